Context: an optimization exercise on an open-source flow, tuned for small area and a short achievable clock period. The choices shown serve that exercise and are no tape-out recipe. In this exercise RTL edits were held to simulation tests only and were not proved equivalent to the original. The runs stand in the order in which they began. Some may have run side by side, so a run need not build on the results above it, and the first need not be the original design. Some runs may be left out. An edit can pass the tests and still lose a function that they never use. Power figures rest on the tool's default switching activity, not on a simulated workload.

==> design.v <==
`timescale 1ns / 1ps
module RV32ICore(
    input wire CPU_CLK,
    input wire CPU_RST,
    output wire [31:0] imem_addr,
    input wire [31:0] imem_rdata,
    output wire [31:0] dmem_addr,
    output wire [31:0] dmem_wdata,
    output wire [3:0] dmem_we,
    input wire [31:0] dmem_rdata
    );
    wire clk = CPU_CLK;
    wire rst = CPU_RST;
    reg  [31:2] pc_if;
    reg         pred_id, pred_ex;       
    reg  [31:5] btb_tag [0:7];
    reg  [7:1]  btb_val;                
    reg  [10:0] btb_ofs [0:7];
    reg  [7:0]  btb_st;
    reg  [1:0]  bht [0:7];
    reg  [31:2] pc_id;
    reg         found_id;
    reg         bub_d, fl_d;            
    reg  [31:0] ir_old;
    reg  [31:2] pc_ex;
    reg  [31:0] reg1_ex, reg2_ex;
    reg  [31:0] imm_ex;                 
    reg  [10:0] bofs_ex;                
    reg  [4:0]  rs1_ex, rs2_ex, rd_ex;
    reg         found_ex;
    reg         e_wen, e_ld, e_jalr, e_link, e_br, e_brinv, e_fwd1, e_pc1, e_fwd2, e_rr;
    reg  [1:0]  e_brk;
    reg  [2:0]  e_ldt;
    reg  [2:0]  e_st;                   
    reg  [3:0]  e_alu;
    reg  [31:0] res_m, wdata_m;
    reg  [3:0]  we_m;
    reg  [4:0]  rd_m;
    reg         wen_m, ld_m;
    reg  [2:0]  ldt_m;
    reg  [31:0] res_w;
    reg  [4:0]  rd_w;
    reg         wen_w, ld_w;
    reg  [2:0]  ldt_w;
    reg [31:0] ext;
    always @(*) begin
        case (ldt_w)
            3'd1: case (res_w[1:0])
                      2'b00: ext = {{24{dmem_rdata[7]}},  dmem_rdata[7:0]};
                      2'b01: ext = {{24{dmem_rdata[15]}}, dmem_rdata[15:8]};
                      2'b10: ext = {{24{dmem_rdata[23]}}, dmem_rdata[23:16]};
                      default: ext = {{24{dmem_rdata[31]}}, dmem_rdata[31:24]};
                  endcase
            3'd2: case (res_w[1:0])
                      2'b00: ext = {{16{dmem_rdata[15]}}, dmem_rdata[15:0]};
                      2'b10: ext = {{16{dmem_rdata[31]}}, dmem_rdata[31:16]};
                      default: ext = 32'b0;
                  endcase
            3'd3: ext = (res_w[1:0] == 2'b00) ? dmem_rdata : 32'b0;
            3'd4: case (res_w[1:0])
                      2'b00: ext = {24'b0, dmem_rdata[7:0]};
                      2'b01: ext = {24'b0, dmem_rdata[15:8]};
                      2'b10: ext = {24'b0, dmem_rdata[23:16]};
                      default: ext = {24'b0, dmem_rdata[31:24]};
                  endcase
            3'd5: case (res_w[1:0])
                      2'b00: ext = {16'b0, dmem_rdata[15:0]};
                      2'b10: ext = {16'b0, dmem_rdata[31:16]};
                      default: ext = 32'b0;
                  endcase
            default: ext = 32'b0;
        endcase
    end
    wire [31:0] data_wb = ld_w ? ext : res_w;
    wire [2:0]  idx_if   = pc_if[4:2];
    wire [7:0]  valv     = {btb_val, 1'b1};
    wire        val_if   = valv[idx_if];
    wire        found_if = val_if & (btb_tag[idx_if] == pc_if[31:5]);
    wire        pred_if  = found_if & btb_st[idx_if] & bht[idx_if][1];
    wire [29:0] step_if  = pred_if ? {{19{btb_ofs[idx_if][10]}}, btb_ofs[idx_if]} : 30'd1;
    wire [31:2] npc_pred = pc_if + step_if;
    wire [31:0] inst = bub_d ? ir_old : (fl_d ? 32'b0 : imem_rdata);
    wire [6:0]  opc = inst[6:0];
    wire [2:0]  f3  = inst[14:12];
    wire [6:0]  f7  = inst[31:25];
    wire [4:0]  rs1 = inst[19:15];
    wire [4:0]  rs2 = inst[24:20];
    wire is_op   = opc == 7'b0110011;
    wire is_opi  = opc == 7'b0010011;
    wire is_lui  = opc == 7'b0110111;
    wire is_aui  = opc == 7'b0010111;
    wire is_jal  = opc == 7'b1101111;
    wire is_jalr = opc == 7'b1100111;
    wire is_br   = opc == 7'b1100011;
    wire is_ld   = opc == 7'b0000011;
    wire is_st   = opc == 7'b0100011;
    wire is_sys  = opc == 7'b1110011;
    wire f7_0  = f7 == 7'h00;
    wire f7_20 = f7 == 7'h20;
    wire f7_ok = f7_0 | f7_20;
    wire op_ok  = is_op  & (((f3 == 3'b000) | (f3 == 3'b101)) ? f7_ok : 1'b1);
    wire opi_ok = is_opi & ((f3 == 3'b101) ? f7_ok : 1'b1);
    wire br_ok  = is_br  & (f3 != 3'b010) & (f3 != 3'b011);
    wire ld_ok  = is_ld  & (f3 != 3'b011) & (f3 != 3'b110) & (f3 != 3'b111);
    wire st_ok  = is_st  & ~f3[2] & (f3[1:0] != 2'b11);
    wire sys_ok = is_sys & (f3[1:0] != 2'b00);
    wire sys_rs = sys_ok & ~f3[2];
    reg [3:0] alu_f;
    always @(*) begin
        case (f3)
            3'b000: alu_f = (is_op & f7_20) ? 4'd4 : 4'd3;
            3'b001: alu_f = 4'd0;
            3'b010: alu_f = 4'd8;
            3'b011: alu_f = 4'd9;
            3'b100: alu_f = 4'd5;
            3'b101: alu_f = f7_20 ? 4'd2 : 4'd1;
            3'b110: alu_f = 4'd6;
            default: alu_f = 4'd7;
        endcase
    end
    wire alu_rr   = op_ok | opi_ok;
    wire [3:0] d_alu = alu_rr ? alu_f : (is_lui ? 4'd10 : 4'd3);
    wire d_wen  = op_ok | opi_ok | is_lui | is_aui | is_jal | is_jalr | ld_ok | sys_ok;
    wire d_src1 = op_ok | opi_ok | is_jalr | br_ok | ld_ok | st_ok | sys_rs;
    wire d_src2 = op_ok | br_ok | st_ok;
    wire d_rr   = is_op | is_br;                       
    wire [2:0] d_ldt = ld_ok ? ((f3 == 3'b000) ? 3'd1 : (f3 == 3'b001) ? 3'd2 :
                                (f3 == 3'b010) ? 3'd3 : (f3 == 3'b100) ? 3'd4 : 3'd5) : 3'd0;
    wire [2:0] d_st = st_ok ? {f3[1], f3[1] | f3[0], 1'b1} : 3'b000;
    wire [1:0] d_brk = f3[2] ? (f3[1] ? 2'd2 : 2'd1) : 2'd0;
    wire       d_brinv = f3[0];
    wire [31:0] imm_i = {{21{inst[31]}}, inst[30:20]};
    wire [31:0] imm_s = {{21{inst[31]}}, inst[30:25], inst[11:7]};
    wire [31:0] imm_b = {{20{inst[31]}}, inst[7], inst[30:25], inst[11:8], 1'b0};
    wire [31:0] imm_u = {inst[31:12], 12'b0};
    wire [31:0] imm_j = {{12{inst[31]}}, inst[19:12], inst[20], inst[30:25], inst[24:21], 1'b0};
    wire [31:0] imm = is_st ? imm_s : ((is_lui | is_aui) ? imm_u : (is_sys ? 32'b0 : imm_i));
    wire [31:2] tgt_id = pc_id + (inst[3] ? imm_j[31:2] : imm_b[31:2]);
    wire [31:0] rf_q [0:31];
    assign rf_q[0] = 32'b0;
    genvar g;
    generate
        for (g = 1; g < 32; g = g + 1) begin : rf
            reg [31:0] r;
            always @(posedge clk)
                if (wen_w && rd_w == g)
                    r <= data_wb;
            assign rf_q[g] = r;
        end
    endgenerate
    wire [31:0] reg1 = (rs1 == 5'd0) ? 32'b0 : ((wen_w && rd_w == rs1) ? data_wb : rf_q[rs1]);
    wire [31:0] reg2 = (rs2 == 5'd0) ? 32'b0 : ((wen_w && rd_w == rs2) ? data_wb : rf_q[rs2]);
    wire m1 = e_fwd1 && wen_m && rs1_ex == rd_m && rs1_ex != 5'd0;
    wire w1 = e_fwd1 && wen_w && rs1_ex == rd_w && rs1_ex != 5'd0;
    wire m2 = e_fwd2 && wen_m && rs2_ex == rd_m && rs2_ex != 5'd0;
    wire w2 = e_fwd2 && wen_w && rs2_ex == rd_w && rs2_ex != 5'd0;
    wire [31:0] op1_early = m1 ? res_m : (e_pc1 ? {pc_ex, 2'b00} : reg1_ex);
    wire [31:0] op1  = (w1 & ~m1) ? data_wb : op1_early;
    wire [31:0] fwd2_early = m2 ? res_m : reg2_ex;
    wire [31:0] fwd2 = (w2 & ~m2) ? data_wb : fwd2_early;
    wire [31:0] op2  = e_rr ? fwd2 : imm_ex;
    wire a_sll = e_alu == 4'd0;
    wire a_srl = e_alu == 4'd1;
    wire a_sra = e_alu == 4'd2;
    wire a_add = e_alu == 4'd3;
    wire a_sub = e_alu == 4'd4;
    wire a_xor = e_alu == 4'd5;
    wire a_or  = e_alu == 4'd6;
    wire a_and = e_alu == 4'd7;
    wire a_slt = e_alu == 4'd8;
    wire a_sltu= e_alu == 4'd9;
    wire a_lui = e_alu == 4'd10;
    wire        sub = a_sub | a_slt | a_sltu | e_br;
    wire [32:0] sum = {1'b0, op1} + {1'b0, op2 ^ {32{sub}}} + {32'b0, sub};
    wire        lt_s = (op1[31] ^ op2[31]) ? op1[31] : sum[31];
    wire        lt_u = ~sum[32];
    wire        eq   = op1 == op2;
    function [31:0] rev32(input [31:0] x);
        integer k;
        for (k = 0; k < 32; k = k + 1) rev32[k] = x[31 - k];
    endfunction
    wire [31:0] sh_in  = a_sll ? rev32(op1) : op1;
    wire [32:0] sh_ext = {a_sra & op1[31], sh_in};
    wire [32:0] sh_r   = $signed(sh_ext) >>> op2[4:0];
    wire [31:0] sh_out = a_sll ? rev32(sh_r[31:0]) : sh_r[31:0];
    wire [31:0] alu_out =
        ({32{a_add | a_sub}} & sum[31:0]) |
        ({32{a_sll | a_srl | a_sra}} & sh_out) |
        ({32{a_xor}} & (op1 ^ op2)) |
        ({32{a_or}}  & (op1 | op2)) |
        ({32{a_and}} & (op1 & op2)) |
        {31'b0, (a_slt & lt_s) | (a_sltu & lt_u)} |
        ({32{a_lui}} & op2);
    wire cond = (e_brk == 2'd0) ? eq : ((e_brk == 2'd1) ? lt_s : lt_u);
    wire br   = e_br & (cond ^ e_brinv);
    wire fail = found_ex ? (br ^ pred_ex) : br;
    wire [31:2] link = pc_ex + 30'd1;
    wire [31:0] result = e_link ? {link, 2'b00} : alu_out;
    wire loaduse = e_ld && (rs1 == rd_ex || rs2 == rd_ex);
    wire flush_d = rst | fail | e_jalr | is_jal;
    wire flush_e = rst | fail | e_jalr | (~is_jal & loaduse);
    wire [31:2] npc = fail ? (br ? imm_ex[31:2] : pc_ex) :
                      e_jalr ? sum[31:2] :
                      is_jal ? tgt_id : npc_pred;
    integer i;
    always @(posedge clk) begin
        if (rst)
            pc_if <= 30'd0;
        else if (!loaduse)
            pc_if <= npc;
        pred_id <= rst ? 1'b0 : pred_if;
        pred_ex <= rst ? 1'b0 : pred_id;
        if (!loaduse) begin
            pc_id    <= pc_if;
            found_id <= flush_d ? 1'b0 : found_if;
        end
        bub_d  <= loaduse;
        fl_d   <= flush_d;
        ir_old <= inst;
        pc_ex   <= pc_id;
        reg1_ex <= reg1;
        reg2_ex <= reg2;
        imm_ex  <= br_ok ? {tgt_id, 2'b00} : imm;
        bofs_ex <= imm_b[12:2];
        rs1_ex  <= rs1;
        rs2_ex  <= rs2;
        rd_ex   <= inst[11:7];
        if (flush_e) begin
            found_ex <= 1'b0;
            e_wen <= 1'b0; e_ld <= 1'b0; e_jalr <= 1'b0; e_link <= 1'b0;
            e_br <= 1'b0; e_brinv <= 1'b0; e_brk <= 2'd0;
            e_fwd1 <= 1'b0; e_pc1 <= 1'b0; e_fwd2 <= 1'b0; e_rr <= 1'b0;
            e_ldt <= 3'd0; e_st <= 3'd0; e_alu <= 4'd0;
        end else begin
            found_ex <= found_id;
            e_wen <= d_wen; e_ld <= is_ld; e_jalr <= is_jalr; e_link <= is_jal | is_jalr;
            e_br <= br_ok; e_brinv <= d_brinv; e_brk <= d_brk;
            e_fwd1 <= d_src1; e_pc1 <= is_aui; e_fwd2 <= d_src2; e_rr <= d_rr;
            e_ldt <= d_ldt; e_st <= d_st; e_alu <= d_alu;
        end
        res_m   <= result;
        wdata_m <= fwd2 << {sum[1:0], 3'b000};
        rd_m    <= rd_ex;
        if (rst) begin
            wen_m <= 1'b0; ld_m <= 1'b0; ldt_m <= 3'd0; we_m <= 4'd0;
        end else begin
            wen_m <= e_wen; ld_m <= e_ld; ldt_m <= e_ldt;
            we_m  <= {e_st[2], e_st[2], e_st[1], e_st[0]} << sum[1:0];
        end
        res_w <= res_m;
        rd_w  <= rd_m;
        ld_w  <= ld_m;
        ldt_w <= ldt_m;
        wen_w <= rst ? 1'b0 : wen_m;
        if (rst) begin
            btb_val    <= 7'd0;
            btb_tag[0] <= 27'd0;
            btb_ofs[0] <= 11'd0;
            btb_st[0]  <= 1'b0;
            for (i = 0; i < 8; i = i + 1)
                bht[i] <= 2'b00;
        end else begin
            if (!found_ex) begin
                if (br) begin
                    btb_tag[pc_ex[4:2]] <= pc_ex[31:5];
                    btb_ofs[pc_ex[4:2]] <= bofs_ex;
                    btb_st[pc_ex[4:2]]  <= 1'b1;
                    if (pc_ex[4:2] != 3'd0)
                        btb_val[pc_ex[4:2]] <= 1'b1;
                end
            end else if (!e_br) begin
                btb_st[pc_ex[4:2]] <= 1'b0;
                if (pred_ex)
                    btb_ofs[pc_ex[4:2]] <= 11'd1;
            end else if (br | pred_ex) begin
                btb_st[pc_ex[4:2]] <= br;
            end
            if (e_br)
                bht[pc_ex[4:2]] <= br ? ((bht[pc_ex[4:2]] == 2'b00) ? 2'b01 : 2'b11)
                                      : ((bht[pc_ex[4:2]] == 2'b11) ? 2'b10 : 2'b00);
        end
    end
    assign imem_addr  = {pc_if, 2'b00};
    assign dmem_addr  = res_m;
    assign dmem_wdata = wdata_m;
    assign dmem_we    = we_m;
endmodule
==> run.sh <==
#!/bin/bash
# synth_recipe.tcl (not shown) runs the flow's synth.tcl, then flattens the netlist and writes it again
# the make line also repeats each setting of config.mk as NAME=value (left out here)
make -C /OpenROAD-flow-scripts/flow DESIGN_CONFIG=/design/flow/config.mk WORK_HOME=/design/flow/orfs CLKGATE_MAP_FILE= SYNTH_SCRIPT=/design/flow/synth_recipe.tcl finish
==> config.mk <==
export PLATFORM = sky130hd
export DESIGN_NAME = RV32ICore
export DESIGN_NICKNAME = RV32ICore
export VERILOG_FILES = /design/flow/design.v
export SDC_FILE = /design/flow/constraint.sdc
export NUM_CORES = 4
export LEC_CHECK = 0
export CAP_MARGIN = 20
export CORE_MARGIN = 2
export CORE_UTILIZATION = 40
export SLEW_MARGIN = 20
==> constraint.sdc <==
create_clock -name core_clock -period 10.0 [get_ports {CPU_CLK}]
set_input_delay 2.0000 -clock core_clock [delete_from_list [all_inputs] [get_ports {CPU_CLK}]]
set_output_delay 2.0000 -clock core_clock [all_outputs]
set_load 0.01 [all_outputs]
==> results of run 1 <==
synthesized netlist by cell type (15+ instances only):
cell	number	share of area
xnor2_1	145	0.016
nor2_1	495	0.023
nand4_1	191	0.015
dfxtp_1	346	0.085
o211ai_1	82	0.0076
a311oi_1	20	0.0021
and2_1	55	0.0042
o21ai_0	322	0.020
a22oi_1	642	0.059
o21bai_1	18	0.0017
nor2b_1	48	0.0037
buf_1	55	0.0025
nand2b_1	32	0.0025
mux2_2	29	0.0040
o21a_1	16	0.0015
a221oi_1	192	0.021
mux2i_1	164	0.020
a21oi_1	394	0.024
edfxtp_1	1350	0.50
mux4_2	61	0.017
a211oi_1	44	0.0041
and3_1	41	0.0031
inv_1	140	0.0064
clkbuf_1	377	0.017
a31oi_1	35	0.0027
o2111ai_1	22	0.0024
a222oi_1	64	0.0079
a21o_1	53	0.0049
nand2_1	343	0.016
ha_1	165	0.025
o221ai_1	20	0.0021
or2_2	15	0.0012
xor2_1	62	0.0067
o22ai_1	43	0.0033
buf_2	41	0.0025
nor3_1	133	0.0082
a22o_1	168	0.018
nor4_1	55	0.0042
nand3_1	169	0.010
area by class of cell:
class,instances,area (um^2),area share
Sequential cell,1696,47500,0.505
Multi-Input combinational cell,4577,32400,0.345
Clock buffer,228,4910,0.0523
Timing Repair Buffer,474,4070,0.0433
Tap cell,2672,3340,0.0356
Clock inverter,110,1130,0.0120
Inverter,154,578,0.00615
Antenna cell,16,40.0,0.000426
state kept, by name, indices dropped and copies added, names as in the netlist, 7 cells and up, named ones only:
| register | count |
|---|---|
| imm_ex | 32 |
| res_w | 32 |
| bofs_ex | 7 |
| bht | 16 |
| btb_st | 8 |
| pc_if | 30 |
| pc_id | 30 |
| btb_ofs | 88 |
| rf.r | 992 |
| wdata_m | 32 |
| btb_tag | 216 |
| reg2_ex | 32 |
| ir_old | 13 |
| res_m | 32 |
| reg1_ex | 32 |
| btb_val | 7 |
| pc_ex | 30 |
where the power goes:
part           internal [mW]  total (mW)  switching (mW)
registers               8.04        8.32           0.278
logic                  0.839        2.96            2.12
clock network           3.83        6.86            3.03
layer usage:
metal	wire, um	vias up
met2	166000	7594
met3	66100	2339
met1	138000	35200
li1	-	27900
met4	42600	28
met5	198	-
cells by family after synthesis:
| kind of cell | Yosys count | synth area share |
|---|---|---|
| AOI/OAI and AO/OA | 2306 | 0.201 |
| and+or+nand+nor | 1640 | 0.0968 |
| other | 1 | 0.0000460 |
| xor gates and xnor gates | 207 | 0.0223 |
| DFF | 1696 | 0.583 |
| adders and majority gates | 168 | 0.0261 |
| muxes | 254 | 0.0410 |
| buffers and inverters | 633 | 0.0302 |
final timing paths:
| check | endpoint | slack [ns] |
|---|---|---|
| max | btb_ofs[2][7]$_DFFE_PP_ | 0.64 |
| min reg2reg | ldt_w[1]$_DFF_P_ | 0.33 |
| max reg2reg | btb_ofs[2][7]$_DFFE_PP_ | 0.75 |
| min | ldt_w[1]$_DFF_P_ | 0.33 |
==> summary.txt, run 1 <==
CTS
  – Clk buf depth: 3
  – H-tree depth: 4
  – CTS tree: done
  – Clock-pin slew on the worst setup and hold paths: 0.06 ns
  – Post-CTS Resized: 0
  – Clock latency on the worst-skew pair: 0.89 ns
  – CTS root buf: clkbuf_16
  – Post-CTS Setup Bufs: 0
  – Num CTS Buffers: 180
  – Hold Buf Count CTS: 0
  – CTS Sinks: 1696

Timing
  – Final setup fails: 0
  – Worst clock skew: 0.114 ns
  – Worst Slack Setup Final: 0.639 ns
  – Period minus WS final: 9.36 ns
  – WHS: 0.326 ns
  – Final Cycle Share: 0.936
  – RSZ-0062 raised after global routing: no
  – Slew headroom: 0.0733
  – Fmax: 107 MHz
  – Slew @ Worst Pin: 1.38 ns
  – Slew Limit Fails: 0
  – Final setup TNS: 0 ns
  – Final hold vios: 0

Floorplanning
  – Die H: 455 um
  – FP Rows: 165
  – Die area: 207000 um^2
  – Width of the die: 455 um
  – Initial Util: 0.403
  – CORE AREA: 202000 um^2
  – IO Pins: 166

Synth
  – Async S/R FF share, synth: 0
  – Cells after Synth: 6905
  – Yosys warning total: 1
  – Synth Register Bits: 1696
  – Sequential share of the synthesized area: 0.583
  – Library cells used by synthesis: 96
  – Synth Flop Type: edfxtp_1
  – Post-synth EDFFs: 1350
  – Mapped Area: 81500 um^2
  – Post-synthesis average cell area: 11.8 um^2

Route
  – Vias: 73000
  – Initial DRC count: 16400
  – 1st-pass router iterations: 15
  – Routed Antenna Nets: 0
  – WL final: 413 mm
  – Avg WL per Cell: 41.6 um
  – Vias/cell: 7.36
  – # DRC: 0

Setup path
  – Critical path peak fanout: 34
  – Crit path max-delay family: compound AO/OA/AOI/OAI gates
  – Slowest CP cell: and3_1
  – Crit path buf inv count: 4
  – WP data arrival: 9.81 ns
  – Startpoint class of the critical path: input port
  – WS Path Type: input port to flop
  – Critical path startpoint: dmem_rdata[31]
  – R2R cell count: 21
  – Reg2Reg Launch Point: ldt_w[1]$_DFF_P_
  – Slowest Stage Delay on Critical Path: 0.71 ns
  – CP required: 10.45 ns
  – Worst path depth: 25
  – Crit. End Element: flop

Status
  – Status: no timing/DRC/antenna violations

Power and ir drop
  – Pleak: 31.9 nW
  – Max IR drop VDD: 0.200 mV
  – Pwr per Cell Area: 193 nW/um^2
  – PnR Total Power: 18.1 mW

Min path
  – Hold Path Stages: 0
  – Min-Delay Path Class: flop to flop
  – Worst Min Path Start: ldt_m[1]$_SDFF_PP0_

Final layout
  – Design Area, Final: 94000 um^2
  – Most frequent cells in the layout: edfxtp_1 (1350), a22oi_1 (642), nor2_1 (397), a21oi_1 (393), dfxtp_1 (341)
  – Final cell count without fillers: 9927
  – Most common cell after layout, fill and taps aside: edfxtp_1
  – NumNets Final: 7317
  – FILL cells: 18100
  – Layout cells sized above 1: 0.119
  – Finished Core Util: 0.465
  – Area growth syn-to-layout: 15.4%

GRT
  – Gr busiest metal: met2
  – All-Layer GR Usage: 0.385
  – GR Util met1: 0.460
  – Vias in the first global route: 68000
  – Maximum number of pins on one net before global-route repair: 65
  – First-pass GRT wire length: 555 mm
  – Initial antenna violation count: 31
  – GRT met2 Usage: 0.545
  – GR Overflow Total: 0
  – Met3 track demand over resource: 0.164

Place
  – PortBufs: 163
  – Placed inst area: 87900 um^2
  – HPWL Detailed: 267 mm
  – Placed cell count: 9572
  – Pre-CTS WS: 0.156 ns
  – GPL Wtd Cong: 1.09

Job
  – Max Cap Viol: 0
==> inputs of run 2 (changes only) <==
--- a/config.mk
+++ b/config.mk
@@ -8,4 +8,5 @@
 export CAP_MARGIN = 20
 export CORE_MARGIN = 2
 export CORE_UTILIZATION = 40
+export SETUP_SLACK_MARGIN = 4
 export SLEW_MARGIN = 20
==> run 2 against run 1 <==
  * Critical path type is now flop to flop
  * Sequential share of layout area decreased by 3.2 points
  * Via count up 3.5%
  * Synthesized cell count unchanged
  * Highest routed layer unchanged
  * Die area did not move
  * Global-route usage up 2.0 points
  * Sequential cell count is the same
  * Register-to-register slack better by 2.5 ns
  * Combinational power grew 16%
  * Routed wire length increased by 5.7%
  * Design area increased by 6.8%
  * Non-clock buffer count increased by 295
  * Worst hold slack got worse by 0.0055 ns
==> summary.txt, run 2 <==
Setup path
  – Crit path buf inv count: 6 (+2)
  – FF-to-FF setup slack: 3.24 ns (+2.49 ns)
  – Slowest CP cell: and4b_1
  – Slowest Stage Delay on Critical Path: 0.76 ns (+0.05 ns)
  – Startpoint class of the critical path: flop
  – Crit. End Element: flop
  – CP required: 10.73 ns (+0.28 ns)
  – Crit path max-delay family: simple AND/OR/NAND/NOR gates
  – Critical path startpoint: ir_old[19]$_DFF_P_
  – WP data arrival: 7.49 ns (-2.32 ns)
  – WS Path Type: flop to flop
  – Critical path peak fanout: 17 (-50%)
  – Reg2Reg Launch Point: ir_old[19]$_DFF_P_

CTS
  – Clk buf depth: 3 (unchanged)
  – H-tree depth: 4 (unchanged)
  – Hold Buf Count CTS: 0 (unchanged)
  – CTS tree: done
  – Clock latency on the worst-skew pair: 0.90 ns (about the same)
  – Clock-pin slew on the worst setup and hold paths: 0.06 ns (about the same)
  – CTS root buf: clkbuf_16
  – CTS Sinks: 1696 (unchanged)
  – Num CTS Buffers: 178 (-1.1%)

Route
  – WL final: 437 mm (+5.7%)
  – 1st-pass router iterations: 10 (-5)
  – Max Used Layer: met5
  – Vias: 75600 (+3.5%)
  – DR WL met3: 70.7 mm (+6.9%)
  – Routed Antenna Nets: 0 (unchanged)
  – Avg WL per Cell: 42.6 um (+2.4%)
  – Routed wire length on met2: 175 mm (+5.1%)
  – # DRC: 0 (unchanged)
  – Metal1 wirelength: 146 mm (+5.9%)
  – Vias/cell: 7.38 (+0.32%)
  – Initial DRC count: 16100 (-1.8%)

Place
  – HPWL Detailed: 272 mm (+1.7%)
  – Pre-CTS WS: 0.615 ns (+0.459 ns)
  – PortBufs: 163 (unchanged)
  – Placed cell count: 9571 (-0.010%)
  – GPL Wtd Cong: 1.09 (-0.12%)

Final layout
  – Most frequent cells in the layout: edfxtp_1 (1350), a22oi_1 (632), buf_4 (456), nor2_1 (374), dfxtp_1 (334)
  – Layout cells sized above 1: 0.210 (+0.0913)
  – Largest registers: rf.r (992), btb_tag (216), btb_ofs (88)
  – NumNets Final: 7628 (+4.3%)
  – Max FFs per register: 992 (unchanged)
  – Most common cell after layout, fill and taps aside: edfxtp_1
  – FILL cells: 17700 (-2.4%)
  – Finished Core Util: 0.496 (+0.0315)
  – Largest register by flop count: rf.r
  – Final cell count without fillers: 10200 (+3.1%)
  – Area growth syn-to-layout: 23.2%

Synth
  – Synth Register Bits: 1696 (unchanged)
  – Mux cell area share after synthesis: 0.0410 (unchanged)
  – Async S/R FF share, synth: 0 (unchanged)
  – Mapped Area: 81500 um^2 (unchanged)
  – Yosys warning total: 1 (unchanged)
  – Post-synth EDFFs: 1350 (unchanged)
  – Post-Synth Simple-Gate Area: 0.0968 (unchanged)
  – Top-area cell type share of the netlist area: 0.498 (unchanged)
  – Post-synth top cells: edfxtp_1 (1350), a22oi_1 (642), nor2_1 (495)
  – Cells after Synth: 6905 (unchanged)
  – Synth Area in Adders: 0.0261 (unchanged)
  – Sequential share of the synthesized area: 0.583 (unchanged)
  – Synth top area cells: edfxtp_1 (50%), dfxtp_1 (8.5%), a22oi_1 (5.9%)
  – Synth Flop Type: edfxtp_1
  – Synth area leader: edfxtp_1
  – Post-synthesis average cell area: 11.8 um^2 (unchanged)
  – Main combinational cell family by area after synthesis: compound AO/OA/AOI/OAI gates
  – Library cells used by synthesis: 96 (unchanged)
  – Top-count cell post-synth: edfxtp_1
  – Synth Area in XOR/XNOR: 0.0223 (unchanged)
  – Compound-cell area share of the yosys netlist: 0.201 (unchanged)

Floorplanning
  – Initial Util: 0.403 (unchanged)
  – Width of the die: 455 um (unchanged)
  – Die H: 455 um (unchanged)
  – CORE AREA: 202000 um^2 (unchanged)
  – Die area: 207000 um^2 (unchanged)
  – IO Pins: 166 (unchanged)
  – FP Rows: 165 (unchanged)

Timing
  – Slew Limit Fails: 0 (unchanged)
  – Final setup TNS: 0 ns (unchanged)
  – Fmax: 148 MHz (+38%)
  – Slew headroom: 0.0905 (+0.0172)
  – RSZ-0062 raised after global routing: yes
  – Slew @ Worst Pin: 1.36 ns (-0.0181 ns)
  – Final hold vios: 0 (unchanged)
  – Final setup fails: 0 (unchanged)
  – Worst clock skew: 0.0836 ns (-0.0304 ns)
  – Period minus WS final: 6.76 ns (-2.60 ns)
  – Final Cycle Share: 0.676 (-0.260)
  – Worst Slack Setup Final: 3.24 ns (+2.60 ns)

Power and ir drop
  – Max IR drop VDD: 0.219 mV (+9.4%)
  – Pleak: 34.4 nW (+7.9%)
  – PnR Total Power: 18.7 mW (+2.8%)
  – Pwr per Cell Area: 186 nW/um^2 (-3.7%)

Job
  – Max Cap Viol: 0 (unchanged)

GRT
  – Initial antenna violation count: 27 (-13%)
  – GR Overflow Total: 0 (unchanged)
  – Vias in the first global route: 69200 (+1.8%)
  – All-Layer GR Usage: 0.405 (+0.0204)
  – Maximum number of pins on one net before global-route repair: 65 (unchanged)
  – First-pass GRT wire length: 579 mm (+4.3%)

Min path
  – Worst Min Path Start: ldt_m[0]$_SDFF_PP0_
  – Min-Delay Path Class: flop to flop

Status
  – Status: no timing/DRC/antenna violations
==> run 2: cell counts after synthesis <==
No cell type changed its count.
==> run 2: layout make-up <==
cell class | instances | area [um^2] | share of cell area
clock inverter | 123 | 1360 | 0.0135
antenna | 22 | 55.1 | 0.000549
multi-input combinational | 4595 | 35200 | 0.350
sequential | 1696 | 47500 | 0.473
timing repair buffer | 769 | 7700 | 0.0767
clock buffer | 208 | 4660 | 0.0464
tap | 2672 | 3340 | 0.0333
inverter | 154 | 584 | 0.00582
==> run 2: path summary, 6_finish.rpt <==
check	to	cells after the start
worst max-delay path	pc_if[14]$_SDFFE_PP0N_	27
worst min-delay path	ldt_w[0]$_DFF_P_	0
worst max register to register	pc_if[14]$_SDFFE_PP0N_	27
worst min register to register	ldt_w[0]$_DFF_P_	0
==> run 2: layer usage <==
metal  global-route usage  vias up
li1                     -    28600
met5              0.00666        -
met1                0.490    36600
met3                0.171     2321
met4                0.308       12
met2                0.570     8053
==> run 2: report_power, final <==
group          internal, mW  leakage, nW  switching [mW]
registers              8.04         15.4           0.279
logic                  1.08         16.1            2.34
clock network          3.81         2.91            3.10
==> run 2: per-stage QoR <==
| stage | cell area, um^2 | hold slack (ns) |
|---|---|---|
| floorplan | 81900 | 0.310 |
| global placement | 88000 | 0.313 |
| detailed placement | 88100 | 0.319 |
| CTS | 98600 | 0.327 |
| global route | 100000 | 0.334 |
| finish | 100000 | 0.321 |
==> run 2: cells by family after synthesis <==
| logic type | after synthesis |
|---|---|
| AO/OA/AOI/OAI | 2306 |
| flip-flops | 1696 |
| AND/OR/NAND/NOR | 1640 |
| buffers and inverters | 633 |
| multiplexers | 254 |
| XOR/XNOR | 207 |
| adder cells (fa/ha/maj) | 168 |
| other | 1 |
==> run 2: what timing repair did <==
| action | 4_1_cts | 5_1_grt |
|---|---|---|
| pin swaps | 171 | 145 |
| endpoints found under the setup margin | 767 | 753 |
| cloned | 33 | 12 |
| buffers inserted | 192 | 78 |
| resized for setup | 548 | 219 |
==> inputs of run 3 (changes only) <==
--- a/design.v
+++ b/design.v
@@ -18,6 +18,10 @@
     reg  [10:0] btb_ofs [0:7];
     reg  [7:0]  btb_st;
     reg  [1:0]  bht [0:7];
+    reg         pa_v, pa_alloc;
+    reg  [2:0]  pa_idx;
+    reg  [31:5] pa_tag;
+    reg  [10:0] pa_ofs;
     reg  [31:2] pc_id;
     reg         found_id;
     reg         bub_d, fl_d;            
@@ -28,7 +32,8 @@
     reg  [10:0] bofs_ex;                
     reg  [4:0]  rs1_ex, rs2_ex, rd_ex;
     reg         found_ex;
-    reg         e_wen, e_ld, e_jalr, e_link, e_br, e_brinv, e_fwd1, e_pc1, e_fwd2, e_rr;
+    reg         ex_v;                   
+    reg         e_wen, e_ld, e_jalr, e_br, e_brinv, e_fwd1, e_pc1, e_fwd2, e_rr;
     reg  [1:0]  e_brk;
     reg  [2:0]  e_ldt;
     reg  [2:0]  e_st;                   
@@ -74,10 +79,14 @@
     wire [31:0] data_wb = ld_w ? ext : res_w;
     wire [2:0]  idx_if   = pc_if[4:2];
     wire [7:0]  valv     = {btb_val, 1'b1};
-    wire        val_if   = valv[idx_if];
-    wire        found_if = val_if & (btb_tag[idx_if] == pc_if[31:5]);
+    wire        pa_hit   = pa_v & (pa_idx == idx_if);
+    wire        pa_new   = pa_hit & pa_alloc;
+    wire        val_if   = pa_new | valv[idx_if];
+    wire [31:5] tag_if   = pa_new ? pa_tag : btb_tag[idx_if];
+    wire [10:0] ofs_if   = pa_hit ? pa_ofs : btb_ofs[idx_if];
+    wire        found_if = val_if & (tag_if == pc_if[31:5]);
     wire        pred_if  = found_if & btb_st[idx_if] & bht[idx_if][1];
-    wire [29:0] step_if  = pred_if ? {{19{btb_ofs[idx_if][10]}}, btb_ofs[idx_if]} : 30'd1;
+    wire [29:0] step_if  = pred_if ? {{19{ofs_if[10]}}, ofs_if} : 30'd1;
     wire [31:2] npc_pred = pc_if + step_if;
     wire [31:0] inst = bub_d ? ir_old : (fl_d ? 32'b0 : imem_rdata);
     wire [6:0]  opc = inst[6:0];
@@ -134,8 +143,9 @@
     wire [31:0] imm_b = {{20{inst[31]}}, inst[7], inst[30:25], inst[11:8], 1'b0};
     wire [31:0] imm_u = {inst[31:12], 12'b0};
     wire [31:0] imm_j = {{12{inst[31]}}, inst[19:12], inst[20], inst[30:25], inst[24:21], 1'b0};
-    wire [31:0] imm = is_st ? imm_s : ((is_lui | is_aui) ? imm_u : (is_sys ? 32'b0 : imm_i));
-    wire [31:2] tgt_id = pc_id + (inst[3] ? imm_j[31:2] : imm_b[31:2]);
+    wire [31:0] imm = is_st ? imm_s : ((is_lui | is_aui) ? imm_u :
+                      (is_sys ? 32'b0 : (is_jal ? 32'd4 : imm_i)));
+    wire [31:2] tgt_id = pc_id + (inst[3] ? imm_j[31:2] : (inst[2] ? 30'd1 : imm_b[31:2]));
     wire [31:0] rf_q [0:31];
     assign rf_q[0] = 32'b0;
     genvar g;
@@ -170,8 +180,9 @@
     wire a_slt = e_alu == 4'd8;
     wire a_sltu= e_alu == 4'd9;
     wire a_lui = e_alu == 4'd10;
-    wire        sub = a_sub | a_slt | a_sltu | e_br;
-    wire [32:0] sum = {1'b0, op1} + {1'b0, op2 ^ {32{sub}}} + {32'b0, sub};
+    wire        sub = a_sub | a_slt | a_sltu | e_br;    
+    wire [33:0] sum2 = {1'b0, op1, 1'b1} + {1'b0, op2 ^ {32{sub}}, sub};
+    wire [32:0] sum  = sum2[33:1];
     wire        lt_s = (op1[31] ^ op2[31]) ? op1[31] : sum[31];
     wire        lt_u = ~sum[32];
     wire        eq   = op1 == op2;
@@ -191,17 +202,20 @@
         ({32{a_and}} & (op1 & op2)) |
         {31'b0, (a_slt & lt_s) | (a_sltu & lt_u)} |
         ({32{a_lui}} & op2);
+    wire v_br    = ex_v & e_br;
+    wire v_found = ex_v & found_ex;
+    wire v_jalr  = ex_v & e_jalr;
+    wire v_ld    = ex_v & e_ld;
     wire cond = (e_brk == 2'd0) ? eq : ((e_brk == 2'd1) ? lt_s : lt_u);
-    wire br   = e_br & (cond ^ e_brinv);
-    wire fail = found_ex ? (br ^ pred_ex) : br;
-    wire [31:2] link = pc_ex + 30'd1;
-    wire [31:0] result = e_link ? {link, 2'b00} : alu_out;
-    wire loaduse = e_ld && (rs1 == rd_ex || rs2 == rd_ex);
-    wire flush_d = rst | fail | e_jalr | is_jal;
-    wire flush_e = rst | fail | e_jalr | (~is_jal & loaduse);
-    wire [31:2] npc = fail ? (br ? imm_ex[31:2] : pc_ex) :
-                      e_jalr ? sum[31:2] :
-                      is_jal ? tgt_id : npc_pred;
+    wire br   = v_br & (cond ^ e_brinv);
+    wire fail = v_found ? (br ^ pred_ex) : br;
+    wire [31:0] result = e_jalr ? reg2_ex : alu_out;    
+    wire loaduse = v_ld && (rs1 == rd_ex || rs2 == rd_ex);
+    wire flush_d = rst | fail | v_jalr | is_jal;
+    wire flush_e = rst | fail | v_jalr | (~is_jal & loaduse);
+    wire [31:2] npc_nf = v_jalr ? sum[31:2] : (is_jal ? tgt_id : npc_pred);
+    wire        fp     = v_found & pred_ex;
+    wire [31:2] npc = br ? (fp ? npc_nf : imm_ex[31:2]) : (fp ? pc_ex : npc_nf);
     integer i;
     always @(posedge clk) begin
         if (rst)
@@ -219,23 +233,18 @@
         ir_old <= inst;
         pc_ex   <= pc_id;
         reg1_ex <= reg1;
-        reg2_ex <= reg2;
+        reg2_ex <= is_jalr ? {tgt_id, 2'b00} : reg2;
         imm_ex  <= br_ok ? {tgt_id, 2'b00} : imm;
         bofs_ex <= imm_b[12:2];
         rs1_ex  <= rs1;
         rs2_ex  <= rs2;
         rd_ex   <= inst[11:7];
-        if (flush_e) begin
-            found_ex <= 1'b0;
-            e_wen <= 1'b0; e_ld <= 1'b0; e_jalr <= 1'b0; e_link <= 1'b0;
-            e_br <= 1'b0; e_brinv <= 1'b0; e_brk <= 2'd0;
-            e_fwd1 <= 1'b0; e_pc1 <= 1'b0; e_fwd2 <= 1'b0; e_rr <= 1'b0;
-            e_ldt <= 3'd0; e_st <= 3'd0; e_alu <= 4'd0;
-        end else begin
+        ex_v <= ~flush_e;
+        begin
             found_ex <= found_id;
-            e_wen <= d_wen; e_ld <= is_ld; e_jalr <= is_jalr; e_link <= is_jal | is_jalr;
+            e_wen <= d_wen; e_ld <= is_ld; e_jalr <= is_jalr; 
             e_br <= br_ok; e_brinv <= d_brinv; e_brk <= d_brk;
-            e_fwd1 <= d_src1; e_pc1 <= is_aui; e_fwd2 <= d_src2; e_rr <= d_rr;
+            e_fwd1 <= d_src1; e_pc1 <= is_aui | is_jal; e_fwd2 <= d_src2; e_rr <= d_rr;
             e_ldt <= d_ldt; e_st <= d_st; e_alu <= d_alu;
         end
         res_m   <= result;
@@ -244,14 +253,19 @@
         if (rst) begin
             wen_m <= 1'b0; ld_m <= 1'b0; ldt_m <= 3'd0; we_m <= 4'd0;
         end else begin
-            wen_m <= e_wen; ld_m <= e_ld; ldt_m <= e_ldt;
-            we_m  <= {e_st[2], e_st[2], e_st[1], e_st[0]} << sum[1:0];
+            wen_m <= ex_v & e_wen; ld_m <= e_ld; ldt_m <= e_ldt;
+            we_m  <= {4{ex_v}} & ({e_st[2], e_st[2], e_st[1], e_st[0]} << sum[1:0]);
         end
         res_w <= res_m;
         rd_w  <= rd_m;
         ld_w  <= ld_m;
         ldt_w <= ldt_m;
         wen_w <= rst ? 1'b0 : wen_m;
+        pa_v     <= ~rst & (v_found ? (~v_br & pred_ex) : br);
+        pa_alloc <= ~v_found;
+        pa_idx   <= pc_ex[4:2];
+        pa_tag   <= pc_ex[31:5];
+        pa_ofs   <= v_found ? 11'd1 : bofs_ex;
         if (rst) begin
             btb_val    <= 7'd0;
             btb_tag[0] <= 27'd0;
@@ -260,22 +274,17 @@
             for (i = 0; i < 8; i = i + 1)
                 bht[i] <= 2'b00;
         end else begin
-            if (!found_ex) begin
-                if (br) begin
-                    btb_tag[pc_ex[4:2]] <= pc_ex[31:5];
-                    btb_ofs[pc_ex[4:2]] <= bofs_ex;
-                    btb_st[pc_ex[4:2]]  <= 1'b1;
-                    if (pc_ex[4:2] != 3'd0)
-                        btb_val[pc_ex[4:2]] <= 1'b1;
+            if (pa_v) begin
+                btb_ofs[pa_idx] <= pa_ofs;
+                if (pa_alloc) begin
+                    btb_tag[pa_idx] <= pa_tag;
+                    if (pa_idx != 3'd0)
+                        btb_val[pa_idx] <= 1'b1;
                 end
-            end else if (!e_br) begin
-                btb_st[pc_ex[4:2]] <= 1'b0;
-                if (pred_ex)
-                    btb_ofs[pc_ex[4:2]] <= 11'd1;
-            end else if (br | pred_ex) begin
-                btb_st[pc_ex[4:2]] <= br;
             end
-            if (e_br)
+            if (v_found | v_br)
+                btb_st[pc_ex[4:2]] <= v_br & (br | (btb_st[pc_ex[4:2]] & ~(v_found & pred_ex)));
+            if (v_br)
                 bht[pc_ex[4:2]] <= br ? ((bht[pc_ex[4:2]] == 2'b00) ? 2'b01 : 2'b11)
                                       : ((bht[pc_ex[4:2]] == 2'b11) ? 2'b10 : 2'b00);
         end
==> run 3 against run 2 <==
  * Critical path depth did not move
  * Clock skew rose by 0.015 ns
  * Die area rose by 1.9%
==> summary.txt, run 3 <==
Final layout
  – Finished Core Util: 0.484 (-0.0116)
  – Max FFs per register: 992 (unchanged)
  – FILL cells: 18100 (+2.6%)
  – Most common cell after layout, fill and taps aside: edfxtp_1
  – Largest register by flop count: rf.r
  – Largest registers: rf.r (992), btb_tag (216), btb_ofs (88)
  – Area of the multi-input gates: 35600 um^2 (+1.2%)
  – Design Area, Final: 100000 um^2 (-0.26%)
  – Layout cells sized above 1: 0.188 (-0.0223)
  – Area growth syn-to-layout: 20.5%
  – Sequential cell area: 48300 um^2 (+1.8%)
  – Final cell count without fillers: 10400 (+1.1%)
  – NumNets Final: 7704 (+1.0%)
  – Most frequent cells in the layout: edfxtp_1 (1350), a22oi_1 (598), buf_4 (448), nor2_1 (423), a21oi_1 (408)

Setup path
  – Reg2Reg Launch Point: pa_alloc$_DFF_P_
  – R2R cell count: 24 (-11%)
  – WP data arrival: 7.72 ns (+0.23 ns)
  – Critical path peak fanout: 7 (-10)
  – WS Path Type: input port to flop
  – FF-to-FF End: pc_if[20]$_SDFFE_PP0N_
  – Startpoint class of the critical path: input port
  – CP required: 10.77 ns (+0.04 ns)
  – Crit. End Element: flop
  – FF-to-FF setup slack: 3.31 ns (+0.07 ns)

Timing
  – Period minus WS final: 6.95 ns (+0.189 ns)
  – Final hold vios: 0 (unchanged)
  – Slew Limit Fails: 0 (unchanged)
  – Fmax: 144 MHz (-2.7%)
  – RSZ-0062 raised after global routing: yes
  – Worst clock skew: 0.0983 ns (+0.0147 ns)
  – Slew @ Worst Pin: 1.32 ns (-0.0377 ns)
  – Final Cycle Share: 0.695 (+0.0189)
  – Slew headroom: 0.112 (+0.0217)
  – Final setup TNS: 0 ns (unchanged)
  – Final setup fails: 0 (unchanged)

Floorplanning
  – IO Pins: 166 (unchanged)
  – Initial Util: 0.402 (-0.000857)
  – Die H: 460 um (+0.95%)
  – Width of the die: 460 um (+0.95%)
  – CORE AREA: 207000 um^2 (+2.1%)
  – FP Rows: 167 (+1.2%)
  – Die area: 211000 um^2 (+1.9%)

CTS
  – Clk buf depth: 3 (unchanged)
  – Clock latency on the worst-skew pair: 0.91 ns (about the same)
  – CTS tree: done
  – Num CTS Buffers: 180 (+1.1%)
  – CTS root buf: clkbuf_16
  – H-tree depth: 4 (unchanged)
  – Clock-pin slew on the worst setup and hold paths: 0.07 ns (about the same)
  – CTS Sinks: 1738 (+2.5%)

GRT
  – First-pass GRT wire length: 570 mm (-1.6%)
  – All-Layer GR Usage: 0.389 (-0.0166)
  – Vias in the first global route: 69400 (+0.26%)
  – Maximum number of pins on one net before global-route repair: 62 (-4.6%)
  – GR Overflow Total: 0 (unchanged)
  – Initial antenna violation count: 42 (+56%)

Min path
  – Min-Delay Path Class: flop to flop
  – Worst Min Path Start: pc_id[19]$_DFFE_PN_
  – Hold Path Stages: 0 (unchanged)
  – Hold worst-path end: pc_ex[19]$_DFF_P_

Route
  – WL final: 428 mm (-2.0%)
  – Initial DRC count: 17600 (+9.6%)
  – Vias: 76200 (+0.82%)
  – Routed Antenna Nets: 0 (unchanged)
  – Avg WL per Cell: 41.3 um (-3.1%)
  – # DRC: 0 (unchanged)
  – Vias/cell: 7.36 (-0.32%)
  – 1st-pass router iterations: 13 (+3)

Synth
  – Post-synthesis average cell area: 11.7 um^2 (-0.69%)
  – Synth area leader: edfxtp_1
  – Synth Register Bits: 1738 (+2.5%)
  – Async S/R FF share, synth: 0 (unchanged)
  – Main combinational cell family by area after synthesis: compound AO/OA/AOI/OAI gates
  – Top-count cell post-synth: edfxtp_1
  – Synth Area in XOR/XNOR: 0.0176 (-0.00464)
  – Compound-cell area share of the yosys netlist: 0.201 (-0.000376)
  – Post-synth EDFFs: 1350 (unchanged)
  – Yosys warning total: 1 (unchanged)
  – Synth Flop Type: edfxtp_1
  – Post-synth top cells: edfxtp_1 (1350), a22oi_1 (610), nor2_1 (540)
  – Post-Synth Simple-Gate Area: 0.102 (+0.00507)
  – Synth top area cells: edfxtp_1 (49%), dfxtp_1 (9.4%), a22oi_1 (5.5%)
  – Library cells used by synthesis: 95 (-1.0%)
  – Synth Area in Adders: 0.0258 (-0.000296)
  – Sequential share of the synthesized area: 0.582 (-0.000873)
  – Top-area cell type share of the netlist area: 0.488 (-0.00939)
  – Cells after Synth: 7087 (+2.6%)
  – Mux cell area share after synthesis: 0.0413 (+0.000295)
  – Mapped Area: 83000 um^2 (+1.9%)

Place
  – HPWL Detailed: 263 mm (-3.1%)
  – Placed cell count: 9749 (+1.9%)
  – GPL Wtd Cong: 1.07 (-1.8%)
  – Placed inst area: 89700 um^2 (+1.8%)
  – PortBufs: 163 (unchanged)

Power and ir drop
  – Max IR drop VDD: 0.208 mV (-5.2%)
  – PnR Total Power: 19.2 mW (+2.7%)
  – Pwr per Cell Area: 191 nW/um^2 (+3.0%)
  – Pleak: 34.2 nW (-0.57%)

Status
  – Status: no timing/DRC/antenna violations

Job
  – Max Cap Viol: 0 (unchanged)
==> run 3: cell count changes after synthesis, moves of 31 or more <==
cell and change:
nor3_1 +43, nor2_1 +45, a21oi_1 +74, mux2i_1 -53, o22ai_1 +34, inv_1 +31
a22oi_1 -32, o21ai_0 -99, dfxtp_1 +42
==> run 3: area by class of cell <==
type,count,area share
flip-flops and latches,1738,0.483
multi-input cells,4692,0.356
repair buffers,675,0.0593
clock buffers,229,0.0480
well taps,2704,0.0338
clock inverters,105,0.0126
inverters,182,0.00702
diodes,31,0.000775
==> run 3: routing by layer <==
metal,wire (um),track usage
met1,146000,0.477
met2,169000,0.533
met3,70500,0.172
met4,41700,0.295
met5,990,0.00896
==> run 3: worst max-delay path by stage <==
stage	cells past startpoint	startpoint	slack (ns)	endpoint
3_3_place_gp	25	dmem_rdata[23]	0.85	pc_if[13]$_SDFFE_PP0N_
4_1_cts	24	dmem_rdata[31]	3.27	bht[6][1]$_SDFFCE_PN0P_
2_1_floorplan	23	dmem_rdata[31]	2.88	pc_if[25]$_SDFFE_PP0N_
5_1_grt	24	dmem_rdata[31]	2.97	pc_if[26]$_SDFFE_PP0N_
6_report	27	dmem_rdata[31]	3.05	flop
3_5_place_dp	24	dmem_rdata[23]	0.82	pc_if[26]$_SDFFE_PP0N_
==> run 3: metrics by stage <==
step / hold WS, ns / setup WS [ns]
floorplan: 0.310 / 2.88
global placement: 0.320 / 0.845
detailed placement: 0.314 / 0.818
CTS: 0.325 / 3.27
global route: 0.338 / 2.97
finish: 0.303 / 3.05
==> run 3: what timing repair did <==
item	CTS	global route
pin swaps	90	108
hold buffers	0	0
setup endpoints to repair	133	129
buffers inserted	131	91
resized for setup	304	196
gates cloned	14	3
==> run 3: kinds of logic after synthesis <==
group,after synthesis
muxes,230
DFF,1738
AOI/OAI and AO/OA,2340
adders and majority gates,170
xor gates and xnor gates,167
other,1
and+or+nand+nor,1768
buffers and inverters,673
==> run 3: worst max-delay path, stage by stage <==
cell and delay (ns):
buf_6 0.09, mux4_2 0.60, a32oi_4 0.24, buf_12 0.18
buf_4 0.15, a21oi_4 0.07, or2_4 0.30, nor2_1 0.12
a211oi_1 0.08, a21oi_1 0.22, nand2_1 0.14, o21ai_4 0.14
xor2_2 0.11, ha_4 0.36, nand4_1 0.19, nor2_2 0.22
nand3_2 0.18, nor2b_4 0.19, buf_4 0.14, a2111oi_4 0.08
a221oi_4 0.31, nand2_4 0.14, a2111o_2 0.64, a21oi_4 0.25
buf_6 0.17, nor4_2 0.05, nor4_2 0.30
==> run 3: where the power goes <==
group	switching, mW	total, mW	internal [mW]
clock network	3.07	6.97	3.90
logic	2.41	3.51	1.10
registers	0.321	8.67	8.35
==> inputs of run 4 (changes only) <==
--- a/design.v
+++ b/design.v
@@ -30,10 +30,11 @@
     reg  [31:0] reg1_ex, reg2_ex;
     reg  [31:0] imm_ex;                 
     reg  [10:0] bofs_ex;                
-    reg  [4:0]  rs1_ex, rs2_ex, rd_ex;
+    reg  [4:0]  rd_ex;
+    reg         f1_m, f1_w, f1_l, f2_m, f2_w, f2_l;    
     reg         found_ex;
     reg         ex_v;                   
-    reg         e_wen, e_ld, e_jalr, e_br, e_brinv, e_fwd1, e_pc1, e_fwd2, e_rr;
+    reg         e_wen, e_ld, e_jalr, e_br, e_brinv, e_pc1, e_rr;
     reg  [1:0]  e_brk;
     reg  [2:0]  e_ldt;
     reg  [2:0]  e_st;                   
@@ -77,6 +78,33 @@
         endcase
     end
     wire [31:0] data_wb = ld_w ? ext : res_w;
+    wire [1:0] la = res_w[1:0];
+    wire x_b  = (ldt_w == 3'd1) | (ldt_w == 3'd4);           
+    wire x_h  = ((ldt_w == 3'd2) | (ldt_w == 3'd5)) & ~la[0];  
+    wire x_w  = (ldt_w == 3'd3) & (la == 2'b00);
+    wire [3:0] s_b0 = ({4{x_b}} & (4'b0001 << la)) |
+                      ({4{x_h}} & (la[1] ? 4'b0100 : 4'b0001)) |
+                      {3'b000, x_w};
+    wire s_b1l1 = (x_h & ~la[1]) | x_w;
+    wire s_b1l3 = x_h & la[1];
+    wire s_hw   = x_w;                                         
+    wire [3:0] s_sg = ({4{ldt_w == 3'd1}} & (4'b0001 << la)) |
+                      ({4{(ldt_w == 3'd2) & ~la[0]}} & (la[1] ? 4'b1000 : 4'b0010));
+    wire s_sb1 = ldt_w == 3'd1;                                
+    wire s_shi = (ldt_w == 3'd1) | ((ldt_w == 3'd2) & ~la[0]);  
+    function [31:0] ld_fwd(input en, input [31:0] d,
+                           input [3:0] b0, input b1l1, input b1l3, input hw,
+                           input [3:0] sg, input sb1, input shi);
+        reg sign;
+        begin
+            sign = |(sg & {d[31], d[23], d[15], d[7]});
+            ld_fwd[7:0]   = {8{en & b0[0]}} & d[7:0]   | {8{en & b0[1]}} & d[15:8] |
+                            {8{en & b0[2]}} & d[23:16] | {8{en & b0[3]}} & d[31:24];
+            ld_fwd[15:8]  = {8{en & b1l1}} & d[15:8] | {8{en & b1l3}} & d[31:24] |
+                            {8{en & sb1 & sign}};
+            ld_fwd[31:16] = {16{en & hw}} & d[31:16] | {16{en & shi & sign}};
+        end
+    endfunction
     wire [2:0]  idx_if   = pc_if[4:2];
     wire [7:0]  valv     = {btb_val, 1'b1};
     wire        pa_hit   = pa_v & (pa_idx == idx_if);
@@ -86,8 +114,9 @@
     wire [10:0] ofs_if   = pa_hit ? pa_ofs : btb_ofs[idx_if];
     wire        found_if = val_if & (tag_if == pc_if[31:5]);
     wire        pred_if  = found_if & btb_st[idx_if] & bht[idx_if][1];
-    wire [29:0] step_if  = pred_if ? {{19{ofs_if[10]}}, ofs_if} : 30'd1;
-    wire [31:2] npc_pred = pc_if + step_if;
+    wire [31:2] pc_inc   = pc_if + 30'd1;
+    wire [31:2] pc_tgt   = pc_if + {{19{ofs_if[10]}}, ofs_if};
+    wire [31:2] npc_pred = pred_if ? pc_tgt : pc_inc;
     wire [31:0] inst = bub_d ? ir_old : (fl_d ? 32'b0 : imem_rdata);
     wire [6:0]  opc = inst[6:0];
     wire [2:0]  f3  = inst[14:12];
@@ -160,14 +189,18 @@
     endgenerate
     wire [31:0] reg1 = (rs1 == 5'd0) ? 32'b0 : ((wen_w && rd_w == rs1) ? data_wb : rf_q[rs1]);
     wire [31:0] reg2 = (rs2 == 5'd0) ? 32'b0 : ((wen_w && rd_w == rs2) ? data_wb : rf_q[rs2]);
-    wire m1 = e_fwd1 && wen_m && rs1_ex == rd_m && rs1_ex != 5'd0;
-    wire w1 = e_fwd1 && wen_w && rs1_ex == rd_w && rs1_ex != 5'd0;
-    wire m2 = e_fwd2 && wen_m && rs2_ex == rd_m && rs2_ex != 5'd0;
-    wire w2 = e_fwd2 && wen_w && rs2_ex == rd_w && rs2_ex != 5'd0;
-    wire [31:0] op1_early = m1 ? res_m : (e_pc1 ? {pc_ex, 2'b00} : reg1_ex);
-    wire [31:0] op1  = (w1 & ~m1) ? data_wb : op1_early;
-    wire [31:0] fwd2_early = m2 ? res_m : reg2_ex;
-    wire [31:0] fwd2 = (w2 & ~m2) ? data_wb : fwd2_early;
+    wire n1_m = d_src1 && rs1 != 5'd0 && ex_v && e_wen && rs1 == rd_ex;
+    wire n1_w = d_src1 && rs1 != 5'd0 && wen_m && rs1 == rd_m;
+    wire n2_m = d_src2 && rs2 != 5'd0 && ex_v && e_wen && rs2 == rd_ex;
+    wire n2_w = d_src2 && rs2 != 5'd0 && wen_m && rs2 == rd_m;
+    wire l1 = f1_l;
+    wire l2 = f2_l;
+    wire [31:0] op1_early = f1_m ? res_m : (f1_w ? res_w : (e_pc1 ? {pc_ex, 2'b00} : reg1_ex));
+    wire [31:0] op1  = ({32{~l1}} & op1_early) |
+                       ld_fwd(l1, dmem_rdata, s_b0, s_b1l1, s_b1l3, s_hw, s_sg, s_sb1, s_shi);
+    wire [31:0] fwd2_early = f2_m ? res_m : (f2_w ? res_w : reg2_ex);
+    wire [31:0] fwd2 = ({32{~l2}} & fwd2_early) |
+                       ld_fwd(l2, dmem_rdata, s_b0, s_b1l1, s_b1l3, s_hw, s_sg, s_sb1, s_shi);
     wire [31:0] op2  = e_rr ? fwd2 : imm_ex;
     wire a_sll = e_alu == 4'd0;
     wire a_srl = e_alu == 4'd1;
@@ -180,12 +213,14 @@
     wire a_slt = e_alu == 4'd8;
     wire a_sltu= e_alu == 4'd9;
     wire a_lui = e_alu == 4'd10;
-    wire        sub = a_sub | a_slt | a_sltu | e_br;    
+    wire        sub = a_sub | a_slt | a_sltu;
     wire [33:0] sum2 = {1'b0, op1, 1'b1} + {1'b0, op2 ^ {32{sub}}, sub};
     wire [32:0] sum  = sum2[33:1];
     wire        lt_s = (op1[31] ^ op2[31]) ? op1[31] : sum[31];
     wire        lt_u = ~sum[32];
-    wire        eq   = op1 == op2;
+    wire        b_ltu = op1 < fwd2;
+    wire        b_lt  = (op1[31] ^ fwd2[31]) ? op1[31] : b_ltu;
+    wire        eq    = op1 == fwd2;
     function [31:0] rev32(input [31:0] x);
         integer k;
         for (k = 0; k < 32; k = k + 1) rev32[k] = x[31 - k];
@@ -206,7 +241,7 @@
     wire v_found = ex_v & found_ex;
     wire v_jalr  = ex_v & e_jalr;
     wire v_ld    = ex_v & e_ld;
-    wire cond = (e_brk == 2'd0) ? eq : ((e_brk == 2'd1) ? lt_s : lt_u);
+    wire cond = (e_brk == 2'd0) ? eq : ((e_brk == 2'd1) ? b_lt : b_ltu);
     wire br   = v_br & (cond ^ e_brinv);
     wire fail = v_found ? (br ^ pred_ex) : br;
     wire [31:0] result = e_jalr ? reg2_ex : alu_out;    
@@ -236,15 +271,19 @@
         reg2_ex <= is_jalr ? {tgt_id, 2'b00} : reg2;
         imm_ex  <= br_ok ? {tgt_id, 2'b00} : imm;
         bofs_ex <= imm_b[12:2];
-        rs1_ex  <= rs1;
-        rs2_ex  <= rs2;
+        f1_m <= n1_m;
+        f1_w <= n1_w & ~n1_m & ~ld_m;
+        f1_l <= n1_w & ~n1_m & ld_m;
+        f2_m <= n2_m;
+        f2_w <= n2_w & ~n2_m & ~ld_m;
+        f2_l <= n2_w & ~n2_m & ld_m;
         rd_ex   <= inst[11:7];
         ex_v <= ~flush_e;
         begin
             found_ex <= found_id;
             e_wen <= d_wen; e_ld <= is_ld; e_jalr <= is_jalr; 
             e_br <= br_ok; e_brinv <= d_brinv; e_brk <= d_brk;
-            e_fwd1 <= d_src1; e_pc1 <= is_aui | is_jal; e_fwd2 <= d_src2; e_rr <= d_rr;
+            e_pc1 <= is_aui | is_jal; e_rr <= d_rr;
             e_ldt <= d_ldt; e_st <= d_st; e_alu <= d_alu;
         end
         res_m   <= result;
==> run 4 against run 3 <==
  * Routed wire length decreased by 0.81%
  * Critical path type unchanged
  * Register-to-register slack improved by 0.77 ns
  * Synthesized cell count increased by 0.49%
  * Clock skew decreased by 0.011 ns
  * Still clean on timing, DRC and antenna
  * Area after synthesis increased by 1.8%
  * Worst hold slack improved by 0.025 ns
  * Utilization decreased by 1.1 points
  * Sequential share of layout area increased by 0.49 points
  * Total power decreased by 0.22%
  * Sequential cell count increased by 4
  * Worst setup slack improved by 0.92 ns
  * Clock power about the same
==> summary.txt, run 4 <==
Status
  – Status: no timing/DRC/antenna violations

Final layout
  – FILL cells: 18800 (+3.6%)
  – Design Area, Final: 99300 um^2 (-0.78%)
  – Area growth syn-to-layout: 17.5%
  – Most common cell after layout, fill and taps aside: edfxtp_1
  – Layout cells sized above 1: 0.157 (-0.0305)
  – Sequential cell area: 48400 um^2 (+0.23%)
  – Largest registers: rf.r (992), btb_tag (216), btb_ofs (88)
  – Largest register by flop count: rf.r
  – Most frequent cells in the layout: edfxtp_1 (1350), a22oi_1 (488), nand2_1 (418), dfxtp_1 (371), nor2_1 (366)
  – Max FFs per register: 992 (unchanged)
  – NumNets Final: 7620 (-1.1%)
  – Area of the multi-input gates: 35700 um^2 (+0.25%)

Synth
  – Sequential share of the synthesized area: 0.572 (-0.00943)
  – Mapped Area: 84600 um^2 (+1.8%)
  – Post-synth EDFFs: 1350 (unchanged)
  – Cells after Synth: 7122 (+0.49%)
  – Top-count cell post-synth: edfxtp_1
  – Synth Register Bits: 1742 (+0.23%)
  – Synth top area cells: edfxtp_1 (48%), dfxtp_1 (9.3%), a22oi_1 (4.4%)
  – Library cells used by synthesis: 108 (+14%)
  – Yosys warning total: 1 (unchanged)
  – Async S/R FF share, synth: 0 (unchanged)
  – Synth area leader: edfxtp_1
  – Synth Flop Type: edfxtp_1
  – Post-synth top cells: edfxtp_1 (1350), a22oi_1 (492), nor2_1 (475)
  – Top-area cell type share of the netlist area: 0.479 (-0.00871)
  – Post-synthesis average cell area: 11.9 um^2 (+1.3%)

Setup path
  – Startpoint class of the critical path: input port
  – CP required: 10.69 ns (-0.08 ns)
  – WP data arrival: 6.72 ns (-1.00 ns)
  – R2R cell count: 19 (-21%)
  – WS Path Type: input port to flop
  – Reg2Reg Launch Point: f1_m$_DFF_P_
  – Critical path peak fanout: 18 (+11)
  – FF-to-FF End: found_id$_SDFFCE_PP0N_
  – Crit. End Element: flop
  – FF-to-FF setup slack: 4.08 ns (+0.77 ns)

Route
  – Vias/cell: 7.25 (-1.4%)
  – WL final: 425 mm (-0.81%)
  – Vias: 75000 (-1.6%)
  – Initial DRC count: 16100 (-8.7%)
  – # DRC: 0 (unchanged)
  – 1st-pass router iterations: 15 (+2)
  – Avg WL per Cell: 41.1 um (-0.60%)
  – Routed Antenna Nets: 0 (unchanged)

Timing
  – Final setup fails: 0 (unchanged)
  – Worst clock skew: 0.0877 ns (-0.0107 ns)
  – Slew Limit Fails: 0 (unchanged)
  – Slew headroom: 0.0887 (-0.0235)
  – Period minus WS final: 6.03 ns (-0.919 ns)
  – Final Cycle Share: 0.603 (-0.0919)
  – Fmax: 166 MHz (+15%)
  – Final hold vios: 0 (unchanged)
  – RSZ-0062 raised after global routing: yes
  – WHS: 0.328 ns (+0.0249 ns)
  – Final setup TNS: 0 ns (unchanged)
  – Slew @ Worst Pin: 1.35 ns (+0.0329 ns)

Power and ir drop
  – Max IR drop VDD: 0.213 mV (+2.8%)
  – Pleak: 33.8 nW (-1.1%)
  – Pwr per Cell Area: 192 nW/um^2 (+0.57%)
  – PnR Total Power: 19.1 mW (-0.22%)

GRT
  – First-pass GRT wire length: 573 mm (+0.54%)
  – All-Layer GR Usage: 0.379 (-0.0101)
  – Vias in the first global route: 69800 (+0.56%)
  – GR Overflow Total: 0 (unchanged)
  – Maximum number of pins on one net before global-route repair: 71 (+15%)
  – Initial antenna violation count: 28 (-33%)

CTS
  – CTS tree: done
  – Num CTS Buffers: 184 (+2.2%)
  – Clk buf depth: 3 (unchanged)
  – CTS root buf: clkbuf_16
  – H-tree depth: 4 (unchanged)
  – Clock latency on the worst-skew pair: 0.90 ns (about the same)
  – Clock-pin slew on the worst setup and hold paths: 0.06 ns (about the same)
  – CTS Sinks: 1742 (+0.23%)

Place
  – Placed inst area: 91000 um^2 (+1.5%)
  – PortBufs: 163 (unchanged)
  – GPL Wtd Cong: 1.05 (-2.5%)
  – HPWL Detailed: 272 mm (+3.3%)

Floorplanning
  – Width of the die: 464 um (+0.90%)
  – Die area: 215000 um^2 (+1.8%)
  – IO Pins: 166 (unchanged)
  – Initial Util: 0.403 (+0.00120)
  – FP Rows: 168 (+0.60%)
  – Die H: 464 um (+0.90%)
  – CORE AREA: 210000 um^2 (+1.5%)

Min path
  – Hold worst-path end: ldt_w[1]$_DFF_P_
  – Worst Min Path Start: ldt_m[1]$_SDFF_PP0_
  – Min-Delay Path Class: flop to flop
  – Hold Path Stages: 0 (unchanged)

Job
  – Max Cap Viol: 0 (unchanged)
[run 4: cell types whose count changed after synthesis, sizes merged, moves of 55 or more]
| cell | change |
|---|---|
| a222oi | +63 |
| nor3 | -68 |
| a221oi | +55 |
| a22oi | -118 |
| nor2 | -62 |
| mux2i | +63 |
| a21oi | -101 |
| nand2 | +71 |
[run 4: how the worst max path moves through the flow]
stage | start | to | slack [ns]
6_report | imem_rdata[18] | reg1_ex[21]$_SDFF_PP0_ | 3.97
5_1_grt | flop | pc_if[29]$_SDFFE_PP0N_ | 3.91
4_1_cts | flop | pc_if[28]$_SDFFE_PP0N_ | 3.99
3_5_place_dp | dmem_rdata[23] | pc_if[23]$_SDFFE_PP0N_ | 1.32
3_3_place_gp | dmem_rdata[31] | pc_if[23]$_SDFFE_PP0N_ | 1.35
2_1_floorplan | dmem_rdata[31] | pc_if[25]$_SDFFE_PP0N_ | 3.88
[run 4: cell families after synthesis]
logic type               count (synthesis)  share of synthesized area
other                                    1                  0.0000444
XOR/XNOR                               166                     0.0172
AND/OR/NAND/NOR                       1738                      0.100
buffers and inverters                  679                     0.0310
flip-flops                            1742                      0.572
adder cells (fa/ha/maj)                199                     0.0296
AO/OA/AOI/OAI                         2301                      0.201
multiplexers                           296                     0.0480
[run 4: area by class of cell]
class,count,share of cell area
Antenna cell,19,0.000479
Clock buffer,246,0.0503
Clock inverter,96,0.0107
Inverter,178,0.00683
Multi-Input combinational cell,4705,0.359
Sequential cell,1742,0.488
Tap cell,2805,0.0353
Timing Repair Buffer,544,0.0492
[run 4: stage by stage]
stage,utilization,cells,setup slack (ns)
floorplan,-,7123,3.88
global placement,0.433,9856,1.35
detailed placement,0.434,9858,1.32
CTS,0.469,10300,3.99
global route,0.473,10300,3.91
finish,0.473,10300,3.97
[run 4: critical path: stages]
cell and delay, ns:
clkdlybuf4s50_1 0.60, inv_1 0.07, o41ai_1 0.55, nand2_1 0.41
nor2_4 1.00, buf_4 0.59, a22o_1 0.24, a221oi_1 0.05
nand3_1 0.12, nor3_1 0.12, a221oi_1 0.92
[run 4: layer usage]
layer	wire [um]	track usage	share of wire	vias to the layer above
met5	331	0.00423	0.00078	-
met4	37700	0.252	0.089	27
met3	63700	0.142	0.15	2066
met2	175000	0.549	0.41	7338
met1	148000	0.469	0.35	36500
li1	-	-	-	29100
[run 4: repair_timing]
| item | in CTS | in global routing |
|---|---|---|
| pin swaps | 31 | 38 |
| gates cloned | 5 | 4 |
| resized for setup | 189 | 106 |
| hold buffers | 0 | 0 |
| setup endpoints to repair | 105 | 80 |
| buffers inserted | 64 | 41 |
[run 4: report_power, final]
group | leakage (nW) | internal [mW] | switching (mW) | total, mW
Combinational | 15.3 | 1.07 | 2.31 | 3.38
Sequential | 15.6 | 8.39 | 0.391 | 8.78
Clock | 2.93 | 3.86 | 3.10 | 6.96
==> inputs of run 5 (changes only) <==
--- a/config.mk
+++ b/config.mk
@@ -7,6 +7,6 @@
 export LEC_CHECK = 0
 export CAP_MARGIN = 20
 export CORE_MARGIN = 2
-export CORE_UTILIZATION = 40
+export CORE_UTILIZATION = 55
 export SETUP_SLACK_MARGIN = 4
 export SLEW_MARGIN = 20
==> run 5 against run 4 <==
  * Still clean on timing, DRC and antenna
  * Final cell count decreased by 7.6%
  * Critical path depth is 1 higher
  * Sequential cell count did not move
  * Global-route usage rose by 14 points
  * Design area down 0.38%
  * Area after synthesis stayed put
  * Total power up 0.28%
  * Highest routed layer unchanged
==> summary.txt, run 5 <==
Setup path
  – CP required: 10.73 ns (+0.04 ns)
  – Critical path startpoint: imem_rdata[24]
  – Startpoint class of the critical path: input port
  – FF-to-FF setup slack: 3.75 ns (-0.33 ns)
  – FF-to-FF End: ex_v$_DFF_P_
  – Reg2Reg Launch Point: e_pc1$_DFF_P_
  – Crit path capture: reg2_ex[2]$_DFF_P_
  – WP data arrival: 7.11 ns (+0.39 ns)
  – WS Path Type: input port to flop
  – Crit. End Element: flop
  – Critical path peak fanout: 17 (-1)
  – R2R cell count: 18 (-1)

Synth
  – Library cells used by synthesis: 108 (unchanged)
  – Mapped Area: 84600 um^2 (unchanged)
  – Synth top area cells: edfxtp_1 (48%), dfxtp_1 (9.3%), a22oi_1 (4.4%)
  – Synth Register Bits: 1742 (unchanged)
  – Sequential share of the synthesized area: 0.572 (unchanged)
  – Top-area cell type share of the netlist area: 0.479 (unchanged)
  – Post-synthesis average cell area: 11.9 um^2 (unchanged)
  – Post-synth EDFFs: 1350 (unchanged)
  – Synth Flop Type: edfxtp_1
  – Async S/R FF share, synth: 0 (unchanged)
  – Cells after Synth: 7122 (unchanged)
  – Post-synth top cells: edfxtp_1 (1350), a22oi_1 (492), nor2_1 (475)
  – Synth area leader: edfxtp_1
  – Top-count cell post-synth: edfxtp_1
  – Yosys warning total: 1 (unchanged)

Power and ir drop
  – Pwr per Cell Area: 194 nW/um^2 (+0.66%)
  – Max IR drop VDD: 0.173 mV (-19%)
  – Pleak: 33.9 nW (+0.29%)

Final layout
  – Max FFs per register: 992 (unchanged)
  – Finished Core Util: 0.650 (+0.176)
  – Largest register by flop count: rf.r
  – Largest registers: rf.r (992), btb_tag (216), btb_ofs (88)
  – Final cell count without fillers: 9547 (-7.6%)
  – FILL cells: 11400 (-39%)
  – Area growth syn-to-layout: 17.0%
  – Most common cell after layout, fill and taps aside: edfxtp_1
  – NumNets Final: 7619 (-0.013%)
  – Layout cells sized above 1: 0.166 (+0.00870)
  – Most frequent cells in the layout: edfxtp_1 (1350), a22oi_1 (490), nand2_1 (415), dfxtp_1 (372), nor2_1 (366)

Floorplanning
  – IO Pins: 166 (unchanged)
  – Initial Util: 0.555 (+0.152)
  – Die area: 157000 um^2 (-27%)
  – CORE AREA: 152000 um^2 (-27%)
  – Width of the die: 396 um (-15%)
  – FP Rows: 143 (-15%)
  – Die H: 396 um (-15%)

Timing
  – Final hold vios: 0 (unchanged)
  – Fmax: 157 MHz (-5.5%)
  – Period minus WS final: 6.38 ns (+0.348 ns)
  – Worst clock skew: 0.0739 ns (-0.0138 ns)
  – Final setup fails: 0 (unchanged)
  – Final Cycle Share: 0.638 (+0.0348)
  – Final setup TNS: 0 ns (unchanged)
  – Slew headroom: 0.0573 (-0.0314)
  – Slew Limit Fails: 0 (unchanged)
  – RSZ-0062 raised after global routing: yes
  – Slew @ Worst Pin: 1.41 ns (+0.0563 ns)

CTS
  – Num CTS Buffers: 176 (-4.3%)
  – CTS Sinks: 1742 (unchanged)
  – CTS tree: done
  – Clock-pin slew on the worst setup and hold paths: 0.06 ns (about the same)
  – Clock latency on the worst-skew pair: 0.85 ns (-0.05 ns)
  – CTS root buf: clkbuf_16
  – Clk buf depth: 3 (unchanged)
  – H-tree depth: 4 (unchanged)
  – Hold Buf Count CTS: 0 (unchanged)

Route
  – Avg WL per Cell: 43.6 um (+6.1%)
  – Vias/cell: 8.04 (+11%)
  – # DRC: 0 (unchanged)
  – 1st-pass router iterations: 17 (+2)
  – Vias: 76800 (+2.4%)
  – WL final: 416 mm (-1.9%)
  – Initial DRC count: 18300 (+13%)
  – Routed Antenna Nets: 0 (unchanged)

GRT
  – First-pass GRT wire length: 561 mm (-2.0%)
  – GR Overflow Total: 0 (unchanged)
  – Maximum number of pins on one net before global-route repair: 71 (unchanged)
  – Vias in the first global route: 70200 (+0.50%)
  – All-Layer GR Usage: 0.514 (+0.135)
  – Initial antenna violation count: 27 (-3.6%)

Place
  – Placed cell count: 9070 (-8.0%)
  – PortBufs: 163 (unchanged)
  – HPWL Detailed: 262 mm (-3.6%)
  – GPL Wtd Cong: 1.09 (+4.4%)

Status
  – Status: no timing/DRC/antenna violations

Min path
  – Min-Delay Path Class: flop to flop
  – Worst Min Path Start: ldt_m[0]$_SDFF_PP0_

Job
  – Max Cap Viol: 0 (unchanged)
run 5: cell counts after synthesis:
No cell type changed its count.
run 5: layer usage:
layer | wire length (um) | vias up | global-route usage
met5 | 960 | - | 0.0197
met4 | 41600 | 50 | 0.373
met3 | 75400 | 2571 | 0.261
met2 | 161000 | 8536 | 0.687
met1 | 137000 | 36600 | 0.633
li1 | - | 29000 | -
run 5: cell type report:
type | instances | area [um^2] | share of cell area
multi-input cells | 4706 | 36200 | 0.366
flip-flops and latches | 1742 | 48400 | 0.490
diodes | 14 | 35.0 | 0.000354
clock buffers | 210 | 4600 | 0.0465
repair inverters | 1 | 5.00 | 0.0000506
well taps | 2030 | 2540 | 0.0257
repair buffers | 549 | 4930 | 0.0499
clock inverters | 117 | 1470 | 0.0149
inverters | 178 | 678 | 0.00685
run 5: worst max-delay path, cell delays in order:
cell and delay, ns:
clkdlybuf4s50_1 0.81, nand2b_1 0.18, o32ai_1 0.43, nand2_1 0.33, nor2_4 1.12, buf_4 0.60, a22o_1 0.22, a221oi_1 0.05
nand4_1 0.17, o22ai_1 0.22, o21ai_0 0.70, a22o_1 0.22
run 5: per-stage QoR:
step	total power, mW	instance area (um^2)	setup WS, ns	hold slack (ns)
3_3_place_gp	11.9	89800	1.22	0.315
5_1_grt	19.4	98900	3.87	0.342
2_1_floorplan	10.3	84700	3.88	0.310
6_report	19.2	98900	3.62	0.334
4_1_cts	18.8	97500	4.00	0.335
3_5_place_dp	11.9	89800	1.19	0.315
run 5: what timing repair did:
action                                  in CTS  in global routing
pin swaps                                   34                 67
gates resized for setup                    214                174
endpoints found under the setup margin     113                 87
cloned                                       9                  3
setup buffers                               63                 58
hold endpoints to repair                     0                  0
run 5: worst min path at each step:
stage | to | slack, ns | cells after the start
after floorplan | ldt_w[0]$_DFF_P_ | 0.31 | 0
after detailed placement | ldt_w[2]$_DFF_P_ | 0.32 | 0
after CTS | ldt_w[0]$_DFF_P_ | 0.33 | 0
after global routing | ldt_w[0]$_DFF_P_ | 0.34 | 0
after global placement | ldt_w[2]$_DFF_P_ | 0.32 | 0
final | ldt_w[0]$_DFF_P_ | 0.33 | 0
run 5: logic make-up (layout without fill, tap and decap cells):
| kind of cell | after synthesis | after routing | synth area share |
|---|---|---|---|
| compound gates | 2301 | 2302 | 0.201 |
| xor+xnor | 166 | 166 | 0.0172 |
| fa+ha+maj | 199 | 199 | 0.0296 |
| buf+inv | 679 | 1055 | 0.0310 |
| flops | 1742 | 1742 | 0.572 |
| mux | 296 | 296 | 0.0480 |
| other cells | 1 | 16 | 0.0000444 |
| simple gates | 1738 | 1741 | 0.100 |
run 5: power breakdown:
group          switching [mW]  internal [mW]
logic                    2.31           1.07
registers               0.369           8.39
clock network            3.05           3.97
==> inputs of run 6 (changes only) <==
--- a/config.mk
+++ b/config.mk
@@ -7,6 +7,6 @@
 export LEC_CHECK = 0
 export CAP_MARGIN = 20
 export CORE_MARGIN = 2
-export CORE_UTILIZATION = 55
-export SETUP_SLACK_MARGIN = 4
+export CORE_UTILIZATION = 40
+export SETUP_SLACK_MARGIN = 4.5
 export SLEW_MARGIN = 20
==> run 6 against run 5 <==
  * Still clean
  * Sequential share of layout area down 1.5 points
  * Register-to-register slack better by 0.45 ns
  * Worst setup slack better by 0.49 ns
  * Clock power up 3.0%
  * Die area up 37%
  * Sequential power about the same
  * First-iteration DRC count down 10%
  * Area after synthesis unchanged
  * Synthesized cell count unchanged
  * Routed wire length up 2.1%
  * Critical path depth up 7
  * Clock skew down 0.021 ns
  * Largest cell class unchanged
  * Highest routed layer unchanged
==> summary.txt, run 6 <==
Status
  – Status: no timing/DRC/antenna violations

Synth
  – Synth top area cells: edfxtp_1 (48%), dfxtp_1 (9.3%), a22oi_1 (4.4%)
  – Synth Flop Type: edfxtp_1
  – Mapped Area: 84600 um^2 (unchanged)
  – Yosys warning total: 1 (unchanged)
  – Cells after Synth: 7122 (unchanged)
  – Top-count cell post-synth: edfxtp_1
  – Post-synthesis average cell area: 11.9 um^2 (unchanged)
  – Sequential share of the synthesized area: 0.572 (unchanged)
  – Synth Register Bits: 1742 (unchanged)
  – Post-synth EDFFs: 1350 (unchanged)
  – Library cells used by synthesis: 108 (unchanged)
  – Post-synth top cells: edfxtp_1 (1350), a22oi_1 (492), nor2_1 (475)
  – Synth area leader: edfxtp_1
  – Top-area cell type share of the netlist area: 0.479 (unchanged)
  – Async S/R FF share, synth: 0 (unchanged)

Route
  – 1st-pass router iterations: 14 (-3)
  – Routed Antenna Nets: 0 (unchanged)
  – WL final: 425 mm (+2.1%)
  – Avg WL per Cell: 40.7 um (-6.7%)
  – Initial DRC count: 16400 (-10%)
  – Vias: 76300 (-0.64%)
  – # DRC: 0 (unchanged)
  – Vias/cell: 7.30 (-9.2%)

Timing
  – Fmax: 170 MHz (+8.3%)
  – Slew headroom: 0.0984 (+0.0411)
  – Final Cycle Share: 0.589 (-0.0488)
  – Slew Limit Fails: 0 (unchanged)
  – RSZ-0062 raised after global routing: yes
  – Period minus WS final: 5.89 ns (-0.488 ns)
  – Worst clock skew: 0.0533 ns (-0.0205 ns)
  – Final setup fails: 0 (unchanged)
  – Final setup TNS: 0 ns (unchanged)
  – WHS: 0.322 ns (-0.0119 ns)
  – Final hold vios: 0 (unchanged)
  – Slew @ Worst Pin: 1.34 ns (-0.0680 ns)

Final layout
  – Layout cells sized above 1: 0.197 (+0.0306)
  – Max FFs per register: 992 (unchanged)
  – Area growth syn-to-layout: 20.6%
  – Largest registers: rf.r (992), btb_tag (216), btb_ofs (88)
  – NumNets Final: 7729 (+1.4%)
  – Most frequent cells in the layout: edfxtp_1 (1350), a22oi_1 (488), buf_4 (415), nand2_1 (412), dfxtp_1 (370)
  – Largest register by flop count: rf.r
  – Most common cell after layout, fill and taps aside: edfxtp_1

CTS
  – CTS Sinks: 1742 (unchanged)
  – Num CTS Buffers: 184 (+4.5%)
  – Clock-pin slew on the worst setup and hold paths: 0.07 ns (about the same)
  – Clk buf depth: 3 (unchanged)
  – CTS root buf: clkbuf_16
  – CTS tree: done
  – Clock latency on the worst-skew pair: 0.86 ns (about the same)
  – H-tree depth: 4 (unchanged)
  – Hold Buf Count CTS: 0 (unchanged)

Floorplanning
  – FP Rows: 168 (+17%)
  – Die area: 215000 um^2 (+37%)
  – Width of the die: 464 um (+17%)
  – IO Pins: 166 (unchanged)
  – Initial Util: 0.403 (-0.152)
  – Die H: 464 um (+17%)
  – CORE AREA: 210000 um^2 (+38%)

GRT
  – Initial antenna violation count: 35 (+30%)
  – First-pass GRT wire length: 571 mm (+1.7%)
  – All-Layer GR Usage: 0.377 (-0.137)
  – Vias in the first global route: 70000 (-0.19%)
  – Maximum number of pins on one net before global-route repair: 71 (unchanged)
  – GR Overflow Total: 0 (unchanged)

Job
  – Max Cap Viol: 0 (unchanged)

Setup path
  – Crit. End Element: flop
  – Critical path peak fanout: 7 (-10)
  – Slowest Stage Delay on Critical Path: 0.74 ns (-0.38 ns)
  – WS Path Type: input port to flop
  – Crit path max-delay family: compound AO/OA/AOI/OAI gates
  – Crit-path most repeated cell: buf_6
  – WP data arrival: 6.62 ns (-0.49 ns)
  – Startpoint class of the critical path: input port
  – Slowest CP cell: dlygate4sd2_1
  – FF-to-FF setup slack: 4.20 ns (+0.45 ns)
  – CP required: 10.73 ns (about the same)
  – Crit path buf inv count: 5 (+3)
  – Worst-path cell chain: dlygate4sd2_1 > nand3_1 > a211oi_1 > or2_4 > ha_4 > nand4_1 > or4_4 > buf_6 > a2111oi_4 > a211o_1 > a211oi_2 > buf_6 > buf_6 > nor2_4 > nor2_4 > buf_4 > a221o_1 > a31oi_1 > o2bb2ai_1

Place
  – GPL Wtd Cong: 1.09 (-0.37%)
  – PortBufs: 163 (unchanged)
  – HPWL Detailed: 269 mm (+2.6%)

Power and ir drop
  – Pwr per Cell Area: 191 nW/um^2 (-1.3%)
  – Max IR drop VDD: 0.227 mV (+31%)
  – Pleak: 34.8 nW (+2.5%)

Min path
  – Min-Delay Path Class: flop to flop
-- run 6: path summary, 6_finish.rpt --
path,from,end,depth (start not counted)
setup / recovery,dmem_rdata[19],pc_if[30]$_SDFFE_PP0N_,19
hold / removal,ldt_m[0]$_SDFF_PP0_,ldt_w[0]$_DFF_P_,0
setup reg to reg,pc_if[3]$_SDFFE_PP0N_,pc_if[28]$_SDFFE_PP0N_,28
hold reg to reg,ldt_m[0]$_SDFF_PP0_,ldt_w[0]$_DFF_P_,0
-- run 6: power breakdown --
group | internal [mW] | leakage (nW) | switching, mW
clock network | 4.16 | 3.08 | 3.08
logic | 1.13 | 16.1 | 2.35
registers | 8.39 | 15.6 | 0.386
-- run 6: worst reg2reg max path, delay by kind of cell, from the launching register on --
kind	cells	cell delay, ns
compound gates	9	1.60
simple gates	6	1.52
buf+inv	8	1.27
xor+xnor	3	0.49
flops	1	0.36
fa+ha+maj	1	0.25
mux	1	0.19
-- run 6: layout make-up --
| cell class | instances | area, um^2 |
|---|---|---|
| clock buffer | 221 | 4850 |
| timing repair buffer | 650 | 5830 |
| inverter | 178 | 679 |
| sequential | 1742 | 48400 |
| multi-input combinational | 4708 | 37200 |
| fill | 18500 | 108000 |
| clock inverter | 123 | 1460 |
| antenna | 16 | 40.0 |
| tap | 2805 | 3510 |
-- run 6: layer usage --
layer	GRT usage	part of all wire
met1	0.467	0.35
met3	0.146	0.15
met2	0.539	0.41
met4	0.259	0.091
met5	0	0.00034
-- run 6: cells by family (layout without fill, tap and decap cells) --
| kind of cell | count (synthesis) | count (layout) | synth area share |
|---|---|---|---|
| flip-flops | 1742 | 1742 | 0.572 |
| adder cells (fa/ha/maj) | 199 | 199 | 0.0296 |
| AO/OA/AOI/OAI | 2301 | 2301 | 0.201 |
| XOR/XNOR | 166 | 166 | 0.0172 |
| buffers and inverters | 679 | 1172 | 0.0310 |
| other | 1 | 18 | 0.0000444 |
| AND/OR/NAND/NOR | 1738 | 1744 | 0.100 |
| multiplexers | 296 | 296 | 0.0480 |
-- run 6: repair_timing --
action	CTS	global route
gates resized for setup	370	251
cloned	11	1
setup endpoints to repair	160	121
pin swaps	94	135
setup buffers	126	84
-- run 6: stage by stage --
stage	instance area [um^2]	worst slack, ns	power, mW	utilization	std cells
2_1_floorplan	84700	3.88	10.3	-	7123
3_3_place_gp	90900	1.60	11.9	0.433	9858
3_5_place_dp	90900	1.50	11.9	0.434	9860
4_1_cts	100000	4.19	19.2	0.477	10300
5_1_grt	102000	3.98	19.9	0.486	10400
6_report	102000	4.11	19.5	0.486	10400
==> inputs of run 7 (changes only) <==
--- a/config.mk
+++ b/config.mk
@@ -8,5 +8,7 @@
 export CAP_MARGIN = 20
 export CORE_MARGIN = 2
 export CORE_UTILIZATION = 40
-export SETUP_SLACK_MARGIN = 4.5
+export CTS_CLUSTER_DIAMETER = 140
+export CTS_CLUSTER_SIZE = 16
+export SETUP_SLACK_MARGIN = 4
 export SLEW_MARGIN = 20
==> run 7 against run 6 <==
  * Combinational power is 3% lower
  * Sequential share of layout area grew 2.7 points
  * Still clean
  * Clock power fell by 33%
  * Clock-buffer cell count is 43 lower
  * Global-route usage grew 0.057 points
  * Critical path type unchanged
  * Via count shrank 2.0%
  * Sequential cell count stayed put
  * Synthesized cell count unchanged
  * Final cell count fell by 2.6%
==> summary.txt, run 7 <==
Final layout
  – Final cell count without fillers: 10200 (-2.6%)
  – Most frequent cells in the layout: edfxtp_1 (1350), a22oi_1 (488), nand2_1 (418), dfxtp_1 (371), nor2_1 (364)
  – Max FFs per register: 992 (unchanged)
  – Design Area, Final: 96500 um^2 (-5.3%)
  – FILL cells: 19000 (+2.9%)
  – Largest registers: rf.r (992), btb_tag (216), btb_ofs (88)
  – Largest register by flop count: rf.r
  – NumNets Final: 7546 (-2.4%)
  – Layout cells sized above 1: 0.142 (-0.0543)
  – Most common cell after layout, fill and taps aside: edfxtp_1
  – Area growth syn-to-layout: 14.2%
  – Finished Core Util: 0.460 (-0.0260)

CTS
  – Clk buf depth: 3 (unchanged)
  – Clock latency on the worst-skew pair: 0.87 ns (about the same)
  – Clock-pin slew on the worst setup and hold paths: 0.08 ns (about the same)
  – CTS Sinks: 1742 (unchanged)
  – Num CTS Buffers: 119 (-35%)
  – H-tree depth: 3 (-1)
  – CTS root buf: clkbuf_16
  – CTS tree: done

Route
  – Vias: 74700 (-2.0%)
  – Initial DRC count: 15800 (-3.9%)
  – Avg WL per Cell: 41.6 um (+2.3%)
  – # DRC: 0 (unchanged)
  – 1st-pass router iterations: 14 (unchanged)
  – Vias/cell: 7.34 (+0.55%)
  – WL final: 424 mm (-0.31%)
  – Routed Antenna Nets: 0 (unchanged)

Setup path
  – Startpoint class of the critical path: input port
  – WP data arrival: 6.83 ns (+0.21 ns)
  – Worst-path cell chain: clkdlybuf4s50_1 > inv_1 > o41ai_1 > nand2_1 > nor2_4 > buf_4 > a22o_1 > a221oi_1 > nand3_1 > nor3_1 > a221oi_1
  – Crit-path most repeated cell: a221oi_1
  – Crit path max-delay family: compound AO/OA/AOI/OAI gates
  – Crit path buf inv count: 3 (-2)
  – FF-to-FF setup slack: 4.13 ns (-0.07 ns)
  – R2R cell count: 19 (-32%)
  – Slowest CP cell: nor2_4
  – Critical path peak fanout: 18 (+11)
  – Crit. End Element: flop
  – CP required: 10.67 ns (-0.06 ns)
  – Slowest Stage Delay on Critical Path: 1.00 ns (+0.26 ns)
  – FF-to-FF End: found_id$_SDFFCE_PP0N_
  – WS Path Type: input port to flop
  – Reg2Reg Launch Point: f1_m$_DFF_P_

Timing
  – Final Cycle Share: 0.616 (+0.0266)
  – Fmax: 162 MHz (-4.3%)
  – Final setup TNS: 0 ns (unchanged)
  – Slew @ Worst Pin: 1.33 ns (-0.00961 ns)
  – Worst clock skew: 0.100 ns (+0.0471 ns)
  – Slew Limit Fails: 0 (unchanged)
  – WHS: 0.336 ns (+0.0135 ns)
  – Final setup fails: 0 (unchanged)
  – Final hold vios: 0 (unchanged)
  – Slew headroom: 0.102 (+0.00345)
  – Period minus WS final: 6.16 ns (+0.266 ns)
  – Worst Slack Setup Final: 3.84 ns (-0.266 ns)
  – RSZ-0062 raised after global routing: no

Place
  – Placed inst area: 91000 um^2 (about the same)
  – PortBufs: 163 (unchanged)
  – HPWL Detailed: 272 mm (+1.1%)
  – GPL Wtd Cong: 1.05 (-3.9%)
  – Placed cell count: 9858 (-0.020%)
  – Pre-CTS WS: 1.32 ns (-0.185 ns)

Synth
  – Synth area leader: edfxtp_1
  – Library cells used by synthesis: 108 (unchanged)
  – Synth top area cells: edfxtp_1 (48%), dfxtp_1 (9.3%), a22oi_1 (4.4%)
  – Async S/R FF share, synth: 0 (unchanged)
  – Post-synth EDFFs: 1350 (unchanged)
  – Sequential share of the synthesized area: 0.572 (unchanged)
  – Cells after Synth: 7122 (unchanged)
  – Post-synth top cells: edfxtp_1 (1350), a22oi_1 (492), nor2_1 (475)
  – Mapped Area: 84600 um^2 (unchanged)
  – Synth Register Bits: 1742 (unchanged)
  – Post-synthesis average cell area: 11.9 um^2 (unchanged)
  – Top-area cell type share of the netlist area: 0.479 (unchanged)
  – Yosys warning total: 1 (unchanged)
  – Synth Flop Type: edfxtp_1
  – Top-count cell post-synth: edfxtp_1

GRT
  – All-Layer GR Usage: 0.378 (+0.000568)
  – Maximum number of pins on one net before global-route repair: 71 (unchanged)
  – Vias in the first global route: 68700 (-1.9%)
  – GR Overflow Total: 0 (unchanged)
  – Initial antenna violation count: 29 (-17%)
  – First-pass GRT wire length: 570 mm (about the same)

Min path
  – Hold Path Stages: 0 (unchanged)
  – Hold worst-path end: ldt_w[1]$_DFF_P_
  – Min-Delay Path Class: flop to flop
  – Worst Min Path Start: ldt_m[1]$_SDFF_PP0_

Power and ir drop
  – PnR Total Power: 17.0 mW (-13%)
  – Max IR drop VDD: 0.202 mV (-11%)
  – Pwr per Cell Area: 176 nW/um^2 (-8.0%)
  – Pleak: 32.5 nW (-6.7%)

Floorplanning
  – Width of the die: 464 um (unchanged)
  – FP Rows: 168 (unchanged)
  – Initial Util: 0.403 (unchanged)
  – Die area: 215000 um^2 (unchanged)
  – CORE AREA: 210000 um^2 (unchanged)
  – Die H: 464 um (unchanged)
  – IO Pins: 166 (unchanged)

Status
  – Status: no timing/DRC/antenna violations

Job
  – Max Cap Viol: 0 (unchanged)
[run 7: cell counts after synthesis]
No cell type changed its count.
[run 7: layer usage]
layer,track usage,wire [um]
met3,0.135,62700
met4,0.250,37800
met1,0.472,148000
met5,0.00490,216
met2,0.548,175000
[run 7: layout make-up]
cell class / instances / area, um^2 / area share
Sequential cell: 1742 / 48400 / 0.502
Multi-Input combinational cell: 4705 / 35700 / 0.370
Timing Repair Buffer: 535 / 4730 / 0.0490
Tap cell: 2805 / 3510 / 0.0364
Clock buffer: 178 / 3200 / 0.0331
Inverter: 178 / 673 / 0.00697
Clock inverter: 8 / 198 / 0.00205
Antenna cell: 23 / 57.6 / 0.000596
[run 7: cells by family after synthesis]
family,after synthesis,synth area share
flops,1742,0.572
other cells,1,0.0000444
simple gates,1738,0.100
mux,296,0.0480
compound gates,2301,0.201
fa+ha+maj,199,0.0296
xor+xnor,166,0.0172
buf+inv,679,0.0310
[run 7: report_power, final]
part / switching [mW] / leakage [nW] / internal (mW)
clock network: 2.60 / 1.62 / 2.23
logic: 2.32 / 15.2 / 1.06
registers: 0.390 / 15.6 / 8.38
[run 7: timing repair]
item                       in CTS  in global routing
pin swaps                      26                 33
gates cloned                    4                  4
buffers inserted               57                 40
hold buffers                    0                  0
setup endpoints to repair     109                 79
resized for setup             176                114
[run 7: worst max-delay path by stage]
| stage | start | to | slack, ns | cells after the start |
|---|---|---|---|---|
| 6_report | imem_rdata[18] | reg1_ex[21]$_SDFF_PP0_ | 3.84 | 11 |
| 5_1_grt | dmem_rdata[31] | res_m[0]$_DFF_P_ | 3.97 | 22 |
| 4_1_cts | flop | pc_if[24]$_SDFFE_PP0N_ | 3.97 | 25 |
| 3_5_place_dp | dmem_rdata[23] | pc_if[23]$_SDFFE_PP0N_ | 1.32 | 18 |
| 3_3_place_gp | dmem_rdata[31] | pc_if[23]$_SDFFE_PP0N_ | 1.35 | 18 |
| 2_1_floorplan | dmem_rdata[31] | pc_if[25]$_SDFFE_PP0N_ | 3.88 | 20 |

## port drivers added, routing unchanged
The flow's constraints put no driver on any port. The routed layouts listed below were extracted and timed again, unchanged, in two steps.
Step 1: set_driving_cell puts a clkbuf_16 on CPU_CLK and a buf_2 on each other input, an assumption about the parent block.
Step 2 moves the port delays by t, midway between the first and last clock arrival at a register: inputs arrive t later, outputs are due t later. That takes back most of the time a late clock gives input paths.
Slacks: ideal ports / drivers / drivers and shift; pairs: ideal ports / drivers.
| run | t (ns) | setup WS [ns] | worst setup path after step 2 | worst register clock-pin slew, ns |
|---|---|---|---|---|
| run 1 | 0.920 | 0.639 / 0.687 / -0.233 | input to register | 0.07 / 0.07 |
| run 2 | 0.949 | 3.240 / 3.240 / 2.439 | input to register | 0.08 / 0.08 |
| run 3 | 0.949 | 3.051 / 3.103 / 2.155 | input to register | 0.07 / 0.07 |
| run 4 | 0.948 | 3.970 / 4.017 / 3.069 | input to register | 0.07 / 0.07 |
| run 5 | 0.902 | 3.622 / 3.655 / 2.753 | input to register | 0.07 / 0.07 |
| run 6 | 0.939 | 4.110 / 4.185 / 3.247 | input to register | 0.08 / 0.08 |
| run 7 | 0.913 | 3.844 / 3.893 / 2.980 | input to register | 0.10 / 0.10 |
With both steps, setup timing fails in run 1, where it was met with ideal ports. The setup slack of run 4, which loses most, moves by +0.047 ns with the drivers and by -0.901 ns with both steps.
